What follows belongs to an exercise in optimizing a design on an open flow for small area; a production flow would make more cautious choices. At most, simulation tests tie the RTL to the original design; equivalence was not proved. Runs are listed by start time; runs that overlapped did not see each other's results, and the first one shown may already differ from the original design. Some runs may be left out. An edit can pass the tests and still lose a function that they never use. For run 8, only the layout was checked, not whether the RTL still works. The clock cells of runs 7 to 10 come from the design's own scripts or RTL, not from TritonCTS. The clock input has no modelled driver; a real chip could not lean on it and would need a root buffer or a full tree. No activity file was given, so power comes from the tool's default toggle rates.

`config.mk`:
```
export PLATFORM = sky130hd
export DESIGN_NAME = hsct_lane
export DESIGN_NICKNAME = hsct_lane
export VERILOG_FILES = /design/flow/design.v
export SDC_FILE = /design/flow/constraint.sdc
export NUM_CORES = 4
export LEC_CHECK = 0
export CAP_MARGIN = 20
export CORE_MARGIN = 2
export CORE_UTILIZATION = 40
export SLEW_MARGIN = 20
```
`constraint.sdc`:
```
create_clock -name core_clock -period 6.4 [get_ports {clk}]
set_input_delay 1.2800 -clock core_clock [delete_from_list [all_inputs] [get_ports {clk}]]
set_output_delay 1.2800 -clock core_clock [all_outputs]
set_load 0.01 [all_outputs]
```
`design.v`:
```
module hsct_lane (
    input         clk,
    input         rst_n,
    input         generate_err,
    input         start_i,
    input         clear_i,
    input         reset_en,
    output [15:0] tx_data,
    output [3:0]  tx_k,
    input         rx_ready,
    input         rx_val_i,
    input  [15:0] rx_data,
    input  [3:0]  rx_k,
    input  [3:0]  disp_err,
    input  [3:0]  lcv_err,
    output        lane_arst_n,
    output reg [15:0] error_count,
    output reg    error_o,
    output reg    rx_val_o,
    output reg    lock_o
);
    reg [15:0] tx_cnt;
    reg        tx_kc;
    reg        gerr_d1, gerr_d2;
    wire gen_run = ~tx_kc | ~tx_cnt[15] | (tx_cnt[3] & tx_cnt[2]);
    always @(posedge clk or negedge rst_n)
        if (!rst_n) begin
            tx_cnt  <= 16'hFFF3;
            tx_kc   <= 1'b1;
            gerr_d1 <= 1'b0;
            gerr_d2 <= 1'b0;
        end else begin
            tx_cnt  <= tx_cnt + 16'd1;
            tx_kc   <= tx_kc & tx_cnt[15];
            gerr_d1 <= generate_err & gen_run;
            gerr_d2 <= gerr_d1;
        end
    assign tx_data = gerr_d2 ? 16'hFFEF : (tx_kc ? 16'h00BC : tx_cnt);
    assign tx_k    = {3'b000, tx_kc};
    reg [1:0]  k_cnt;       
    reg        started;     
    reg        counting;    
    reg [15:0] cnt;         
    wire comma   = (rx_k == 4'b0001) && (rx_data == 16'h00BC);
    wire cnt_en  = counting | (started & (rx_k == 4'b0000));
    wire [15:0] cnt_nx = cnt + {15'd0, cnt_en};
    reg        clr_d1, st_d1, st_d2;
    reg        pre_lock;    
    reg        s_lock, s_rxv;
    reg [15:0] s_ecnt;
    always @(posedge clk or negedge rst_n)
        if (!rst_n) begin
            k_cnt    <= 2'd0;
            started  <= 1'b0;
            counting <= 1'b0;
            cnt      <= 16'd0;
            clr_d1   <= 1'b0;
            st_d1    <= 1'b0;
            st_d2    <= 1'b0;
            pre_lock <= 1'b0;
            s_lock   <= 1'b0;
            s_rxv    <= 1'b0;
            s_ecnt   <= 16'd0;
            rx_val_o <= 1'b0;
            lock_o   <= 1'b0;
            error_o  <= 1'b0;
            error_count <= 16'd0;
        end else begin
            k_cnt    <= comma ? k_cnt + 2'd1 : 2'd0;
            started  <= started | (comma & (k_cnt == 2'd3));
            counting <= cnt_en;
            cnt      <= cnt_nx;
            clr_d1   <= clear_i;
            st_d1    <= start_i;
            st_d2    <= st_d1;
            pre_lock <= clr_d1 | (started & (cnt_nx == rx_data));
            s_lock   <= pre_lock;
            s_rxv    <= rx_val_i;
            s_ecnt   <= pre_lock ? 16'd0 : s_ecnt + 16'd1;
            if (st_d2) begin
                rx_val_o    <= s_rxv;
                lock_o      <= s_lock;
                error_o     <= ~s_lock;
                error_count <= s_ecnt;
            end
        end
    reg [7:0] cinit;
    reg [2:0] err_c;
    reg [2:0] since_e;
    wire lane_run = rx_ready & ~generate_err;
    wire err_e    = err_c[2] & ~err_c[0];
    wire any_err  = (|disp_err) | (|lcv_err);
    assign lane_arst_n = ~(since_e[2] | since_e[1]);
    always @(posedge clk or negedge rst_n)
        if (!rst_n) begin
            cinit   <= 8'd0;
            err_c   <= 3'd0;
            since_e <= 3'd0;
        end else begin
            cinit <= (lane_arst_n & lane_run) ? cinit + 8'd1 : 8'd0;
            if (~lane_arst_n | ~reset_en | (&cinit) | ~lane_run)
                err_c <= 3'd0;
            else if (any_err)
                err_c <= {err_c[1], err_c[0] | err_c[2], ~err_c[2]};
            since_e <= {since_e[1] & (since_e[0] | since_e[2]),
                        since_e[0] | (since_e[1] & ~since_e[2]),
                        ~since_e[2] & (err_e ^ (since_e[0] | since_e[1]))};
        end
endmodule
```
`run.sh`:
```
#!/bin/bash
# synth_recipe.tcl (not shown) runs the flow's synth.tcl, then flattens the netlist and writes it again
# the make line also repeats each setting of config.mk as NAME=value (left out here)
make -C /OpenROAD-flow-scripts/flow DESIGN_CONFIG=/design/flow/config.mk WORK_HOME=/design/flow/orfs CLKGATE_MAP_FILE= SYNTH_SCRIPT=/design/flow/synth_recipe.tcl finish
```
==> results of run 1 <==
-- cells by family after synthesis --
group           synth area share, %
other cells                  0.0849
flops                          53.7
compound gates                 5.67
simple gates                   18.4
fa+ha+maj                      1.98
mux                            5.04
xor+xnor                       12.8
buf+inv                        2.29
-- worst paths after layout --
kind	start	to	slack [ns]
setup / recovery	rx_k[1]	pre_lock	2.94
hold / removal	st_d1	st_d2	0.35
setup reg to reg	started	pre_lock	4.11
min in group asynchronous	rst_n	error_count[8]	0.90
hold reg to reg	st_d1	st_d2	0.35
max in group asynchronous	rst_n	cnt[8]	4.45
-- stage by stage --
stage	area, sq um	utilization, %
floorplan	4420	-
finish	5450	50.5
global route	5450	50.5
global placement	5260	48.7
detailed placement	5260	48.7
CTS	5450	50.5
-- synthesized netlist by cell type, types with 3 or more instances --
library cell	instances
a21o_1	13
a21oi_1	3
and2_1	7
and3_1	6
buf_4	4
clkbuf_1	4
dfrtp_1	79
dfstp_2	15
ha_1	7
inv_1	10
mux2_2	18
nand2_1	17
nand2b_1	3
nand3_1	19
nand4_1	14
nor2_1	43
nor2b_1	4
nor3_1	9
nor4_1	6
o21ai_0	6
or3_1	6
xnor2_1	29
xor2_1	33
-- flip-flops by register name, indices dropped and copies added, names as in the netlist, 2 cells and up --
| register | cells |
|---|---|
| cinit | 8 |
| tx_cnt | 16 |
| s_ecnt | 16 |
| error_count | 16 |
| k_cnt | 2 |
| cnt | 16 |
| since_e | 3 |
| err_c | 3 |
-- layout by cell type (no fill, tap or decap), drive strengths merged, types with 2 or more instances in the layout --
| cell | synthesis | routed |
|---|---|---|
| a211oi | 2 | 2 |
| a21o | 13 | 13 |
| a21oi | 3 | 3 |
| a41o | 2 | 2 |
| and2 | 7 | 7 |
| and3 | 6 | 6 |
| and4 | 2 | 2 |
| buf | 6 | 2 |
| clkbuf | 6 | 10 |
| clkdlybuf4s50 | 0 | 71 |
| clkinv | 0 | 3 |
| conb | 1 | 3 |
| dfrtp | 79 | 79 |
| dfstp | 15 | 15 |
| ha | 7 | 7 |
| inv | 10 | 11 |
| mux2 | 18 | 18 |
| mux2i | 2 | 2 |
| nand2 | 17 | 17 |
| nand2b | 3 | 3 |
| nand3 | 21 | 21 |
| nand4 | 16 | 16 |
| nor2 | 43 | 43 |
| nor2b | 4 | 4 |
| nor3 | 10 | 10 |
| nor4 | 8 | 8 |
| o21ai | 6 | 6 |
| or3 | 6 | 6 |
| xnor2 | 29 | 29 |
| xor2 | 33 | 33 |
-- where the power goes --
group	switching (mW)	internal, mW
Combinational	0.0454	0.0605
Sequential	0.0206	0.613
Clock	0.204	0.180
Total	0.270	0.853
-- layer usage --
| metal | share of wire [%] | vias up | track usage (%) | wire (um) |
|---|---|---|---|---|
| li1 | - | 1479 | - | - |
| met1 | 46 | 1513 | 21.2 | 4020 |
| met2 | 48 | 66 | 25.9 | 4140 |
| met3 | 4.2 | 11 | 3.59 | 363 |
| met4 | 1.5 | 0 | 5.49 | 127 |
| met5 | 0 | - | 0 | 0 |
-- layout make-up --
type | count | area share [%]
Clock inverter | 6 | 1.12
Sequential cell | 94 | 43.5
Multi-Input combinational cell | 274 | 35.8
Tap cell | 140 | 3.21
Clock buffer | 10 | 2.34
Timing Repair Buffer | 73 | 13.3
Inverter | 10 | 0.689
==> results by group, run 1 <==
Run status
  – Status: finished clean

Detailed routing
  – Wire length per cell: 14.3 um
  – Final wirelength: 8.65 mm
  – Via Count: 3,069
  – Drc violations: 0
  – TritonRoute pass-1 iters: 4
  – Starting DRT DRC Count: 105
  – Routed Antenna Nets: 0
  – Via density: 5.06

STA
  – Max-slew violations: 0
  – Clk_skew: 0.00578 ns
  – Final setup margin: 2.94 ns
  – WHS: 0.353 ns
  – Worst-Margin Slew: 0.775 ns
  – Final setup TNS: 0 ns
  – Worst slew margin: 48.3%
  – RSZ-0062 raised after global routing: no
  – Period utilisation layout: 54.1%
  – Count of final hold-check violations: 0
  – Period minus WS final: 3.46 ns
  – Final setup vio count: 0
  – Fmax achieved: 289 MHz

Min path
  – Hold depth: 0
  – Min-delay worst type: reg2reg

Critical path
  – Worst EP arrival: 3.76 ns
  – Critical Path Source Type: primary input
  – Crit path buf inv count: 1
  – Top delay family on crit path: simple AND/OR/NAND/NOR gates
  – Crit path depth: 11
  – CP Max Fanout: 3
  – CP Capture Type: flop
  – Worst stage delay on the critical path: 0.40 ns
  – CP Data Required Time: 6.70 ns
  – FF-to-FF path depth: 8
  – Setup CP Type: in2reg
  – Slowest-stage cell, CP: clkdlybuf4s50_1
  – Cell Chain, Critical Path: clkdlybuf4s50_1 -> nor3_1 -> a31o_2 -> ha_1 -> ha_1 -> nand3_1 -> nor3_1 -> xor2_1 -> xor2_1 -> nor4_1 -> a41o_1

Pwr
  – Peak VDD IR: 0.0850 mV
  – Pwr/cell area: 206 nW/um^2
  – Pleak: 2.49 nW
  – Tot Pwr: 1.12 mW

Place
  – Gp weighted congestion: 0.887
  – Dpl cells: 591
  – HPWL after detailed placement: 6.32 mm
  – DP Worst Slack: 2.57 ns
  – Port buffer count: 72

Global route
  – Gr usage total: 16.0%
  – Largest net degree at the start of global routing: 51
  – Vias in the first global route: 3,151
  – Overflow after GRT: 0
  – Initial antenna violation count: 0
  – Global-route wire length before repair: 14.9 mm

Clocking
  – Root Buffer: clkbuf_8
  – TritonCTS clock tree: done
  – Maximum clock path buffer count: 2
  – Worst skew pair latency: 0.36 ns
  – Clock sinks: 94
  – Reg clk slew, reported paths: 0.09 ns
  – # hold bufs at CTS: 0
  – Post-CTS Setup Repair Bufs: 0
  – H-tree depth: 3
  – PostCTS Resize Cnt: 0
  – TritonCTS Buffers: 9

Floorplanning
  – Die footprint: 11,900 sq um
  – Initial Utilization: 40.9%
  – Die Ht: 109 um
  – Die width: 109 um
  – Std-Cell Rows: 38
  – Total I/O pin count: 76
  – Core area: 10,800 sq um

Synth
  – Synth warn: 1
  – Sequential area share after synthesis: 53.7%
  – Asr flop ratio synth: 100%
  – Synth area leader: dfrtp_1
  – Avg Cell Area, Syn: 11.4 sq um
  – Area contributors post-synth: dfrtp_1 45%, dfstp_2 8.9%, xor2_1 6.5%, xnor2_1 5.8%, mux2_2 4.6%
  – Post-synth EDFFs: 0
  – Main flop type after synthesis: dfrtp_1
  – FF+latch count, synth: 94
  – Synth top area share: 44.8%
  – Netlist cell types: 49
  – Mapped Area: 4420 sq um
  – Mapped Cells: 388

Layout
  – Post-layout nets: 505
  – Area grow syn2layout: 23.4%
  – Final Non-Filler Cells: 607
  – Antenna fix cells: 0
  – Fraction of layout cells with a size suffix above 1: 13.1%
  – Multi-input gate area: 1950 sq um
  – Fillers: 993
  – FF/Latch Area: 2370 sq um

Flow run
  – Max Cap Viol: 0
==> run 2: changes to the inputs <==
==> flow/run.sh (new file) <==
#!/bin/bash
set -e
export BUFFER_PORTS_ARGS="-buffer_cell sky130_fd_sc_hd__buf_1"
export CTS_ARGS="-repair_clock_nets -dont_use_dummy_load -buf_list sky130_fd_sc_hd__clkbuf_16"
bash standard.sh > standard.log 2>&1
==> standard.sh (new file) <==
#!/bin/bash
# synth_recipe.tcl (not shown) runs the flow's synth.tcl, then flattens the netlist and writes it again
# the make line also repeats each setting of config.mk as NAME=value (left out here)
make -C /OpenROAD-flow-scripts/flow DESIGN_CONFIG=/design/flow/config.mk WORK_HOME=/design/flow/orfs CLKGATE_MAP_FILE= SYNTH_SCRIPT=/design/flow/synth_recipe.tcl "${@:-finish}"
removed: run.sh
==> results by group, run 2 <==
Global route
  – Gr usage total: 14.7% (-1.3 points)
  – Overflow after GRT: 0 (unchanged)
  – Vias in the first global route: 2,781 (-12%)
  – Met3 Use GR: 5.08% (+1.5 points)
  – Met1 Use GR: 19.8% (-1.4 points)
  – Met2 Resource Use GR: 22.7% (-3.2 points)
  – Global route hottest layer: met2
  – Global-route wire length before repair: 13.5 mm (-9.8%)
  – Initial antenna violation count: 0 (unchanged)
  – Largest net degree at the start of global routing: 49 (-3.9%)

Synth
  – Avg Cell Area, Syn: 11.4 sq um (unchanged)
  – Sequential area share after synthesis: 53.7% (unchanged)
  – Post-synth EDFFs: 0 (unchanged)
  – Most common cell in the netlist: dfrtp_1
  – Mapped Cells: 388 (unchanged)
  – Synth Area in Compound Gates: 5.67% (unchanged)
  – Post-synth top cells: 79 x dfrtp_1, 43 x nor2_1, 33 x xor2_1, 29 x xnor2_1, 19 x nand3_1
  – Asr flop ratio synth: 100% (unchanged)
  – Main combinational cell family by area after synthesis: simple AND/OR/NAND/NOR gates
  – FF+latch count, synth: 94 (unchanged)
  – Area contributors post-synth: dfrtp_1 45%, dfstp_2 8.9%, xor2_1 6.5%, xnor2_1 5.8%, mux2_2 4.6%
  – Main flop type after synthesis: dfrtp_1
  – Post-synthesis mux area share: 5.04% (unchanged)
  – Netlist cell types: 49 (unchanged)
  – Adder-cell share of the synthesized area: 1.98% (unchanged)
  – Mapped Area: 4420 sq um (unchanged)
  – Post-Synth XOR/XNOR Area: 12.8% (unchanged)
  – Synth Area in Simple Gates: 18.4% (unchanged)
  – Synth top area share: 44.8% (unchanged)
  – Synth area leader: dfrtp_1
  – Synth warn: 1 (unchanged)

Floorplanning
  – Core area: 10,800 sq um (unchanged)
  – Die footprint: 11,900 sq um (unchanged)
  – Die Ht: 109 um (unchanged)
  – Total I/O pin count: 76 (unchanged)
  – Std-Cell Rows: 38 (unchanged)
  – Initial Utilization: 40.9% (unchanged)
  – Die width: 109 um (unchanged)

Detailed routing
  – Final wirelength: 8.19 mm (-5.4%)
  – Via Count: 3,016 (-1.7%)
  – Starting DRT DRC Count: 115 (+9.5%)
  – Routed Antenna Nets: 0 (unchanged)
  – Wire length per cell: 13.6 um (-4.3%)
  – Via density: 5.03 (-0.58%)
  – TritonRoute pass-1 iters: 4 (unchanged)
  – Drc violations: 0 (unchanged)

Critical path
  – Worst EP arrival: 3.46 ns (-0.30 ns)
  – Cell Chain, Critical Path: buf_1 -> nor3_1 -> a31o_2 -> ha_1 -> ha_1 -> nand3_1 -> nor4_4 -> xnor2_1 -> o2bb2ai_1 -> nor4_1 -> a41o_1
  – Setup CP Type: in2reg
  – Crit path buf inv count: 1 (unchanged)
  – CP dominant cell by count: ha_1
  – CP Capture Type: flop
  – Worst stage delay on the critical path: 0.41 ns (about the same)
  – CP Data Required Time: 6.66 ns (-0.04 ns)
  – Top delay family on crit path: simple AND/OR/NAND/NOR gates
  – CP Max Fanout: 4 (+1)
  – Slowest-stage cell, CP: nor4_4
  – Critical Path Source Type: primary input

STA
  – Worst slew margin: 49.0% (+0.69 points)
  – Max-slew violations: 0 (unchanged)
  – Period utilisation layout: 49.9% (-4.3 points)
  – Final setup vio count: 0 (unchanged)
  – Count of final hold-check violations: 0 (unchanged)
  – Period minus WS final: 3.19 ns (-0.273 ns)
  – RSZ-0062 raised after global routing: no
  – Worst-Margin Slew: 0.765 ns (-0.0103 ns)
  – Final setup TNS: 0 ns (unchanged)
  – Clk_skew: 0.0130 ns (+0.00722 ns)
  – Fmax achieved: 313 MHz (+8.6%)

Layout
  – Post-layout nets: 505 (unchanged)
  – Commonest cells after routing, fill and taps aside: 79 x dfrtp_1, 71 x buf_1, 43 x nor2_1
  – Commonest non-fill, non-tap cell in the layout: dfrtp_1
  – Antenna fix cells: 0 (unchanged)
  – Design area: 5040 sq um (-7.5%)
  – Fraction of layout cells with a size suffix above 1: 12.0% (-1.1 points)
  – Area grow syn2layout: 14.2%

Clocking
  – Maximum clock path buffer count: 2 (unchanged)
  – Post-CTS Setup Repair Bufs: 0 (unchanged)
  – H-tree depth: 3 (unchanged)
  – TritonCTS clock tree: done
  – Worst skew pair latency: 0.33 ns (-0.03 ns)
  – # hold bufs at CTS: 0 (unchanged)
  – Clock sinks: 94 (unchanged)
  – Root Buffer: clkbuf_16
  – TritonCTS Buffers: 9 (unchanged)
  – Reg clk slew, reported paths: 0.05 ns (-0.04 ns)
  – PostCTS Resize Cnt: 0 (unchanged)

Min path
  – Min-delay worst type: reg2reg

Pwr
  – Peak VDD IR: 0.137 mV (+61%)
  – Pwr/cell area: 228 nW/um^2 (+11%)
  – Tot Pwr: 1.15 mW (+2.4%)
  – Pleak: 2.32 nW (-6.9%)

Place
  – Port buffer count: 72 (unchanged)
  – Placed inst area: 4820 sq um (-8.4%)
  – HPWL after detailed placement: 6.01 mm (-4.9%)
  – Gp weighted congestion: 0.827 (-6.9%)

Flow run
  – Max Cap Viol: 0 (unchanged)

Run status
  – Status: finished clean
run 2: cells by family after synthesis:
logic type,count (synthesis)
compound gates,34
xor+xnor,63
fa+ha+maj,7
buf+inv,22
flops,94
mux,20
other cells,1
simple gates,147
run 2: cell type report:
cell class | count | area, sq um
inverters | 10 | 37.5
flip-flops and latches | 94 | 2370
clock buffers | 9 | 225
well taps | 140 | 175
repair buffers | 73 | 282
multi-input cells | 274 | 1950
fillers | 1002 | 5750
run 2: per-layer routing:
| layer | share of wire [%] | vias to the layer above | routed length, um |
|---|---|---|---|
| li1 | - | 1479 | - |
| met1 | 47 | 1464 | 3890 |
| met2 | 46 | 68 | 3800 |
| met3 | 5.3 | 5 | 437 |
| met4 | 0.75 | 0 | 61 |
| met5 | 0 | - | 0 |
run 2: path summary, 6_finish.rpt:
check                         from        endpoint  slack (ns)  cells past startpoint
max reg2reg                started        pre_lock        4.08                      8
min                          st_d1           st_d2        0.34                      0
min in group asynchronous    rst_n  error_count[7]        0.99                      1
max                        rx_k[1]        pre_lock        3.21                     11
min reg2reg                  st_d1           st_d2        0.34                      0
max in group asynchronous    rst_n        cinit[6]        4.38                      2
run 2: where the power goes:
part / leakage, nW / total [mW] / switching, mW / internal (mW)
clock: 0.111 / 0.439 / 0.192 / 0.247
combinational: 0.985 / 0.0777 / 0.0444 / 0.0332
sequential: 1.22 / 0.634 / 0.0198 / 0.614
total: 2.32 / 1.15 / 0.256 / 0.894
run 2: stage by stage:
step / worst slack [ns] / util, % / hold WS [ns] / cells
finish: 3.21 / 46.7 / 0.341 / 600
global route: 3.06 / 46.7 / 0.360 / 600
CTS: 3.23 / 46.7 / 0.343 / 600
detailed placement: 2.88 / 44.6 / 0.335 / 591
global placement: 3.00 / 44.6 / 0.333 / 591
floorplan: 3.23 / - / 0.331 / 390
==> run 3: changes to the inputs <==
==> flow/run.sh (replaced) <==
#!/bin/bash
set -e
export BUFFER_PORTS_ARGS="-buffer_cell sky130_fd_sc_hd__buf_1"
export CTS_ARGS="-sink_clustering_enable -repair_clock_nets -dont_use_dummy_load -sink_clustering_size 50 -sink_clustering_max_diameter 300 -buf_list sky130_fd_sc_hd__clkbuf_8"
bash standard.sh > standard.log 2>&1
==> results by group, run 3 <==
STA
  – Count of final hold-check violations: 0 (unchanged)
  – Final setup TNS: 0 ns (unchanged)
  – Max-slew violations: 0 (unchanged)
  – RSZ-0062 raised after global routing: no
  – Clk_skew: 0.0207 ns (+0.00767 ns)
  – Worst slew margin: 48.8% (-0.24 points)
  – Period utilisation layout: 49.6% (-0.24 points)
  – Final setup margin: 3.22 ns (+0.0154 ns)
  – Worst-Margin Slew: 0.769 ns (+0.00365 ns)
  – Period minus WS final: 3.18 ns (-0.0154 ns)
  – Final setup vio count: 0 (unchanged)
  – Fmax achieved: 315 MHz (+0.48%)

Detailed routing
  – Met1 Routed Length: 3.94 mm (+1.5%)
  – Final wirelength: 8.15 mm (-0.48%)
  – Starting DRT DRC Count: 123 (+7.0%)
  – TritonRoute pass-1 iters: 5 (+1)
  – Drc violations: 0 (unchanged)
  – Routed wl met3: 398 um (-8.9%)
  – Metal2 WL: 3.72 mm (-2.0%)
  – Via density: 4.99 (-0.70%)
  – Wire length per cell: 13.6 um (-0.48%)
  – Via Count: 2,995 (-0.70%)
  – Highest Signal Layer: met4
  – Routed Antenna Nets: 0 (unchanged)

Place
  – Placed inst area: 4820 sq um (unchanged)
  – Gp weighted congestion: 0.827 (unchanged)
  – DP Worst Slack: 2.88 ns (unchanged)
  – HPWL after detailed placement: 6.01 mm (unchanged)
  – Port buffer count: 72 (unchanged)

Synth
  – Post-synth top cells: 79 x dfrtp_1, 43 x nor2_1, 33 x xor2_1, 29 x xnor2_1, 19 x nand3_1
  – Main flop type after synthesis: dfrtp_1
  – FF+latch count, synth: 94 (unchanged)
  – Synth area leader: dfrtp_1
  – Synth top area share: 44.8% (unchanged)
  – Sequential area share after synthesis: 53.7% (unchanged)
  – Area contributors post-synth: dfrtp_1 45%, dfstp_2 8.9%, xor2_1 6.5%, xnor2_1 5.8%, mux2_2 4.6%
  – Post-synth EDFFs: 0 (unchanged)
  – Asr flop ratio synth: 100% (unchanged)
  – Synth warn: 1 (unchanged)
  – Netlist cell types: 49 (unchanged)
  – Most common cell in the netlist: dfrtp_1
  – Avg Cell Area, Syn: 11.4 sq um (unchanged)
  – Mapped Cells: 388 (unchanged)
  – Mapped Area: 4420 sq um (unchanged)

Layout
  – Design area: 4940 sq um (-2.0%)
  – Fillers: 1,018 (+1.6%)
  – Commonest non-fill, non-tap cell in the layout: dfrtp_1
  – Post-layout nets: 505 (unchanged)
  – FF/Latch Area: 2370 sq um (unchanged)
  – Commonest cells after routing, fill and taps aside: 79 x dfrtp_1, 71 x buf_1, 43 x nor2_1
  – Fraction of layout cells with a size suffix above 1: 12.0% (unchanged)
  – Final Util: 45.8% (-0.94 points)
  – Antenna fix cells: 0 (unchanged)
  – Area grow syn2layout: 11.9%
  – Multi-input gate area: 1950 sq um (unchanged)

Clocking
  – Root Buffer: clkbuf_8
  – PostCTS Resize Cnt: 0 (unchanged)
  – Post-CTS Setup Repair Bufs: 0 (unchanged)
  – Maximum clock path buffer count: 2 (unchanged)
  – # hold bufs at CTS: 0 (unchanged)
  – TritonCTS clock tree: done
  – TritonCTS Buffers: 9 (unchanged)
  – H-tree depth: 3 (unchanged)
  – Reg clk slew, reported paths: 0.07 ns (+0.02 ns)
  – Worst skew pair latency: 0.37 ns (+0.04 ns)
  – Clock sinks: 94 (unchanged)

Critical path
  – RR Startpoint: started
  – Worst setup path endpoint: pre_lock
  – CP dominant cell by count: ha_1
  – CP Capture Type: flop
  – Setup CP Type: in2reg
  – Critical Path Source Type: primary input
  – Worst stage delay on the critical path: 0.41 ns (about the same)
  – Worst setup startpoint: rx_k[1]
  – Slowest-stage cell, CP: nor4_4
  – Worst EP arrival: 3.47 ns (about the same)
  – FF-to-FF path depth: 9 (+1)
  – CP Max Fanout: 4 (unchanged)
  – Flop2flop setup slack: 4.08 ns (about the same)
  – CP Data Required Time: 6.69 ns (+0.03 ns)
  – Cell Chain, Critical Path: buf_1 -> nor3_1 -> a31o_2 -> ha_1 -> ha_1 -> nand3_1 -> nor4_4 -> xnor2_1 -> o2bb2ai_1 -> nor4_1 -> a41o_1
  – Reg2Reg Capture Point: pre_lock

Pwr
  – Peak VDD IR: 0.113 mV (-18%)
  – Pwr/cell area: 205 nW/um^2 (-10%)
  – Tot Pwr: 1.01 mW (-12%)
  – Pleak: 2.27 nW (-2.0%)

Global route
  – Gr usage total: 14.8% (+0.051 points)
  – Largest net degree at the start of global routing: 49 (unchanged)
  – Global-route wire length before repair: 13.5 mm (+0.21%)
  – Initial antenna violation count: 0 (unchanged)
  – Overflow after GRT: 0 (unchanged)
  – Vias in the first global route: 2,786 (+0.18%)

Floorplanning
  – Die Ht: 109 um (unchanged)
  – Die width: 109 um (unchanged)
  – Initial Utilization: 40.9% (unchanged)
  – Die footprint: 11,900 sq um (unchanged)
  – Std-Cell Rows: 38 (unchanged)
  – Core area: 10,800 sq um (unchanged)
  – Total I/O pin count: 76 (unchanged)

Flow run
  – Max Cap Viol: 0 (unchanged)

Run status
  – Status: finished clean

Min path
  – Min-delay worst type: reg2reg
==> run 3: cell counts after synthesis <==
Identical to the previous run, type by type.
==> run 3: power by group <==
| part | internal (mW) | switching [mW] | total [mW] |
|---|---|---|---|
| clock | 0.126 | 0.179 | 0.305 |
| combinational | 0.0333 | 0.0442 | 0.0774 |
| sequential | 0.613 | 0.0195 | 0.632 |
==> run 3: worst min-delay path by stage <==
stage	startpoint	endpoint	slack, ns	cells after the start
global placement	gerr_d1	gerr_d2	0.33	0
detailed placement	st_d1	st_d2	0.33	0
finish	st_d1	st_d2	0.34	0
global route	st_d1	st_d2	0.36	0
CTS	st_d1	st_d2	0.35	0
floorplan	gerr_d1	gerr_d2	0.33	0
==> run 3: cell type report <==
type                    instances  share of cell area, %
clock buffers                   9                   2.51
inverters                      10                  0.760
multi-input cells             274                   39.5
flip-flops and latches         94                   48.0
well taps                     140                   3.55
repair buffers                 73                   5.70
==> run 3: critical path, delay by kind of cell <==
kind                       cells  cell delay [ns]
and+or+nand+nor                4             1.07
AOI/OAI and AO/OA              3             0.51
adders and majority gates      2             0.37
xor gates and xnor gates       1             0.16
buffers and inverters          1             0.07
==> run 3: logic make-up (layout without fill, tap and decap cells) <==
kind of cell	count (synthesis)	after routing	synth area share (%)
buffers and inverters	22	92	2.29
adder cells (fa/ha/maj)	7	7	1.98
XOR/XNOR	63	63	12.8
AND/OR/NAND/NOR	147	147	18.4
other	1	3	0.0849
flip-flops	94	94	53.7
multiplexers	20	20	5.04
AO/OA/AOI/OAI	34	34	5.67
==> run 3: metal layers <==
metal	GRT usage, %	vias up
met5	0	-
met1	19.9	1443
li1	-	1475
met3	5.08	10
met2	22.5	67
met4	4.12	0
==> run 3: stage by stage <==
stage	std cells	hold WS, ns
finish	600	0.344
global placement	591	0.333
global route	600	0.363
floorplan	390	0.331
CTS	600	0.345
detailed placement	591	0.335
==> run 4: changes to the inputs <==
--- a/design.v
+++ b/design.v
@@ -24,6 +24,7 @@
     reg        gerr_d1, gerr_d2;
-    wire gen_run = ~tx_kc | ~tx_cnt[15] | (tx_cnt[3] & tx_cnt[2]);
+    wire gen_run = ~tx_kc | ~tx_cnt[4] | (tx_cnt[3] & tx_cnt[2]);
+    wire tx_c5   = ~tx_kc & (&tx_cnt[4:0]);
     always @(posedge clk or negedge rst_n)
         if (!rst_n) begin
-            tx_cnt  <= 16'hFFF3;
+            tx_cnt  <= 16'h0013;
             tx_kc   <= 1'b1;
@@ -32,4 +33,4 @@
         end else begin
-            tx_cnt  <= tx_cnt + 16'd1;
-            tx_kc   <= tx_kc & tx_cnt[15];
+            tx_cnt  <= {tx_cnt[15:5] + {10'd0, tx_c5}, tx_cnt[4:0] + 5'd1};
+            tx_kc   <= tx_kc & tx_cnt[4];
             gerr_d1 <= generate_err & gen_run;
@@ -37,11 +38,17 @@
         end
-    assign tx_data = gerr_d2 ? 16'hFFEF : (tx_kc ? 16'h00BC : tx_cnt);
+    wire [15:0] tx_word = {tx_cnt[15:8], tx_cnt[7] | tx_kc, tx_cnt[6],
+                           tx_cnt[5] | tx_kc,
+                           tx_kc ? 5'b11100 : tx_cnt[4:0]};
+    assign tx_data = gerr_d2 ? 16'hFFEF : tx_word;
     assign tx_k    = {3'b000, tx_kc};
-    reg [1:0]  k_cnt;       
     reg        started;     
     reg        counting;    
-    reg [15:0] cnt;         
-    wire comma   = (rx_k == 4'b0001) && (rx_data == 16'h00BC);
-    wire cnt_en  = counting | (started & (rx_k == 4'b0000));
-    wire [15:0] cnt_nx = cnt + {15'd0, cnt_en};
+    reg [15:0] cnt;
+    wire comma  = (rx_k == 4'b0001) && (rx_data == 16'h00BC);
+    wire k0     = (rx_k == 4'b0000);
+    wire cnt_en = started ? (counting | k0) : comma;
+    wire lo_clr = ~started & ~comma;
+    wire c2     = started & cnt_en & cnt[1] & cnt[0];
+    wire [1:0]  lo_nx  = cnt[1:0] + {1'b0, cnt_en};
+    wire [15:0] cnt_nx = {cnt[15:2] + {13'd0, c2}, lo_clr ? 2'b00 : lo_nx};
     reg        clr_d1, st_d1, st_d2;
@@ -52,3 +59,2 @@
         if (!rst_n) begin
-            k_cnt    <= 2'd0;
             started  <= 1'b0;
@@ -68,5 +74,4 @@
         end else begin
-            k_cnt    <= comma ? k_cnt + 2'd1 : 2'd0;
-            started  <= started | (comma & (k_cnt == 2'd3));
-            counting <= cnt_en;
+            started  <= started | (comma & cnt[1] & cnt[0]);
+            counting <= counting | (started & k0);
             cnt      <= cnt_nx;
@@ -92,2 +97,5 @@
     wire any_err  = (|disp_err) | (|lcv_err);
+    wire ci_z7    = ~(|cinit[6:0]);
+    wire ci_fb    = cinit[7] ^ cinit[5] ^ cinit[4] ^ cinit[3] ^ ci_z7;
+    wire ci_last  = cinit[7] & ci_z7;
     assign lane_arst_n = ~(since_e[2] | since_e[1]);
@@ -99,4 +107,4 @@
         end else begin
-            cinit <= (lane_arst_n & lane_run) ? cinit + 8'd1 : 8'd0;
-            if (~lane_arst_n | ~reset_en | (&cinit) | ~lane_run)
+            cinit <= (lane_arst_n & lane_run) ? {cinit[6:0], ci_fb} : 8'd0;
+            if (~lane_arst_n | ~reset_en | ci_last | ~lane_run)
                 err_c <= 3'd0;
==> flow/run.sh (replaced) <==
#!/bin/bash
# Layout flow: the standard ORFS flow (standard.sh) with
#  - synthesis mapped by ABC for area (flow/synth_wrap.tcl),
#  - sky130_fd_sc_hd__buf_1 as the port buffers,
#  - no dummy loads in clock tree synthesis.
# Each step's output goes to a log of its own in this folder.
set -euo pipefail
W=$(pwd)
export FLOW_ABC_SCRIPT=$W/flow/abc_area.script
export FLOW_SYNTH_TCL=$W/synth_recipe.tcl
sed "s#SYNTH_SCRIPT=[^ ]*#SYNTH_SCRIPT=$W/flow/synth_wrap.tcl#" standard.sh > standard_area.sh
export BUFFER_PORTS_ARGS="-buffer_cell sky130_fd_sc_hd__buf_1"
export CTS_ARGS="-sink_clustering_enable -repair_clock_nets -dont_use_dummy_load"
bash standard_area.sh synth > synth.log 2>&1
bash standard_area.sh finish > finish.log 2>&1
==> flow/abc_area.script (new file) <==
strash
dch -f
amap
topo
==> flow/synth_wrap.tcl (new file) <==
# Wraps the standard flow's synthesis script: the same synthesis, except that ABC maps
# the logic with an area-oriented script (flow/abc_area.script) and no delay
# target. Flip-flop mapping (before ABC) is unchanged.
proc abc {args} {
  set i [lsearch -exact $args -script]
  if { $i >= 0 } {
    set args [lreplace $args [expr {$i + 1}] [expr {$i + 1}] $::env(FLOW_ABC_SCRIPT)]
  }
  set j [lsearch -exact $args -D]
  if { $j >= 0 } { set args [lreplace $args $j [expr {$j + 1}]] }
  yosys abc {*}$args
}
source $::env(FLOW_SYNTH_TCL)
==> results by group, run 4 <==
Layout
  – Design area: 4480 sq um (-9.3%)
  – Fillers: 970 (-4.7%)
  – Commonest cells after routing, fill and taps aside: 88 x dfrtp_1, 71 x buf_1, 61 x nor2_1
  – Commonest non-fill, non-tap cell in the layout: dfrtp_1
  – Antenna fix cells: 0 (unchanged)
  – Multi-input gate area: 1380 sq um (-29%)
  – Post-layout nets: 532 (+5.3%)
  – Final Util: 46.5% (+0.70 points)
  – Fraction of layout cells with a size suffix above 1: 3.09% (-8.9 points)
  – FF/Latch Area: 2310 sq um (-2.7%)
  – Area grow syn2layout: 14.0%

Synth
  – Sequential area share after synthesis: 58.7% (+5.0 points)
  – Most common cell in the netlist: dfrtp_1
  – Asr flop ratio synth: 100% (unchanged)
  – Synth top area share: 56.0% (+11 points)
  – Area contributors post-synth: dfrtp_1 56%, nor2_1 5.8%, clkinv_1 5.6%, a21oi_1 3.6%, nand2_1 3.4%
  – Post-synth EDFFs: 0 (unchanged)
  – Main flop type after synthesis: dfrtp_1
  – Post-synth top cells: 88 x dfrtp_1, 61 x nor2_1, 59 x clkinv_1, 36 x nand2_1, 28 x a21oi_1
  – Avg Cell Area, Syn: 9.68 sq um (-15%)
  – FF+latch count, synth: 92 (-2.1%)
  – Synth warn: 1 (unchanged)
  – Mapped Area: 3930 sq um (-11%)
  – Netlist cell types: 31 (-37%)
  – Mapped Cells: 406 (+4.6%)
  – Synth area leader: dfrtp_1

Critical path
  – CP dominant cell by count: nor3_1
  – Worst stage delay on the critical path: 0.27 ns (-0.14 ns)
  – CP Capture Type: flop
  – CP Data Required Time: 6.66 ns (-0.03 ns)
  – Critical Path Source Type: primary input
  – CP Max Fanout: 4 (unchanged)
  – Cell Chain, Critical Path: buf_1 -> or2_0 -> nor3_1 -> nor3_1 -> nor3_1 -> ha_1 -> nand2_1 -> nor2_1 -> nand2_1 -> clkinv_1 -> nand3_1 -> nor4_1 -> nor2_1 -> a21oi_1 -> a21oi_1 -> a211oi_1 -> nand4_1 -> nor4_1 -> a41o_1
  – Worst EP arrival: 4.25 ns (+0.78 ns)
  – Slowest-stage cell, CP: nor4_1
  – Setup CP Type: in2reg

Pwr
  – Pleak: 1.85 nW (-19%)
  – Peak VDD IR: 0.0985 mV (-12%)
  – Pwr/cell area: 226 nW/um^2 (+10%)

STA
  – Period minus WS final: 3.98 ns (+0.805 ns)
  – Worst slew margin: 44.7% (-4.0 points)
  – Worst-Margin Slew: 0.829 ns (+0.0602 ns)
  – Clk_skew: 0.0234 ns (+0.00270 ns)
  – Count of final hold-check violations: 0 (unchanged)
  – Period utilisation layout: 62.2% (+13 points)
  – RSZ-0062 raised after global routing: no
  – Fmax achieved: 251 MHz (-20%)
  – Max-slew violations: 0 (unchanged)
  – Final setup vio count: 0 (unchanged)
  – Final setup TNS: 0 ns (unchanged)

Global route
  – Global-route wire length before repair: 12.5 mm (-7.5%)
  – Initial antenna violation count: 0 (unchanged)
  – Largest net degree at the start of global routing: 51 (+4.1%)
  – Overflow after GRT: 0 (unchanged)
  – Vias in the first global route: 2,808 (+0.79%)
  – Gr usage total: 15.0% (+0.24 points)

Floorplanning
  – Die Ht: 103 um (-5.5%)
  – Die width: 103 um (-5.5%)
  – Die footprint: 10,600 sq um (-11%)
  – Initial Utilization: 40.8% (-0.14 points)
  – Core area: 9640 sq um (-11%)
  – Std-Cell Rows: 36 (-5.3%)
  – Total I/O pin count: 76 (unchanged)

Detailed routing
  – Wire length per cell: 11.7 um (-14%)
  – Drc violations: 0 (unchanged)
  – TritonRoute pass-1 iters: 4 (-1)
  – Via density: 4.84 (-3.1%)
  – Starting DRT DRC Count: 49 (-60%)
  – Routed Antenna Nets: 0 (unchanged)
  – Via Count: 2,995 (unchanged)
  – Final wirelength: 7.22 mm (-11%)

Clocking
  – H-tree depth: 3 (unchanged)
  – # hold bufs at CTS: 0 (unchanged)
  – Maximum clock path buffer count: 2 (unchanged)
  – Clock sinks: 92 (-2.1%)
  – Worst skew pair latency: 0.35 ns (-0.02 ns)
  – Root Buffer: clkbuf_8
  – TritonCTS clock tree: done
  – Reg clk slew, reported paths: 0.08 ns (about the same)
  – TritonCTS Buffers: 9 (unchanged)
  – Post-CTS Setup Repair Bufs: 0 (unchanged)
  – PostCTS Resize Cnt: 0 (unchanged)

Place
  – Placed inst area: 4360 sq um (-9.6%)
  – Port buffer count: 72 (unchanged)
  – HPWL after detailed placement: 5.35 mm (-11%)
  – Gp weighted congestion: 0.807 (-2.4%)

Flow run
  – Max Cap Viol: 0 (unchanged)

Run status
  – Status: finished clean

Min path
  – Min-delay worst type: reg2reg
==> run 4: area by class of cell <==
class	count	area share, %
clock buffer	9	2.76
inverter	59	4.94
multi-input combinational	253	30.8
sequential	92	51.5
tap	133	3.71
timing repair buffer	73	6.28
==> run 4: final timing paths <==
path                           start         end  slack, ns  cells past startpoint
max                          rx_k[3]    pre_lock       2.42                     19
min                          gerr_d1     gerr_d2       0.35                      0
max reg2reg                tx_cnt[1]  tx_cnt[15]       3.23                     17
min reg2reg                  gerr_d1     gerr_d2       0.35                      0
max in group asynchronous      rst_n   tx_cnt[9]       4.39                      2
min in group asynchronous      rst_n      cnt[4]       0.94                      1
==> run 4: critical path: cells and delay by family <==
kind	cells	cell delay, ns
simple gates	12	1.95
fa+ha+maj	1	0.20
compound gates	4	0.69
buf+inv	2	0.14
==> run 4: where the power goes <==
group	switching, mW	internal, mW
Clock	0.176	0.126
Sequential	0.0183	0.605
Combinational	0.0550	0.0318
==> run 4: cells by family after synthesis <==
group / after synthesis / share of synthesized area, %
AO/OA/AOI/OAI: 87 / 14.0
XOR/XNOR: 5 / 1.11
adder cells (fa/ha/maj): 8 / 2.55
buffers and inverters: 63 / 6.40
flip-flops: 92 / 58.7
other: 1 / 0.0954
AND/OR/NAND/NOR: 150 / 17.1
==> run 4: routing by layer <==
metal	wire length (um)	track usage (%)	vias to the layer above
met5	0	0	-
met4	53	3.95	0
met3	380	4.68	5
met2	3350	24.4	72
met1	3430	19.6	1373
li1	-	-	1545
==> run 4: metrics by stage <==
step           hold slack [ns]  total power [mW]  std cells  setup WS (ns)
3_5_place_dp             0.336             0.725        610           2.03
2_1_floorplan            0.331             0.680        408           2.50
6_report                 0.354              1.01        619           2.42
4_1_cts                  0.360              1.03        619           2.40
5_1_grt                  0.372              1.07        619           1.89
3_3_place_gp             0.333             0.721        610           2.14
==> run 5: changes to the inputs <==
--- a/config.mk
+++ b/config.mk
@@ -9,3 +9,4 @@
 export CORE_MARGIN = 2
-export CORE_UTILIZATION = 40
+export CORE_UTILIZATION = 80
+export PLACE_DENSITY = 0.9
 export SLEW_MARGIN = 20
==> results by group, run 5 <==
Min path
  – Hold path start: gerr_d1
  – Hold depth: 0 (unchanged)
  – Min-delay worst type: reg2reg
  – Min-Delay Endpoint: gerr_d2

Floorplanning
  – Die footprint: 5490 sq um (-48%)
  – Core area: 4720 sq um (-51%)
  – Std-Cell Rows: 25 (-31%)
  – Die Ht: 74.1 um (-28%)
  – Initial Utilization: 83.2% (+42 points)
  – Total I/O pin count: 76 (unchanged)
  – Die width: 74.1 um (-28%)

Critical path
  – Reg2Reg Capture Point: tx_cnt[15]
  – CP Data Required Time: 6.69 ns (+0.03 ns)
  – Setup CP Type: in2reg
  – CP dominant cell by count: nor3_1
  – Top delay family on crit path: simple AND/OR/NAND/NOR gates
  – Crit path buf inv count: 2 (unchanged)
  – RR Startpoint: tx_cnt[1]
  – Worst stage delay on the critical path: 0.35 ns (+0.08 ns)
  – FF-to-FF path depth: 17 (unchanged)
  – Worst EP arrival: 4.62 ns (+0.37 ns)
  – Flop2flop setup slack: 2.88 ns (-0.35 ns)
  – CP Capture Type: flop
  – Slowest-stage cell, CP: nor3_1
  – Cell Chain, Critical Path: buf_1 -> or2_0 -> nor3_1 -> nor3_1 -> nor3_1 -> ha_1 -> nand2_1 -> nor2_1 -> nand2_1 -> nor3_1 -> clkinv_1 -> nor4_1 -> o21ai_0 -> nor2_1 -> a21oi_1 -> nor4_1 -> a41o_1
  – Critical Path Source Type: primary input
  – CP Max Fanout: 4 (unchanged)

Layout
  – Area grow syn2layout: 12.0%
  – Antenna fix cells: 0 (unchanged)
  – Commonest cells after routing, fill and taps aside: 88 x dfrtp_1, 71 x buf_1, 61 x nor2_1
  – Fraction of layout cells with a size suffix above 1: 3.09% (unchanged)
  – Post-layout nets: 532 (unchanged)
  – Final Util: 93.2% (+47 points)
  – Fillers: 168 (-83%)
  – Commonest non-fill, non-tap cell in the layout: dfrtp_1
  – Design area: 4400 sq um (-1.8%)

Synth
  – Synth warn: 1 (unchanged)
  – FF+latch count, synth: 92 (unchanged)
  – Mapped Cells: 406 (unchanged)
  – Asr flop ratio synth: 100% (unchanged)
  – Post-synth EDFFs: 0 (unchanged)
  – Mapped Area: 3930 sq um (unchanged)
  – Netlist cell types: 31 (unchanged)
  – Post-synth top cells: 88 x dfrtp_1, 61 x nor2_1, 59 x clkinv_1, 36 x nand2_1, 28 x a21oi_1
  – Avg Cell Area, Syn: 9.68 sq um (unchanged)
  – Synth area leader: dfrtp_1
  – Area contributors post-synth: dfrtp_1 56%, nor2_1 5.8%, clkinv_1 5.6%, a21oi_1 3.6%, nand2_1 3.4%
  – Synth top area share: 56.0% (unchanged)
  – Main flop type after synthesis: dfrtp_1
  – Most common cell in the netlist: dfrtp_1
  – Sequential area share after synthesis: 58.7% (unchanged)

STA
  – Max-slew violations: 0 (unchanged)
  – Count of final hold-check violations: 0 (unchanged)
  – Final setup TNS: 0 ns (unchanged)
  – Period utilisation layout: 67.7% (+5.5 points)
  – Final setup vio count: 0 (unchanged)
  – Clk_skew: 0.0170 ns (-0.00632 ns)
  – Fmax achieved: 231 MHz (-8.1%)
  – Worst-Margin Slew: 0.836 ns (+0.00671 ns)
  – Worst slew margin: 44.3% (-0.45 points)
  – RSZ-0062 raised after global routing: no
  – Period minus WS final: 4.33 ns (+0.353 ns)

Global route
  – Largest net degree at the start of global routing: 93 (+82%)
  – Global-route wire length before repair: 15.4 mm (+23%)
  – Gr usage total: 38.0% (+23 points)
  – Initial antenna violation count: 0 (unchanged)
  – Overflow after GRT: 0 (unchanged)
  – Vias in the first global route: 3,330 (+19%)

Detailed routing
  – TritonRoute pass-1 iters: 6 (+2)
  – Drc violations: 0 (unchanged)
  – Routed Antenna Nets: 0 (unchanged)
  – Via density: 6.17 (+27%)
  – Wire length per cell: 17.0 um (+46%)
  – Starting DRT DRC Count: 465 (+850%)
  – Via Count: 3,411 (+14%)
  – Final wirelength: 9.39 mm (+30%)

Clocking
  – PostCTS Resize Cnt: 0 (unchanged)
  – Clock sinks: 92 (unchanged)
  – Reg clk slew, reported paths: 0.09 ns (about the same)
  – Maximum clock path buffer count: 2 (unchanged)
  – Worst skew pair latency: 0.36 ns (about the same)
  – Root Buffer: clkbuf_8
  – TritonCTS clock tree: done
  – Post-CTS Setup Repair Bufs: 0 (unchanged)
  – # hold bufs at CTS: 0 (unchanged)
  – TritonCTS Buffers: 9 (unchanged)
  – H-tree depth: 3 (unchanged)

Place
  – HPWL after detailed placement: 6.14 mm (+15%)
  – Placed inst area: 4270 sq um (-1.9%)
  – Port buffer count: 72 (unchanged)
  – Gp weighted congestion: 0.855 (+5.9%)

Pwr
  – Peak VDD IR: 0.151 mV (+53%)
  – Pwr/cell area: 232 nW/um^2 (+2.5%)
  – Pleak: 1.85 nW (about the same)
  – Tot Pwr: 1.02 mW (+0.68%)

Run status
  – Status: finished clean

Flow run
  – Max Cap Viol: 0 (unchanged)
[run 5: cell counts after synthesis]
Identical to the previous run, type by type.
[run 5: metrics by stage]
stage,std cells,hold slack [ns],setup WS (ns)
2_1_floorplan,408,0.331,2.50
3_3_place_gp,544,0.336,2.21
3_5_place_dp,544,0.335,1.95
4_1_cts,553,0.365,2.17
5_1_grt,553,0.392,1.73
6_report,553,0.368,2.07
[run 5: worst max-delay path by stage]
stage / from / slack (ns) / to / cells after the start
after floorplan: rx_k[3] / 2.50 / pre_lock / 18
after global placement: rx_k[3] / 2.21 / pre_lock / 19
after detailed placement: rx_k[3] / 1.95 / pre_lock / 19
after CTS: rx_k[3] / 2.17 / pre_lock / 17
after global routing: rx_k[3] / 1.73 / pre_lock / 17
final: rx_k[3] / 2.07 / pre_lock / 17
[run 5: per-layer routing]
metal,global-route usage (%),vias up,part of all wire [%]
met4,18.6,0,3.5
li1,-,1545,-
met3,6.37,43,5.7
met2,66.6,195,53
met1,45.9,1628,37
met5,0,-,0
[run 5: cell type report]
type                    count  area, sq um  area share (%)
flip-flops and latches     92         2310            52.4
well taps                  67         83.8            1.90
repair buffers             73          285            6.48
clock buffers               9          124            2.81
inverters                  59          221            5.03
multi-input cells         253         1380            31.4
[run 5: logic make-up (layout without fill, tap and decap cells)]
family          after synthesis  after routing  share of synthesized area (%)
flops                        92             92                           58.7
fa+ha+maj                     8              8                           2.55
xor+xnor                      5              5                           1.11
buf+inv                      63            141                           6.40
compound gates               87             87                           14.0
other cells                   1              3                         0.0954
simple gates                150            150                           17.1
[run 5: power breakdown]
group | total, mW | internal (mW) | leakage [nW] | switching (mW)
Combinational | 0.0908 | 0.0320 | 0.593 | 0.0588
Sequential | 0.627 | 0.605 | 1.19 | 0.0216
Clock | 0.302 | 0.126 | 0.0647 | 0.175
Total | 1.02 | 0.763 | 1.85 | 0.256
==> run 6: changes to the inputs <==
--- a/flow/run.sh
+++ b/flow/run.sh
@@ -2,3 +2,4 @@
 # Layout flow: the standard ORFS flow (standard.sh) with
-#  - synthesis mapped by ABC for area (flow/synth_wrap.tcl),
+#  - synthesis mapped by ABC for area (flow/synth_wrap.tcl), with the
+#    adders left to ABC instead of the ADDER_MAP_FILE cells,
 #  - sky130_fd_sc_hd__buf_1 as the port buffers,
@@ -13,3 +14,3 @@
 export CTS_ARGS="-sink_clustering_enable -repair_clock_nets -dont_use_dummy_load"
-bash standard_area.sh synth > synth.log 2>&1
-bash standard_area.sh finish > finish.log 2>&1
+bash standard_area.sh synth ADDER_MAP_FILE= > synth.log 2>&1
+bash standard_area.sh finish ADDER_MAP_FILE= > finish.log 2>&1
==> flow/abc_area.script (replaced) <==
strash
balance
rewrite
refactor
balance
rewrite
rewrite -z
balance
refactor -z
rewrite -z
balance
balance
rewrite
refactor
balance
rewrite
rewrite -z
balance
refactor -z
rewrite -z
balance
dch -f
amap
topo
--- a/config.mk
+++ b/config.mk
@@ -9,4 +9,3 @@
 export CORE_MARGIN = 2
-export CORE_UTILIZATION = 80
-export PLACE_DENSITY = 0.9
+export CORE_UTILIZATION = 40
 export SLEW_MARGIN = 20
==> results by group, run 6 <==
Run status
  – Status: finished clean

Critical path
  – Critical Path Source Type: primary input
  – CP Capture Type: flop
  – Reg2Reg Capture Point: pre_lock
  – Setup CP Type: in2reg
  – FF-to-FF path depth: 13 (-4)
  – CP Data Required Time: 6.66 ns (-0.03 ns)
  – Slowest-stage cell, CP: or4_1
  – Crit path buf inv count: 2 (unchanged)
  – CP Max Fanout: 6 (+2)
  – Cell Chain, Critical Path: buf_1 -> or2_0 -> nor3_1 -> nor3_1 -> nor3_1 -> nand2_1 -> nor3_1 -> clkinv_1 -> nor3_1 -> and2_0 -> nor2_1 -> nor2_1 -> a21oi_1 -> or4_1 -> nor2_1 -> a41o_1
  – CP dominant cell by count: nor3_1
  – Worst EP arrival: 4.35 ns (-0.27 ns)
  – Top delay family on crit path: simple AND/OR/NAND/NOR gates
  – Flop2flop setup slack: 3.28 ns (+0.40 ns)
  – Worst stage delay on the critical path: 0.47 ns (+0.12 ns)
  – RR Startpoint: started

Detailed routing
  – Final wirelength: 7.08 mm (-25%)
  – TritonRoute pass-1 iters: 5 (-1)
  – Via density: 5.05 (-18%)
  – Drc violations: 0 (unchanged)
  – Routed Antenna Nets: 0 (unchanged)
  – Via Count: 2,860 (-16%)
  – Wire length per cell: 12.5 um (-26%)
  – Starting DRT DRC Count: 72 (-85%)

Place
  – Dpl cells: 557 (+2.4%)
  – Port buffer count: 72 (unchanged)
  – HPWL after detailed placement: 5.12 mm (-17%)
  – Gp weighted congestion: 0.790 (-7.6%)

Min path
  – Min-delay worst type: reg2reg
  – Min-Delay Endpoint: st_d2
  – Hold depth: 0 (unchanged)
  – Hold path start: st_d1

Floorplanning
  – Std-Cell Rows: 35 (+40%)
  – Total I/O pin count: 76 (unchanged)
  – Core area: 9200 sq um (+95%)
  – Initial Utilization: 41.1% (-42 points)
  – Die width: 101 um (+37%)
  – Die Ht: 101 um (+37%)
  – Die footprint: 10,200 sq um (+87%)

Layout
  – FF/Latch Area: 2310 sq um (unchanged)
  – Final Util: 46.8% (-46 points)
  – Post-layout nets: 493 (-7.3%)
  – Fillers: 885 (+430%)
  – Antenna fix cells: 0 (unchanged)
  – Final Non-Filler Cells: 566 (+2.4%)
  – Commonest cells after routing, fill and taps aside: 88 x dfrtp_1, 77 x nor2_1, 71 x buf_1
  – Fraction of layout cells with a size suffix above 1: 3.30% (+0.21 points)
  – Area grow syn2layout: 13.8%
  – Multi-input gate area: 1340 sq um (-2.9%)
  – Commonest non-fill, non-tap cell in the layout: dfrtp_1

Global route
  – Global-route wire length before repair: 12.3 mm (-20%)
  – Gr usage total: 15.2% (-23 points)
  – Vias in the first global route: 2,655 (-20%)
  – Largest net degree at the start of global routing: 54 (-42%)
  – Overflow after GRT: 0 (unchanged)
  – Initial antenna violation count: 0 (unchanged)

Clocking
  – TritonCTS clock tree: done
  – Reg clk slew, reported paths: 0.06 ns (-0.03 ns)
  – TritonCTS Buffers: 9 (unchanged)
  – H-tree depth: 3 (unchanged)
  – Maximum clock path buffer count: 2 (unchanged)
  – PostCTS Resize Cnt: 0 (unchanged)
  – Worst skew pair latency: 0.34 ns (-0.02 ns)
  – Root Buffer: clkbuf_8
  – # hold bufs at CTS: 0 (unchanged)
  – Clock sinks: 92 (unchanged)
  – Post-CTS Setup Repair Bufs: 0 (unchanged)

Pwr
  – Clock Power Share: 29.5% (about the same)
  – Combinational share of power: 8.4% (-0.5 points)
  – Pwr/cell area: 235 nW/um^2 (+1.3%)
  – Pleak: 1.91 nW (+3.4%)
  – Int Pwr: 0.765 mW (+0.19%)
  – Peak VDD IR: 0.0864 mV (-43%)
  – Flop pwr share: 62.1% (+0.6 points)
  – Net Sw Power: 0.244 mW (-4.6%)
  – Sw Ratio: 24.2% (-0.90 points)

STA
  – Clk_skew: 0.0231 ns (+0.00605 ns)
  – Period minus WS final: 4.09 ns (-0.240 ns)
  – Count of final hold-check violations: 0 (unchanged)
  – Worst-Margin Slew: 0.647 ns (-0.188 ns)
  – Period utilisation layout: 64.0% (-3.8 points)
  – Final setup vio count: 0 (unchanged)
  – Fmax achieved: 244 MHz (+5.9%)
  – RSZ-0062 raised after global routing: no
  – Max-slew violations: 0 (unchanged)
  – Final setup TNS: 0 ns (unchanged)
  – Worst slew margin: 56.8% (+13 points)

Synth
  – Post-synth top cells: 88 x dfrtp_1, 77 x nor2_1, 29 x clkinv_1, 26 x a21oi_1, 21 x nor3_1
  – Mapped Cells: 375 (-7.6%)
  – Post-synth EDFFs: 0 (unchanged)
  – Mapped Area: 3780 sq um (-3.9%)
  – Synth top area share: 58.3% (+2.3 points)
  – Sequential area share after synthesis: 61.1% (+2.4 points)
  – Synth area leader: dfrtp_1
  – Area contributors post-synth: dfrtp_1 58%, nor2_1 7.6%, o22a_1 4.2%, a21oi_1 3.4%, and3_1 3.3%
  – Asr flop ratio synth: 100% (unchanged)
  – Most common cell in the netlist: dfrtp_1
  – Synth warn: 1 (unchanged)
  – Avg Cell Area, Syn: 10.1 sq um (+4.1%)
  – FF+latch count, synth: 92 (unchanged)
  – Netlist cell types: 32 (+3.2%)
  – Main flop type after synthesis: dfrtp_1

Flow run
  – Max Cap Viol: 0 (unchanged)
-- run 6: cell count changes after synthesis, sizes merged, moves of 8 or more --
| cell | change |
|---|---|
| clkinv | -30 |
| and3 | +20 |
| nor2 | +16 |
| ha | -8 |
| or2 | +8 |
| nand2 | -23 |
-- run 6: logic make-up after synthesis --
group           count (synthesis)  share of synthesized area, %
simple gates                  174                          22.3
flops                          92                          61.1
compound gates                 75                          12.9
buf+inv                        33                          3.68
other cells                     1                        0.0992
-- run 6: area by class of cell --
type                    instances  share of cell area [%]
multi-input cells             252                    31.2
inverters                      29                    2.53
clock buffers                   9                    2.88
well taps                     111                    3.23
repair buffers                 73                    6.55
flip-flops and latches         92                    53.7
-- run 6: worst max-delay path by stage --
stage	startpoint	endpoint	depth (start not counted)
after global routing	rx_k[3]	pre_lock	16
final	rx_k[3]	pre_lock	16
after detailed placement	rx_k[3]	pre_lock	16
after global placement	rx_k[3]	pre_lock	16
after floorplan	rx_k[3]	pre_lock	15
after CTS	rx_k[3]	pre_lock	16
-- run 6: power groups by stage --
stage               clock (mW)  combinational, mW  sequential (mW)
floorplan                    0             0.0428            0.638
global placement             0             0.0852            0.637
detailed placement           0             0.0867            0.639
CTS                      0.313             0.0870            0.627
global route             0.337             0.0990            0.631
finish                   0.297             0.0846            0.627
-- run 6: metrics by stage --
step	total power [mW]	hold WS (ns)	setup WS (ns)	area, sq um
after detailed placement	0.725	0.335	1.93	4180
final	1.01	0.348	2.31	4300
after global routing	1.07	0.375	1.93	4300
after floorplan	0.680	0.331	2.44	3790
after global placement	0.722	0.332	2.07	4180
after CTS	1.03	0.350	2.28	4300
-- run 6: routing by layer --
layer / GRT usage (%) / routed length, um / share of wire [%]
met2: 22.6 / 3190 / 45
met3: 2.69 / 274 / 3.9
met1: 22.1 / 3570 / 50
met5: 0 / 0 / 0
met4: 6.24 / 56 / 0.79
==> run 7: changes to the inputs <==
--- a/flow/run.sh
+++ b/flow/run.sh
@@ -5,3 +5,4 @@
 #  - sky130_fd_sc_hd__buf_1 as the port buffers,
-#  - no dummy loads in clock tree synthesis.
+#  - a one-level clock tree of FLOW_CTS_GROUPS buffers (flow/cts_tree.tcl)
+#    instead of TritonCTS.
 # Each step's output goes to a log of its own in this folder.
@@ -13,3 +14,5 @@
 export BUFFER_PORTS_ARGS="-buffer_cell sky130_fd_sc_hd__buf_1"
-export CTS_ARGS="-sink_clustering_enable -repair_clock_nets -dont_use_dummy_load"
+export PRE_CTS_TCL=$W/flow/cts_tree.tcl
+export FLOW_CTS_GROUPS=4
+export FLOW_CTS_BUFFER=sky130_fd_sc_hd__clkbuf_16
 bash standard_area.sh synth ADDER_MAP_FILE= > synth.log 2>&1
==> flow/cts_tree.tcl (new file) <==
proc build_clock_tree { K cell {rootcell ""} } {
  set block [ord::get_db_block]
  set clknet [$block findNet clk]
  set pins {}
  foreach it [$clknet getITerms] {
    set inst [$it getInst]
    set loc [$inst getLocation]
    set m [$inst getMaster]
    lappend pins [list $it [expr {[lindex $loc 0] + [$m getWidth]/2}] [expr {[lindex $loc 1] + [$m getHeight]/2}]]
  }
  set n [llength $pins]
  # initial centres: spread along sorted x+y
  set sorted [lsort -real -index 1 $pins]
  set cx {}; set cy {}
  for {set k 0} {$k < $K} {incr k} {
    set p [lindex $sorted [expr {int(($k + 0.5) * $n / $K)}]]
    lappend cx [lindex $p 1]; lappend cy [lindex $p 2]
  }
  for {set iter 0} {$iter < 50} {incr iter} {
    set asg {}
    foreach p $pins {
      set best 0; set bd 1e30
      for {set k 0} {$k < $K} {incr k} {
        set d [expr {abs([lindex $p 1]-[lindex $cx $k]) + abs([lindex $p 2]-[lindex $cy $k])}]
        if {$d < $bd} {set bd $d; set best $k}
      }
      lappend asg $best
    }
    set sx [lrepeat $K 0.0]; set sy [lrepeat $K 0.0]; set sc [lrepeat $K 0]
    foreach p $pins a $asg {
      lset sx $a [expr {[lindex $sx $a] + [lindex $p 1]}]
      lset sy $a [expr {[lindex $sy $a] + [lindex $p 2]}]
      lset sc $a [expr {[lindex $sc $a] + 1}]
    }
    for {set k 0} {$k < $K} {incr k} {
      if {[lindex $sc $k] > 0} {
        lset cx $k [expr {[lindex $sx $k] / [lindex $sc $k]}]
        lset cy $k [expr {[lindex $sy $k] / [lindex $sc $k]}]
      }
    }
  }
  set master [[ord::get_db] findMaster $cell]
  set src $clknet
  if {$rootcell ne ""} {
    set rm [[ord::get_db] findMaster $rootcell]
    set rinst [odb::dbInst_create $block $rm clkbuf_root]
    set rnet [odb::dbNet_create $block clknet_root]
    $rnet setSigType CLOCK
    [$rinst findITerm A] connect $clknet
    [$rinst findITerm X] connect $rnet
    set mx 0; set my 0; foreach x $cx y $cy { set mx [expr {$mx + $x/$K}]; set my [expr {$my + $y/$K}] }
    $rinst setLocation [expr {int($mx)}] [expr {int($my)}]
    $rinst setPlacementStatus PLACED
    set src $rnet
  }
  for {set k 0} {$k < $K} {incr k} {
    set grp {}
    foreach p $pins a $asg { if {$a == $k} { lappend grp [lindex $p 0] } }
    if {[llength $grp] == 0} continue
    set inst [odb::dbInst_create $block $master clkbuf_leaf_$k]
    set net [odb::dbNet_create $block clknet_leaf_$k]
    $net setSigType CLOCK
    [$inst findITerm A] connect $src
    [$inst findITerm X] connect $net
    foreach it $grp { $it disconnect; $it connect $net }
    set x [expr {int([lindex $cx $k]) - [$master getWidth]/2}]
    set y [expr {int([lindex $cy $k]) - [$master getHeight]/2}]
    $inst setLocation $x $y
    $inst setPlacementStatus PLACED
    puts "clock group $k: [llength $grp] registers"
  }
}

build_clock_tree $::env(FLOW_CTS_GROUPS) $::env(FLOW_CTS_BUFFER)
set_propagated_clock [all_clocks]
# cts.tcl calls clock_tree_synthesis next: the tree is already built
proc clock_tree_synthesis { args } {
  puts "clock tree built by flow/cts_tree.tcl; TritonCTS not run"
}
--- a/config.mk
+++ b/config.mk
@@ -9,3 +9,4 @@
 export CORE_MARGIN = 2
-export CORE_UTILIZATION = 40
+export CORE_UTILIZATION = 70
+export PLACE_DENSITY = 0.8
 export SLEW_MARGIN = 20
==> results by group, run 7 <==
Run status
  – Status: finished clean

Clocking
  – Worst skew pair latency: 0.16 ns (-0.18 ns)
  – # hold bufs at CTS: 0 (unchanged)
  – PostCTS Resize Cnt: 0 (unchanged)
  – Post-CTS Setup Repair Bufs: 0 (unchanged)
  – Reg clk slew, reported paths: 0.09 ns (+0.03 ns)

Detailed routing
  – Via Count: 2,989 (+4.5%)
  – Via density: 5.75 (+14%)
  – Starting DRT DRC Count: 136 (+89%)
  – Routed Antenna Nets: 0 (unchanged)
  – Wire length per cell: 13.8 um (+9.9%)
  – TritonRoute pass-1 iters: 4 (-1)
  – Final wirelength: 7.15 mm (+0.96%)
  – Drc violations: 0 (unchanged)

Critical path
  – FF-to-FF path depth: 13 (unchanged)
  – Reg2Reg Capture Point: pre_lock
  – CP Capture Type: flop
  – Setup CP Type: in2reg
  – RR Startpoint: started
  – CP Max Fanout: 6 (unchanged)
  – Slowest-stage cell, CP: or4_1
  – CP Data Required Time: 6.47 ns (-0.19 ns)
  – Cell Chain, Critical Path: buf_1 -> or2_0 -> nor3_1 -> nor3_1 -> nor3_1 -> nand2_1 -> nor3_1 -> clkinv_1 -> nor3_1 -> and2_0 -> nor2_1 -> nor2_1 -> a21oi_1 -> or4_1 -> nor2_1 -> a41o_1
  – Critical Path Source Type: primary input
  – Worst stage delay on the critical path: 0.49 ns (+0.02 ns)
  – CP dominant cell by count: nor3_1
  – Worst EP arrival: 4.37 ns (+0.02 ns)
  – Flop2flop setup slack: 3.28 ns (about the same)

Synth
  – FF+latch count, synth: 92 (unchanged)
  – Asr flop ratio synth: 100% (unchanged)
  – Synth top area share: 58.3% (unchanged)
  – Post-synth EDFFs: 0 (unchanged)
  – Mapped Area: 3780 sq um (unchanged)
  – Most common cell in the netlist: dfrtp_1
  – Synth warn: 1 (unchanged)
  – Sequential area share after synthesis: 61.1% (unchanged)
  – Netlist cell types: 32 (unchanged)
  – Main flop type after synthesis: dfrtp_1
  – Post-synth top cells: 88 x dfrtp_1, 77 x nor2_1, 29 x clkinv_1, 26 x a21oi_1, 21 x nor3_1
  – Mapped Cells: 375 (unchanged)
  – Area contributors post-synth: dfrtp_1 58%, nor2_1 7.6%, o22a_1 4.2%, a21oi_1 3.4%, and3_1 3.3%
  – Avg Cell Area, Syn: 10.1 sq um (unchanged)
  – Synth area leader: dfrtp_1

STA
  – Final setup TNS: 0 ns (unchanged)
  – WHS: 0.362 ns (+0.0137 ns)
  – Count of final hold-check violations: 0 (unchanged)
  – Worst-Margin Slew: 0.738 ns (+0.0912 ns)
  – Worst slew margin: 50.8% (-6.1 points)
  – Fmax achieved: 233 MHz (-4.8%)
  – Final setup vio count: 0 (unchanged)
  – RSZ-0062 raised after global routing: no
  – Clk_skew: 0.0383 ns (+0.0152 ns)
  – Period utilisation layout: 67.2% (+3.2 points)
  – Period minus WS final: 4.30 ns (+0.207 ns)
  – Max-slew violations: 0 (unchanged)

Layout
  – Area grow syn2layout: 11.8%
  – Design area: 4230 sq um (-1.7%)
  – Final Non-Filler Cells: 520 (-8.1%)
  – Fillers: 314 (-65%)
  – Commonest cells after routing, fill and taps aside: 88 x dfrtp_1, 77 x nor2_1, 71 x buf_1
  – Fraction of layout cells with a size suffix above 1: 2.22% (-1.1 points)
  – Commonest non-fill, non-tap cell in the layout: dfrtp_1
  – Antenna fix cells: 0 (unchanged)
  – Post-layout nets: 488 (-1.0%)

Global route
  – Initial antenna violation count: 0 (unchanged)
  – Largest net degree at the start of global routing: 62 (+15%)
  – Global-route wire length before repair: 12.8 mm (+3.4%)
  – Overflow after GRT: 0 (unchanged)
  – Gr usage total: 25.6% (+10 points)
  – Vias in the first global route: 3,016 (+14%)

Flow run
  – Max Cap Viol: 0 (unchanged)

Place
  – Placed inst area: 4130 sq um (-1.2%)
  – Port buffer count: 72 (unchanged)
  – Gp weighted congestion: 0.869 (+10%)
  – Dpl cells: 516 (-7.4%)
  – HPWL after detailed placement: 5.21 mm (+1.8%)

Min path
  – Hold path start: st_d1
  – Min-delay worst type: reg2reg
  – Hold depth: 0 (unchanged)
  – Min-Delay Endpoint: st_d2

Pwr
  – Tot Pwr: 0.962 mW (-4.7%)
  – Net Sw Power: 0.209 mW (-14%)
  – Sw Ratio: 21.8% (-2.4 points)
  – Peak VDD IR: 0.202 mV (+130%)
  – Combinational share of power: 8.9% (+0.5 points)
  – Int Pwr: 0.752 mW (-1.6%)
  – Pleak: 1.89 nW (-0.81%)
  – Flop pwr share: 65.3% (+3.2 points)
  – Clock Power Share: 25.8% (-3.7 points)
  – Pwr/cell area: 228 nW/um^2 (-3.0%)

Floorplanning
  – Total I/O pin count: 76 (unchanged)
  – Std-Cell Rows: 26 (-26%)
  – Die footprint: 6000 sq um (-41%)
  – Core area: 5170 sq um (-44%)
  – Die width: 77.5 um (-23%)
  – Die Ht: 77.5 um (-23%)
  – Initial Utilization: 73.1% (+32 points)
run 7: metrics by stage:
stage	utilization, %	worst slack (ns)
floorplan	-	2.44
global placement	79.8	2.17
detailed placement	79.8	1.98
CTS	81.7	2.11
global route	81.7	1.63
finish	81.7	2.10
run 7: worst max path at each step:
stage	from	slack, ns	endpoint	cells after the start
after global routing	rx_k[3]	1.63	pre_lock	16
after global placement	rx_k[3]	2.17	pre_lock	16
after CTS	rx_k[3]	2.11	pre_lock	16
after detailed placement	rx_k[3]	1.98	pre_lock	16
final	rx_k[3]	2.10	pre_lock	16
after floorplan	rx_k[3]	2.44	pre_lock	15
run 7: power groups by stage:
stage	combinational [mW]	clock, mW	sequential [mW]
2_1_floorplan	0.0428	0	0.638
3_3_place_gp	0.0834	0	0.636
3_5_place_dp	0.0867	0	0.639
4_1_cts	0.0878	0.253	0.627
5_1_grt	0.0980	0.276	0.633
6_report	0.0860	0.248	0.628
run 7: worst max-delay path: cells and delay by family:
kind | cells | cell delay, ns
simple gates | 12 | 2.63
buf+inv | 2 | 0.26
compound gates | 2 | 0.21
run 7: cell families (layout without fill, tap and decap cells):
| group | count (synthesis) | after routing | synth area share [%] |
|---|---|---|---|
| other | 1 | 3 | 0.0992 |
| and+or+nand+nor | 174 | 174 | 22.3 |
| AOI/OAI and AO/OA | 75 | 75 | 12.9 |
| DFF | 92 | 92 | 61.1 |
| buffers and inverters | 33 | 106 | 3.68 |
run 7: final cells by class:
cell class	count	area, sq um	share of cell area, %
well taps	70	87.6	2.07
plain buffers	4	100	2.37
multi-input cells	252	1340	31.7
inverters	29	109	2.58
flip-flops and latches	92	2310	54.6
repair buffers	73	282	6.66
run 7: metal layers:
metal	vias to the layer above	global-route usage [%]	wire length, um
met3	8	1.74	284
met1	1441	33.6	3110
met5	-	0	0
li1	1461	-	-
met4	0	3.21	85
met2	79	48.3	3670
==> run 8: changes to the inputs <==
--- a/design.v
+++ b/design.v
@@ -21,2 +21,15 @@
 );
+    function [15:0] inc16;
+        input [15:0] a;
+        input        ci;
+        integer      k;
+        reg          c;
+        begin
+            c = ci;
+            for (k = 0; k < 16; k = k + 1) begin
+                inc16[k] = a[k] ^ c;
+                c = c & a[k];
+            end
+        end
+    endfunction
     reg [15:0] tx_cnt;
@@ -26,2 +39,4 @@
     wire tx_c5   = ~tx_kc & (&tx_cnt[4:0]);
+    wire [15:0] tx_cnt_lo = inc16({11'd0, tx_cnt[4:0]}, 1'b1);
+    wire [15:0] tx_cnt_hi = inc16({5'd0, tx_cnt[15:5]}, tx_c5);
     always @(posedge clk or negedge rst_n)
@@ -33,3 +48,3 @@
         end else begin
-            tx_cnt  <= {tx_cnt[15:5] + {10'd0, tx_c5}, tx_cnt[4:0] + 5'd1};
+            tx_cnt  <= {tx_cnt_hi[10:0], tx_cnt_lo[4:0]};
             tx_kc   <= tx_kc & tx_cnt[4];
@@ -52,3 +67,4 @@
     wire [1:0]  lo_nx  = cnt[1:0] + {1'b0, cnt_en};
-    wire [15:0] cnt_nx = {cnt[15:2] + {13'd0, c2}, lo_clr ? 2'b00 : lo_nx};
+    wire [15:0] cnt_hi = inc16({2'd0, cnt[15:2]}, c2);
+    wire [15:0] cnt_nx = {cnt_hi[13:0], lo_clr ? 2'b00 : lo_nx};
     reg        clr_d1, st_d1, st_d2;
@@ -83,3 +99,3 @@
             s_rxv    <= rx_val_i;
-            s_ecnt   <= pre_lock ? 16'd0 : s_ecnt + 16'd1;
+            s_ecnt   <= pre_lock ? 16'd0 : inc16(s_ecnt, 1'b1);
             if (st_d2) begin
==> results by group, run 8 <==
Run status
  – Status: finished clean

Critical path
  – CP Capture Type: flop
  – CP dominant cell by count: nand2_1
  – FF-to-FF path depth: 26 (+13)
  – CP Max Fanout: 3 (-3)
  – Worst setup startpoint: rx_k[3]
  – Critical Path Source Type: primary input
  – RR Startpoint: started
  – Slowest-stage cell, CP: a2111oi_0
  – Worst EP arrival: 4.86 ns (+0.49 ns)
  – Worst stage delay on the critical path: 0.30 ns (-0.19 ns)
  – Worst setup path endpoint: pre_lock
  – Flop2flop setup slack: 2.57 ns (-0.71 ns)
  – Reg2Reg Capture Point: pre_lock
  – Setup CP Type: in2reg
  – CP Data Required Time: 6.49 ns (+0.02 ns)

Detailed routing
  – TritonRoute pass-1 iters: 4 (unchanged)
  – Starting DRT DRC Count: 103 (-24%)
  – Final wirelength: 7.55 mm (+5.6%)
  – Via Count: 3,048 (+2.0%)
  – Routed Antenna Nets: 0 (unchanged)
  – Drc violations: 0 (unchanged)
  – Wire length per cell: 14.4 um (+4.9%)
  – Via density: 5.83 (+1.4%)

STA
  – Final setup TNS: 0 ns (unchanged)
  – Clk_skew: 0.0108 ns (-0.0275 ns)
  – Max-slew violations: 0 (unchanged)
  – WHS: 0.352 ns (-0.0104 ns)
  – Worst slew margin: 47.0% (-3.8 points)
  – Period utilisation layout: 74.5% (+7.3 points)
  – Count of final hold-check violations: 0 (unchanged)
  – RSZ-0062 raised after global routing: no
  – Fmax achieved: 210 MHz (-9.8%)
  – Final setup vio count: 0 (unchanged)
  – Worst-Margin Slew: 0.795 ns (+0.0570 ns)
  – Period minus WS final: 4.77 ns (+0.469 ns)
  – Final setup margin: 1.63 ns (-0.469 ns)

Synth
  – Mapped Area: 3780 sq um (about the same)
  – Asr flop ratio synth: 100% (unchanged)
  – Netlist cell types: 35 (+9.4%)
  – FF+latch count, synth: 92 (unchanged)
  – Synth top area share: 58.2% (about the same)
  – Post-synth EDFFs: 0 (unchanged)
  – Sequential area share after synthesis: 61.0% (about the same)
  – Synth warn: 1 (unchanged)
  – Area contributors post-synth: dfrtp_1 58%, clkinv_1 5.3%, nor2_1 5.2%, o22a_1 4.2%, dfstp_2 2.8%
  – Avg Cell Area, Syn: 10.0 sq um (-0.70%)
  – Post-synth top cells: 88 x dfrtp_1, 53 x clkinv_1, 52 x nor2_1, 27 x nand2_1, 21 x o21ai_0
  – Mapped Cells: 378 (+0.80%)
  – Synth area leader: dfrtp_1
  – Most common cell in the netlist: dfrtp_1
  – Main flop type after synthesis: dfrtp_1

Floorplanning
  – Die footprint: 6010 sq um (about the same)
  – Total I/O pin count: 76 (unchanged)
  – Die Ht: 77.5 um (about the same)
  – Std-Cell Rows: 26 (unchanged)
  – Die width: 77.5 um (about the same)
  – Core area: 5170 sq um (unchanged)
  – Initial Utilization: 73.1% (about the same)

Place
  – HPWL after detailed placement: 5.34 mm (+2.4%)
  – Gp weighted congestion: 0.817 (-6.1%)
  – DP Worst Slack: 1.53 ns (-0.454 ns)
  – Port buffer count: 72 (unchanged)

Clocking
  – Reg clk slew, reported paths: 0.09 ns (about the same)
  – Post-CTS Setup Repair Bufs: 0 (unchanged)
  – Worst skew pair latency: 0.15 ns (about the same)
  – # hold bufs at CTS: 0 (unchanged)
  – PostCTS Resize Cnt: 0 (unchanged)

Layout
  – Post-layout nets: 491 (+0.61%)
  – Commonest cells after routing, fill and taps aside: 88 x dfrtp_1, 71 x buf_1, 53 x clkinv_1
  – Commonest non-fill, non-tap cell in the layout: dfrtp_1
  – Fraction of layout cells with a size suffix above 1: 2.21% (-0.015 points)
  – Area grow syn2layout: 11.9% (about the same)
  – Antenna fix cells: 0 (unchanged)

Pwr
  – Peak VDD IR: 0.185 mV (-8.7%)
  – Pleak: 1.86 nW (-1.8%)
  – Pwr/cell area: 228 nW/um^2 (about the same)

Global route
  – Overflow after GRT: 0 (unchanged)
  – Largest net degree at the start of global routing: 93 (+50%)
  – Initial antenna violation count: 0 (unchanged)
  – Gr usage total: 26.1% (+0.46 points)
  – Global-route wire length before repair: 13.0 mm (+2.0%)
  – Vias in the first global route: 2,985 (-1.0%)

Min path
  – Min-delay worst type: reg2reg
  – Hold depth: 0 (unchanged)

Flow run
  – Max Cap Viol: 0 (unchanged)
==> run 8: worst max-delay path, delay by kind of cell <==
family	cells	cell delay, ns
AOI/OAI and AO/OA	6	1.15
buffers and inverters	7	0.42
and+or+nand+nor	16	2.02
==> run 8: worst min path at each step <==
stage,start,end,slack (ns)
6_report,gerr_d1,gerr_d2,0.35
5_1_grt,gerr_d1,gerr_d2,0.36
4_1_cts,gerr_d1,gerr_d2,0.35
3_5_place_dp,gerr_d1,gerr_d2,0.34
3_3_place_gp,gerr_d1,gerr_d2,0.33
2_1_floorplan,gerr_d1,gerr_d2,0.33
==> run 8: layout make-up <==
class,count,area [sq um]
sequential,92,2310
fill,314,940
inverter,53,199
buffer,4,100
timing repair buffer,73,285
multi-input combinational,231,1250
tap,70,87.6
==> run 8: metal layers <==
layer	global-route usage (%)	vias to the layer above	routed length [um]
met3	2.91	23	347
met1	34.0	1467	3230
met4	6.79	0	162
met5	0	-	0
met2	46.9	109	3810
li1	-	1449	-
==> run 8: logic make-up (layout without fill, tap and decap cells) <==
logic type,after synthesis,count (layout),synth area share [%]
AO/OA/AOI/OAI,86,86,15.2
buffers and inverters,57,130,6.05
flip-flops,92,92,61.0
other,1,3,0.0991
AND/OR/NAND/NOR,142,142,17.6
==> run 8: through the flow <==
stage / power [mW] / cells / area (sq um) / utilization (%)
2_1_floorplan: 0.679 / 380 / 3790 / -
4_1_cts: 0.966 / 523 / 4230 / 81.8
6_report: 0.963 / 523 / 4230 / 81.8
3_3_place_gp: 0.718 / 519 / 4130 / 79.8
5_1_grt: 0.998 / 523 / 4230 / 81.8
3_5_place_dp: 0.724 / 519 / 4130 / 79.8
==> run 8: where the power goes <==
group / leakage [nW] / switching, mW / total [mW] / internal, mW
registers: 1.20 / 0.0232 / 0.628 / 0.605
clock network: 0.0493 / 0.137 / 0.251 / 0.114
logic: 0.607 / 0.0520 / 0.0843 / 0.0323
total: 1.86 / 0.212 / 0.963 / 0.751
==> run 9: changes to the inputs <==
--- a/design.v
+++ b/design.v
@@ -21,15 +21,2 @@
 );
-    function [15:0] inc16;
-        input [15:0] a;
-        input        ci;
-        integer      k;
-        reg          c;
-        begin
-            c = ci;
-            for (k = 0; k < 16; k = k + 1) begin
-                inc16[k] = a[k] ^ c;
-                c = c & a[k];
-            end
-        end
-    endfunction
     reg [15:0] tx_cnt;
@@ -39,4 +26,2 @@
     wire tx_c5   = ~tx_kc & (&tx_cnt[4:0]);
-    wire [15:0] tx_cnt_lo = inc16({11'd0, tx_cnt[4:0]}, 1'b1);
-    wire [15:0] tx_cnt_hi = inc16({5'd0, tx_cnt[15:5]}, tx_c5);
     always @(posedge clk or negedge rst_n)
@@ -48,3 +33,3 @@
         end else begin
-            tx_cnt  <= {tx_cnt_hi[10:0], tx_cnt_lo[4:0]};
+            tx_cnt  <= {tx_cnt[15:5] + {10'd0, tx_c5}, tx_cnt[4:0] + 5'd1};
             tx_kc   <= tx_kc & tx_cnt[4];
@@ -67,4 +52,3 @@
     wire [1:0]  lo_nx  = cnt[1:0] + {1'b0, cnt_en};
-    wire [15:0] cnt_hi = inc16({2'd0, cnt[15:2]}, c2);
-    wire [15:0] cnt_nx = {cnt_hi[13:0], lo_clr ? 2'b00 : lo_nx};
+    wire [15:0] cnt_nx = {cnt[15:2] + {13'd0, c2}, lo_clr ? 2'b00 : lo_nx};
     reg        clr_d1, st_d1, st_d2;
@@ -99,3 +83,3 @@
             s_rxv    <= rx_val_i;
-            s_ecnt   <= pre_lock ? 16'd0 : inc16(s_ecnt, 1'b1);
+            s_ecnt   <= pre_lock ? 16'd0 : s_ecnt + 16'd1;
             if (st_d2) begin
--- a/flow/cts_tree.tcl
+++ b/flow/cts_tree.tcl
@@ -18,11 +18,31 @@
   }
-  for {set iter 0} {$iter < 50} {incr iter} {
-    set asg {}
+  # k-means with balanced groups: each group takes at most ceil(n/K)
+  # registers; registers are assigned in order of how much they lose by
+  # not getting their nearest centre
+  set cap [expr {($n + $K - 1) / $K}]
+  for {set iter 0} {$iter < 30} {incr iter} {
+    set order {}
+    set idx 0
     foreach p $pins {
-      set best 0; set bd 1e30
+      set ds {}
       for {set k 0} {$k < $K} {incr k} {
-        set d [expr {abs([lindex $p 1]-[lindex $cx $k]) + abs([lindex $p 2]-[lindex $cy $k])}]
-        if {$d < $bd} {set bd $d; set best $k}
+        lappend ds [list $k [expr {abs([lindex $p 1]-[lindex $cx $k]) + abs([lindex $p 2]-[lindex $cy $k])}]]
       }
-      lappend asg $best
+      set ds [lsort -real -index 1 $ds]
+      set regret [expr {[lindex $ds 1 1] - [lindex $ds 0 1]}]
+      lappend order [list $idx $regret $ds]
+      incr idx
+    }
+    set order [lsort -real -decreasing -index 1 $order]
+    set cnt [lrepeat $K 0]
+    set asg [lrepeat $n 0]
+    foreach o $order {
+      foreach d [lindex $o 2] {
+        set k [lindex $d 0]
+        if {[lindex $cnt $k] < $cap} {
+          lset asg [lindex $o 0] $k
+          lset cnt $k [expr {[lindex $cnt $k] + 1}]
+          break
+        }
+      }
     }
==> results by group, run 9 <==
Run status
  – Status: finished clean

Synth
  – Mapped Area: 3780 sq um (about the same)
  – FF+latch count, synth: 92 (unchanged)
  – Sequential area share after synthesis: 61.1% (about the same)
  – Post-synth top cells: 88 x dfrtp_1, 77 x nor2_1, 29 x clkinv_1, 26 x a21oi_1, 21 x nor3_1
  – Mapped Cells: 375 (-0.79%)
  – Synth top area share: 58.3% (about the same)
  – Synth warn: 1 (unchanged)
  – Netlist cell types: 32 (-8.6%)
  – Main flop type after synthesis: dfrtp_1
  – Avg Cell Area, Syn: 10.1 sq um (+0.70%)
  – Synth area leader: dfrtp_1
  – Most common cell in the netlist: dfrtp_1
  – Post-synth EDFFs: 0 (unchanged)
  – Asr flop ratio synth: 100% (unchanged)
  – Area contributors post-synth: dfrtp_1 58%, nor2_1 7.6%, o22a_1 4.2%, a21oi_1 3.4%, and3_1 3.3%

Pwr
  – Pleak: 1.89 nW (+1.8%)
  – Int Pwr: 0.752 mW (+0.17%)
  – Pwr/cell area: 229 nW/um^2 (+0.50%)
  – Combinational share of power: 8.9% (about the same)
  – Clock Power Share: 26.2% (about the same)
  – Sw Ratio: 22.1% (+0.12 points)
  – Tot Pwr: 0.966 mW (+0.32%)
  – Net Sw Power: 0.214 mW (+0.84%)
  – Peak VDD IR: 0.174 mV (-5.7%)
  – Flop pwr share: 64.9% (-0.3 points)

Layout
  – Antenna fix cells: 0 (unchanged)
  – Fraction of layout cells with a size suffix above 1: 2.22% (+0.015 points)
  – Area grow syn2layout: 11.8% (about the same)
  – Final Non-Filler Cells: 520 (-0.57%)
  – Design area: 4230 sq um (-0.18%)
  – Commonest cells after routing, fill and taps aside: 88 x dfrtp_1, 77 x nor2_1, 71 x buf_1
  – Post-layout nets: 488 (-0.61%)
  – Final Util: 81.7% (-0.15 points)
  – Fillers: 318 (+1.3%)
  – Commonest non-fill, non-tap cell in the layout: dfrtp_1

Critical path
  – Worst stage delay on the critical path: 0.49 ns (+0.19 ns)
  – Worst EP arrival: 4.36 ns (-0.50 ns)
  – Slowest-stage cell, CP: or4_1
  – CP Data Required Time: 6.49 ns (about the same)
  – CP dominant cell by count: nor3_1
  – Setup CP Type: in2reg
  – Cell Chain, Critical Path: buf_1 -> or2_0 -> nor3_1 -> nor3_1 -> nor3_1 -> nand2_1 -> nor3_1 -> clkinv_1 -> nor3_1 -> and2_0 -> nor2_1 -> nor2_1 -> a21oi_1 -> or4_1 -> nor2_1 -> a41o_1
  – CP Max Fanout: 6 (+3)
  – CP Capture Type: flop
  – Critical Path Source Type: primary input

Detailed routing
  – Starting DRT DRC Count: 193 (+87%)
  – Drc violations: 0 (unchanged)
  – Via density: 5.71 (-2.0%)
  – Wire length per cell: 13.8 um (-4.1%)
  – Final wirelength: 7.20 mm (-4.7%)
  – Routed Antenna Nets: 0 (unchanged)
  – TritonRoute pass-1 iters: 4 (unchanged)
  – Via Count: 2,970 (-2.6%)

STA
  – Final setup TNS: 0 ns (unchanged)
  – Fmax achieved: 234 MHz (+12%)
  – Worst slew margin: 50.4% (+3.4 points)
  – Count of final hold-check violations: 0 (unchanged)
  – Clk_skew: 0.00594 ns (-0.00485 ns)
  – Final setup vio count: 0 (unchanged)
  – Final setup margin: 2.13 ns (+0.502 ns)
  – RSZ-0062 raised after global routing: no
  – Period utilisation layout: 66.7% (-7.8 points)
  – WHS: 0.359 ns (+0.00755 ns)
  – Max-slew violations: 0 (unchanged)
  – Worst-Margin Slew: 0.744 ns (-0.0512 ns)
  – Period minus WS final: 4.27 ns (-0.502 ns)

Clocking
  – Post-CTS Setup Repair Bufs: 0 (unchanged)
  – Worst skew pair latency: 0.15 ns (about the same)
  – Reg clk slew, reported paths: 0.09 ns (about the same)
  – PostCTS Resize Cnt: 0 (unchanged)
  – # hold bufs at CTS: 0 (unchanged)

Global route
  – Overflow after GRT: 0 (unchanged)
  – Global-route wire length before repair: 12.8 mm (-1.8%)
  – Initial antenna violation count: 0 (unchanged)
  – Met1 Use GR: 33.9% (-0.086 points)
  – Gr usage total: 25.5% (-0.53 points)
  – Met3 Use GR: 1.16% (-1.7 points)
  – Largest net degree at the start of global routing: 62 (-33%)
  – Vias in the first global route: 3,008 (+0.77%)
  – Global route hottest layer: met2
  – Met2 Resource Use GR: 48.1% (+1.2 points)

Floorplanning
  – Die Ht: 77.5 um (about the same)
  – Total I/O pin count: 76 (unchanged)
  – Initial Utilization: 73.1% (about the same)
  – Core area: 5170 sq um (unchanged)
  – Std-Cell Rows: 26 (unchanged)
  – Die footprint: 6000 sq um (about the same)
  – Die width: 77.5 um (about the same)

Place
  – Placed inst area: 4130 sq um (about the same)
  – HPWL after detailed placement: 5.21 mm (-2.4%)
  – Port buffer count: 72 (unchanged)
  – DP Worst Slack: 1.98 ns (+0.454 ns)
  – Dpl cells: 516 (-0.58%)
  – Gp weighted congestion: 0.869 (+6.5%)

Flow run
  – Max Cap Viol: 0 (unchanged)

Min path
  – Min-delay worst type: reg2reg
[run 9: layout make-up]
| class | instances | area (sq um) | share of cell area (%) |
|---|---|---|---|
| sequential | 92 | 2310 | 54.6 |
| buffer | 4 | 100 | 2.37 |
| inverter | 29 | 109 | 2.58 |
| timing repair buffer | 73 | 282 | 6.66 |
| tap | 70 | 87.6 | 2.07 |
| multi-input combinational | 252 | 1340 | 31.7 |
[run 9: kinds of logic (layout without fill, tap and decap cells)]
group           after synthesis  count (layout)  synth area share, %
compound gates               75              75                 12.9
flops                        92              92                 61.1
buf+inv                      33             106                 3.68
other cells                   1               3               0.0992
simple gates                174             174                 22.3
[run 9: critical path: cells and delay by family]
kind / cells / cell delay (ns)
AOI/OAI and AO/OA: 2 / 0.21
and+or+nand+nor: 12 / 2.62
buffers and inverters: 2 / 0.26
[run 9: worst paths after layout]
path                             to  cells after the start  slack (ns)  startpoint
hold reg to reg               st_d2                      0        0.36       st_d1
min in group asynchronous   error_o                      1        1.07       rst_n
setup reg to reg           pre_lock                     13        3.28     started
hold / removal                st_d2                      0        0.36       st_d1
max in group asynchronous   gerr_d2                      2        4.23       rst_n
setup / recovery           pre_lock                     16        2.13     rx_k[3]
[run 9: routing by layer]
| layer | vias to the layer above | routed length [um] |
|---|---|---|
| li1 | 1454 | - |
| met1 | 1428 | 3130 |
| met2 | 73 | 3670 |
| met3 | 15 | 260 |
| met4 | 0 | 138 |
| met5 | - | 0 |
[run 9: power by group through the flow]
stage | sequential [mW] | clock [mW] | combinational, mW
floorplan | 0.638 | 0 | 0.0428
global placement | 0.636 | 0 | 0.0834
detailed placement | 0.639 | 0 | 0.0867
CTS | 0.627 | 0.253 | 0.0876
global route | 0.632 | 0.277 | 0.0979
finish | 0.627 | 0.253 | 0.0859
==> run 10: changes to the inputs <==
--- a/flow/run.sh
+++ b/flow/run.sh
@@ -15,3 +15,3 @@
 export PRE_CTS_TCL=$W/flow/cts_tree.tcl
-export FLOW_CTS_GROUPS=4
+export FLOW_CTS_GROUPS=3
 export FLOW_CTS_BUFFER=sky130_fd_sc_hd__clkbuf_16
==> results by group, run 10 <==
Detailed routing
  – Starting DRT DRC Count: 121 (-37%)
  – Drc violations: 0 (unchanged)
  – TritonRoute pass-1 iters: 4 (unchanged)
  – Via Count: 2,988 (+0.61%)
  – Wire length per cell: 13.7 um (-0.91%)
  – Final wirelength: 7.12 mm (-1.1%)
  – Routed Antenna Nets: 0 (unchanged)
  – Via density: 5.76 (+0.80%)

STA
  – Period minus WS final: 4.29 ns (+0.0229 ns)
  – Max-slew violations: 0 (unchanged)
  – Count of final hold-check violations: 0 (unchanged)
  – Final setup TNS: 0 ns (unchanged)
  – Worst slew margin: 50.3% (-0.079 points)
  – RSZ-0062 raised after global routing: no
  – Fmax achieved: 233 MHz (-0.53%)
  – Period utilisation layout: 67.0% (+0.36 points)
  – Worst-Margin Slew: 0.745 ns (+0.00119 ns)
  – Clk_skew: 0.00809 ns (+0.00215 ns)
  – Final setup margin: 2.11 ns (-0.0229 ns)
  – Final setup vio count: 0 (unchanged)

Clocking
  – Post-CTS Setup Repair Bufs: 0 (unchanged)
  – PostCTS Resize Cnt: 0 (unchanged)
  – Reg clk slew, reported paths: 0.11 ns (+0.02 ns)
  – # hold bufs at CTS: 0 (unchanged)
  – Worst skew pair latency: 0.17 ns (+0.02 ns)

Synth
  – Mapped Area: 3780 sq um (unchanged)
  – Synth area leader: dfrtp_1
  – Post-Synth XOR/XNOR Area: 0% (unchanged)
  – Post-synth EDFFs: 0 (unchanged)
  – Synth warn: 1 (unchanged)
  – Netlist cell types: 32 (unchanged)
  – Post-synth top cells: 88 x dfrtp_1, 77 x nor2_1, 29 x clkinv_1, 26 x a21oi_1, 21 x nor3_1
  – Main combinational cell family by area after synthesis: simple AND/OR/NAND/NOR gates
  – Most common cell in the netlist: dfrtp_1
  – Adder-cell share of the synthesized area: 0% (unchanged)
  – Asr flop ratio synth: 100% (unchanged)
  – Post-synthesis mux area share: 0% (unchanged)
  – FF+latch count, synth: 92 (unchanged)
  – Synth top area share: 58.3% (unchanged)
  – Avg Cell Area, Syn: 10.1 sq um (unchanged)
  – Sequential area share after synthesis: 61.1% (unchanged)
  – Main flop type after synthesis: dfrtp_1
  – Synth Area in Compound Gates: 12.9% (unchanged)
  – Mapped Cells: 375 (unchanged)
  – Synth Area in Simple Gates: 22.3% (unchanged)
  – Area contributors post-synth: dfrtp_1 58%, nor2_1 7.6%, o22a_1 4.2%, a21oi_1 3.4%, and3_1 3.3%

Global route
  – Met1 Use GR: 33.7% (-0.22 points)
  – Met2 Resource Use GR: 47.7% (-0.35 points)
  – Vias in the first global route: 3,020 (+0.40%)
  – Met3 Use GR: 1.51% (+0.35 points)
  – Gr usage total: 25.6% (+0.058 points)
  – Global-route wire length before repair: 12.7 mm (-0.43%)
  – Global route hottest layer: met2
  – Overflow after GRT: 0 (unchanged)
  – Initial antenna violation count: 0 (unchanged)
  – Largest net degree at the start of global routing: 62 (unchanged)

Critical path
  – Worst stage delay on the critical path: 0.49 ns (about the same)
  – CP Data Required Time: 6.52 ns (+0.03 ns)
  – Cell Chain, Critical Path: buf_1 -> or2_0 -> nor3_1 -> nor3_1 -> nor3_1 -> nand2_1 -> nor3_1 -> clkinv_1 -> nor3_1 -> and2_0 -> nor2_1 -> nor2_1 -> a21oi_1 -> or4_1 -> nor2_1 -> a41o_1
  – Worst setup startpoint: rx_k[3]
  – Setup CP Type: in2reg
  – CP dominant cell by count: nor3_1
  – Critical Path Source Type: primary input
  – Slowest-stage cell, CP: or4_1
  – Worst EP arrival: 4.41 ns (+0.05 ns)
  – RR Startpoint: started
  – CP Capture Type: flop
  – CP Max Fanout: 6 (unchanged)

Floorplanning
  – Std-Cell Rows: 26 (unchanged)
  – Initial Utilization: 73.1% (unchanged)
  – Die Ht: 77.5 um (unchanged)
  – Core area: 5170 sq um (unchanged)
  – Die footprint: 6000 sq um (unchanged)
  – Die width: 77.5 um (unchanged)
  – Total I/O pin count: 76 (unchanged)

Pwr
  – Tot Pwr: 0.938 mW (-3.0%)
  – Pwr/cell area: 223 nW/um^2 (-2.4%)
  – Pleak: 1.88 nW (-0.65%)
  – Peak VDD IR: 0.195 mV (+12%)

Layout
  – Commonest cells after routing, fill and taps aside: 88 x dfrtp_1, 77 x nor2_1, 71 x buf_1
  – Fraction of layout cells with a size suffix above 1: 2.00% (-0.22 points)
  – Area grow syn2layout: 11.2%
  – Final Non-Filler Cells: 519 (-0.19%)
  – Post-layout nets: 487 (-0.20%)
  – Commonest non-fill, non-tap cell in the layout: dfrtp_1
  – Final Util: 81.2% (-0.48 points)
  – Antenna fix cells: 0 (unchanged)

Place
  – Gp weighted congestion: 0.869 (unchanged)
  – HPWL after detailed placement: 5.21 mm (unchanged)
  – Dpl cells: 516 (unchanged)
  – Port buffer count: 72 (unchanged)
  – DP Worst Slack: 1.98 ns (unchanged)

Flow run
  – Max Cap Viol: 0 (unchanged)

Min path
  – Hold path start: gerr_d1
  – Min-delay worst type: reg2reg

Run status
  – Status: finished clean
run 10: cells by family after synthesis:
family                 count (synthesis)
flip-flops                            92
other                                  1
buffers and inverters                 33
AO/OA/AOI/OAI                         75
AND/OR/NAND/NOR                      174
run 10: metal layers:
| metal | share of wire, % | vias to the layer above |
|---|---|---|
| li1 | - | 1455 |
| met1 | 44 | 1438 |
| met2 | 51 | 80 |
| met3 | 3.7 | 15 |
| met4 | 1.8 | 0 |
| met5 | 0 | - |
run 10: critical path, delay by kind of cell:
kind,cells,cell delay (ns)
AND/OR/NAND/NOR,12,2.66
buffers and inverters,2,0.29
AO/OA/AOI/OAI,2,0.21
run 10: final cells by class:
class | count | area, sq um
buffer | 3 | 75.1
inverter | 29 | 109
sequential | 92 | 2310
multi-input combinational | 252 | 1340
timing repair buffer | 73 | 282
fill | 331 | 972
tap | 70 | 87.6
run 10: power breakdown:
group          leakage [nW]  switching, mW  internal (mW)
clock network        0.0370          0.137         0.0872
registers              1.18         0.0227          0.605
logic                 0.662         0.0519         0.0335
total                  1.88          0.212          0.726
run 10: through the flow:
step	area [sq um]	hold slack, ns
floorplan	3790	0.331
global placement	4130	0.332
detailed placement	4130	0.343
CTS	4200	0.369
global route	4200	0.375
finish	4200	0.366
run 10: final timing paths:
| check | slack [ns] | to | cells after the start |
|---|---|---|---|
| worst max-delay path | 2.11 | pre_lock | 16 |
| worst min-delay path | 0.37 | gerr_d2 | 0 |
| worst max register to register | 3.23 | pre_lock | 13 |
| worst min register to register | 0.37 | gerr_d2 | 0 |
| max in group asynchronous | 4.26 | s_ecnt[4] | 2 |
| min in group asynchronous | 1.05 | error_count[9] | 1 |

-- what the ideal ports hide --
No port has a modelled driver above. Below, the same layouts with a new extraction and two added sets of constraints.
Step 1 sets driving cells, clkbuf_16 on the clock port and buf_2 on the other inputs (assumed; they add their load-dependent delay and slew).
Step 2 adds t to the input delays and takes it off the output delays; t is the mean of the earliest and latest rising clock arrival at the registers after step 1. Input paths then give back, and output paths get back, about the clock's delay inside the block.
Slacks: ideal ports / drivers / drivers and shift; pairs: ideal ports / drivers.
| run | t, ns | slack for setup (ns) | worst setup path after step 2 | clock arrival spread, ns |
|---|---|---|---|---|
| run 1 | 0.385 | 2.935 / 2.939 / 2.555 | input to register | 0.007 / 0.007 |
| run 2 | 0.364 | 3.208 / 3.223 / 2.859 | input to register | 0.014 / 0.014 |
| run 3 | 0.386 | 3.224 / 3.234 / 2.849 | input to register | 0.022 / 0.023 |
| run 4 | 0.367 | 2.419 / 2.431 / 2.064 | input to register | 0.024 / 0.023 |
| run 5 | 0.379 | 2.066 / 2.077 / 1.698 | input to register | 0.023 / 0.023 |
| run 6 | 0.359 | 2.307 / 2.315 / 1.956 | input to register | 0.023 / 0.023 |
| run 7 | 0.220 | 2.100 / 2.155 / 1.936 | input to register | 0.038 / 0.039 |
| run 8 | 0.223 | 1.631 / 1.681 / 1.459 | input to register | 0.011 / 0.011 |
| run 9 | 0.223 | 2.133 / 2.188 / 1.966 | input to register | 0.007 / 0.007 |
| run 10 | 0.228 | 2.110 / 2.152 / 1.925 | input to register | 0.008 / 0.009 |
After both steps every run listed still meets setup and hold. The setup slack of run 1, which loses most, moves by +0.004 ns with the drivers and by -0.380 ns with both steps.
